This design comes from an exercise in tuning for small area on the open sky130 flow, not from production work. In this exercise RTL edits were held to simulation tests only and were not proved equivalent to the original. Order is by start time. A run may have started before the one above it ended, and the first run may already hold edits. Not every run is shown, and edits may drop behaviour that the tests do not exercise.

File: design/flow/config.mk
export PLATFORM = sky130hd
export DESIGN_NAME = core
export DESIGN_NICKNAME = core
export VERILOG_FILES = /design/flow/design.v
export SDC_FILE = /design/flow/constraint.sdc
export NUM_CORES = 8
export LEC_CHECK = 0
export CAP_MARGIN = 20
export CORE_MARGIN = 2
export CORE_UTILIZATION = 40
export SLEW_MARGIN = 20
File: design/flow/constraint.sdc
create_clock -name core_clock -period 60.0 [get_ports {clk}]
set_input_delay 12.0000 -clock core_clock [delete_from_list [all_inputs] [get_ports {clk}]]
set_output_delay 12.0000 -clock core_clock [all_outputs]
set_load 0.01 [all_outputs]
File: design/flow/design.v
module core (clk, sum_out, mem_in, inst, reset, req_in, sum_in, ack_in, req_out, ack_out, out);
parameter col = 8;
parameter bw = 8;
parameter bw_psum = 2*bw+4;
parameter pr = 16;
output [bw_psum+3:0] sum_out;
output [bw_psum*col-1:0] out;
input  [bw_psum+3:0] sum_in;
input ack_in;
input req_in;
output ack_out;
output req_out;
wire   [bw_psum*col-1:0] pmem_out;
input  [pr*bw-1:0] mem_in;
input  clk;
input  [18:0] inst; 
input  reset;
wire  div;
wire  acc;
wire  fifo_valid;
wire  [pr*bw-1:0] mac_in;
wire  [pr*bw-1:0] kmem_out;     
wire  [pr*bw-1:0] qmem_out;
wire  [bw_psum*col-1:0] pmem_in;
wire  [bw_psum*col-1:0] fifo_out;
wire  [bw_psum*col-1:0] sfp_out;
wire  [bw_psum*col-1:0] array_out;
wire  [col-1:0] fifo_wr;
wire  ofifo_rd;
wire [3:0] qkmem_add;
wire [3:0] pmem_add;
wire  qmem_rd;
wire  qmem_wr; 
wire  kmem_rd;
wire  kmem_wr; 
wire  pmem_rd;
wire  pmem_wr; 
assign div = inst[18];
assign acc = inst[17];
assign ofifo_rd = inst[16];
assign qkmem_add = inst[15:12];
assign pmem_add = inst[11:8];
assign qmem_rd = inst[5];
assign qmem_wr = inst[4];
assign kmem_rd = inst[3];
assign kmem_wr = inst[2];
assign pmem_rd = inst[1];
assign pmem_wr = inst[0];
assign mac_in  = inst[6] ? kmem_out : qmem_out;
assign pmem_in = (div) ? sfp_out :fifo_out;
assign out = pmem_in;
mac_array #(.bw(bw), .bw_psum(bw_psum), .col(col), .pr(pr)) mac_array_instance (
        .in(mac_in), 
        .clk(clk), 
        .reset(reset), 
        .inst(inst[7:6]),     
        .fifo_wr(fifo_wr),     
 .out(array_out)
);
wire o_empty;
wire req_in_q_q;
wire ack_in_q_q;
wire sfp_valid;
sfp_row #(.bw(bw), .bw_psum(bw_psum), .col(col)) sfp_row_instance (
        .clk(clk),
        .reset(reset),
        .acc(acc),
        .div(div),
        .fifo_ext_rd(ack_in_q_q),
        .sum_in(sum_in),
        .sum_out(sum_out),
        .sfp_in(pmem_out),
        .sfp_out(sfp_out),
        .o_empty(o_empty),
        .ack_out(ack_out),
        .req_in(req_in_q_q),
        .valid_out(sfp_valid)
);
ofifo #(.bw(bw_psum), .col(col))  ofifo_inst (
        .reset(reset),
        .clk(clk),
        .in(array_out),
        .wr(fifo_wr),
        .rd(ofifo_rd),
        .o_valid(fifo_valid),
        .out(fifo_out)
);
handshake handshake_init (
    .reset(reset), 
    .clk(clk), 
    .ready(!o_empty), 
    .ack(ack_in_q_q), 
    .req(req_out)
);
sync sync_ack_in (
        .clk(clk), 
        .in(ack_in), 
        .out(ack_in_q_q)
);
sync sync_req_in (
        .clk(clk), 
        .in(req_in), 
        .out(req_in_q_q)
);
sram_w16 #(.sram_bit(pr*bw)) qmem_instance (
        .CLK(clk),
        .D(mem_in),
        .Q(qmem_out),
        .CEN(!(qmem_rd||qmem_wr)),
        .WEN(!qmem_wr), 
        .A(qkmem_add)
);
sram_w16 #(.sram_bit(pr*bw)) kmem_instance (
        .CLK(clk),
        .D(mem_in),
        .Q(kmem_out),
        .CEN(!(kmem_rd||kmem_wr)),
        .WEN(!kmem_wr), 
        .A(qkmem_add)
);
wire pmem_sfp_wr = (sfp_valid) ? 1 : 0;
wire pmem_wr_disable = (div) ? 0 : pmem_wr;
sram_w16 #(.sram_bit(col*bw_psum)) psum_mem_instance (
        .CLK(clk),
        .D(pmem_in),
        .Q(pmem_out),
        .CEN(!(pmem_rd||pmem_wr)),
        .WEN(!(pmem_wr_disable || pmem_sfp_wr)), 
        .A(pmem_add)
);
endmodule
module sfp_row (clk, reset, acc, div, fifo_ext_rd, sum_in, sum_out, sfp_in, sfp_out, o_empty, ack_out, req_in, valid_out);
  parameter col = 8;
  parameter bw = 8;
  parameter bw_psum = 2*bw+4;
  input  clk, reset, div, acc, fifo_ext_rd, req_in;
  input  [bw_psum+3:0] sum_in;
  input  [col*bw_psum-1:0] sfp_in;
  wire  [col*bw_psum-1:0] abs;
  reg    div_q;
  output [col*bw_psum-1:0] sfp_out;
  output [bw_psum+3:0] sum_out;
  output valid_out;
  output ack_out;
  output o_empty;
  assign ack_out = div_q;
  wire update_rd_ptr;
  wire update_ext_rd_ptr;
  reg valid;
  reg valid_q;
  reg valid_q_q;
  reg fifo_ext_rd_q;
  reg acc_q;
  wire [bw_psum+3:0] sum_this_core;
  wire signed [bw_psum-1:0] sum_2core;
  wire signed [bw_psum-1:0] sfp_in_sign0;
  wire signed [bw_psum-1:0] sfp_in_sign1;
  wire signed [bw_psum-1:0] sfp_in_sign2;
  wire signed [bw_psum-1:0] sfp_in_sign3;
  wire signed [bw_psum-1:0] sfp_in_sign4;
  wire signed [bw_psum-1:0] sfp_in_sign5;
  wire signed [bw_psum-1:0] sfp_in_sign6;
  wire signed [bw_psum-1:0] sfp_in_sign7;
  reg signed [bw_psum-1:0] sfp_out_sign0;
  reg signed [bw_psum-1:0] sfp_out_sign1;
  reg signed [bw_psum-1:0] sfp_out_sign2;
  reg signed [bw_psum-1:0] sfp_out_sign3;
  reg signed [bw_psum-1:0] sfp_out_sign4;
  reg signed [bw_psum-1:0] sfp_out_sign5;
  reg signed [bw_psum-1:0] sfp_out_sign6;
  reg signed [bw_psum-1:0] sfp_out_sign7;
  reg [bw_psum+3:0] sum_q;
  reg fifo_wr;
  assign sfp_in_sign0 =  sfp_in[bw_psum*1-1 : bw_psum*0];
  assign sfp_in_sign1 =  sfp_in[bw_psum*2-1 : bw_psum*1];
  assign sfp_in_sign2 =  sfp_in[bw_psum*3-1 : bw_psum*2];
  assign sfp_in_sign3 =  sfp_in[bw_psum*4-1 : bw_psum*3];
  assign sfp_in_sign4 =  sfp_in[bw_psum*5-1 : bw_psum*4];
  assign sfp_in_sign5 =  sfp_in[bw_psum*6-1 : bw_psum*5];
  assign sfp_in_sign6 =  sfp_in[bw_psum*7-1 : bw_psum*6];
  assign sfp_in_sign7 =  sfp_in[bw_psum*8-1 : bw_psum*7];
  assign sfp_out[bw_psum*1-1 : bw_psum*0] = sfp_out_sign0;
  assign sfp_out[bw_psum*2-1 : bw_psum*1] = sfp_out_sign1;
  assign sfp_out[bw_psum*3-1 : bw_psum*2] = sfp_out_sign2;
  assign sfp_out[bw_psum*4-1 : bw_psum*3] = sfp_out_sign3;
  assign sfp_out[bw_psum*5-1 : bw_psum*4] = sfp_out_sign4;
  assign sfp_out[bw_psum*6-1 : bw_psum*5] = sfp_out_sign5;
  assign sfp_out[bw_psum*7-1 : bw_psum*6] = sfp_out_sign6;
  assign sfp_out[bw_psum*8-1 : bw_psum*7] = sfp_out_sign7;
  assign sum_2core = sum_this_core[bw_psum+3:7] + sum_in[bw_psum+3:7];
  wire signed [bw_psum-1:0] quot0 = sfp_in_sign0 / sum_2core;
  wire signed [bw_psum-1:0] quot1 = sfp_in_sign1 / sum_2core;
  wire signed [bw_psum-1:0] quot2 = sfp_in_sign2 / sum_2core;
  wire signed [bw_psum-1:0] quot3 = sfp_in_sign3 / sum_2core;
  wire signed [bw_psum-1:0] quot4 = sfp_in_sign4 / sum_2core;
  wire signed [bw_psum-1:0] quot5 = sfp_in_sign5 / sum_2core;
  wire signed [bw_psum-1:0] quot6 = sfp_in_sign6 / sum_2core;
  wire signed [bw_psum-1:0] quot7 = sfp_in_sign7 / sum_2core;
  assign abs[bw_psum*1-1 : bw_psum*0] = (sfp_in[bw_psum*1-1]) ?  (~sfp_in[bw_psum*1-1 : bw_psum*0] + 1)  :  sfp_in[bw_psum*1-1 : bw_psum*0];
  assign abs[bw_psum*2-1 : bw_psum*1] = (sfp_in[bw_psum*2-1]) ?  (~sfp_in[bw_psum*2-1 : bw_psum*1] + 1)  :  sfp_in[bw_psum*2-1 : bw_psum*1];
  assign abs[bw_psum*3-1 : bw_psum*2] = (sfp_in[bw_psum*3-1]) ?  (~sfp_in[bw_psum*3-1 : bw_psum*2] + 1)  :  sfp_in[bw_psum*3-1 : bw_psum*2];
  assign abs[bw_psum*4-1 : bw_psum*3] = (sfp_in[bw_psum*4-1]) ?  (~sfp_in[bw_psum*4-1 : bw_psum*3] + 1)  :  sfp_in[bw_psum*4-1 : bw_psum*3];
  assign abs[bw_psum*5-1 : bw_psum*4] = (sfp_in[bw_psum*5-1]) ?  (~sfp_in[bw_psum*5-1 : bw_psum*4] + 1)  :  sfp_in[bw_psum*5-1 : bw_psum*4];
  assign abs[bw_psum*6-1 : bw_psum*5] = (sfp_in[bw_psum*6-1]) ?  (~sfp_in[bw_psum*6-1 : bw_psum*5] + 1)  :  sfp_in[bw_psum*6-1 : bw_psum*5];
  assign abs[bw_psum*7-1 : bw_psum*6] = (sfp_in[bw_psum*7-1]) ?  (~sfp_in[bw_psum*7-1 : bw_psum*6] + 1)  :  sfp_in[bw_psum*7-1 : bw_psum*6];
  assign abs[bw_psum*8-1 : bw_psum*7] = (sfp_in[bw_psum*8-1]) ?  (~sfp_in[bw_psum*8-1 : bw_psum*7] + 1)  :  sfp_in[bw_psum*8-1 : bw_psum*7];
  fifo_depth16 #(.bw(bw_psum+4)) fifo_inst_int (
     .rd_clk(clk), 
     .wr_clk(clk), 
     .in(sum_q),
     .out(sum_this_core), 
     .rd(update_rd_ptr), 
     .wr(fifo_wr), 
     .reset(reset)
  );
  fifo_depth16 #(.bw(bw_psum+4)) fifo_inst_ext (
     .rd_clk(clk), 
     .wr_clk(clk), 
     .in(sum_q),
     .out(sum_out), 
     .rd(update_ext_rd_ptr), 
     .wr(fifo_wr), 
     .reset(reset),
     .o_empty(o_empty)
  );
  assign update_rd_ptr = (valid_q == 0 && valid == 1) ? 1 : 0;
  assign update_ext_rd_ptr = (fifo_ext_rd_q == 0 && fifo_ext_rd == 1) ? 1 : 0;
  assign valid_out = (valid_q_q == 0 && valid_q == 1 && valid == 1) ? 1 : 0;
  always @ (posedge clk) begin
    if (reset) begin
      fifo_wr <= 0;
      valid <= 0;
    end
    else begin
       fifo_ext_rd_q <= fifo_ext_rd;
       valid_q_q <= valid_q;
       valid_q <= valid;
       div_q <= div && req_in;
       acc_q <= acc;
       if (acc_q) begin
         sum_q <= 
           {4'b0, abs[bw_psum*1-1 : bw_psum*0]} +
           {4'b0, abs[bw_psum*2-1 : bw_psum*1]} +
           {4'b0, abs[bw_psum*3-1 : bw_psum*2]} +
           {4'b0, abs[bw_psum*4-1 : bw_psum*3]} +
           {4'b0, abs[bw_psum*5-1 : bw_psum*4]} +
           {4'b0, abs[bw_psum*6-1 : bw_psum*5]} +
           {4'b0, abs[bw_psum*7-1 : bw_psum*6]} +
           {4'b0, abs[bw_psum*8-1 : bw_psum*7]} ;
         fifo_wr <= 1;
       end
       else begin
         fifo_wr <= 0;
         valid <= 0;
         if (div && req_in) begin
           valid <= 1;
           sfp_out_sign0 <= (sum_2core == 0) ? {bw_psum{1'b0}} : quot0;
           sfp_out_sign1 <= (sum_2core == 0) ? {bw_psum{1'b0}} : quot1;
           sfp_out_sign2 <= (sum_2core == 0) ? {bw_psum{1'b0}} : quot2;
           sfp_out_sign3 <= (sum_2core == 0) ? {bw_psum{1'b0}} : quot3;
           sfp_out_sign4 <= (sum_2core == 0) ? {bw_psum{1'b0}} : quot4;
           sfp_out_sign5 <= (sum_2core == 0) ? {bw_psum{1'b0}} : quot5;
           sfp_out_sign6 <= (sum_2core == 0) ? {bw_psum{1'b0}} : quot6;
           sfp_out_sign7 <= (sum_2core == 0) ? {bw_psum{1'b0}} : quot7;
         end
       end
   end
 end
endmodule
module handshake(reset, clk, ready, ack, req);
input reset;
input clk;
input ready;
input ack;
output req;
parameter SIZE = 2;
parameter IDLE = 2'b00; 
parameter READY = 2'b01;  
parameter SENT_WAIT = 2'b10;
reg [1:0] counter;
reg   [SIZE-1:0]    state;   
wire  [SIZE-1:0]    next_state   ;
assign next_state = fsm_function(state, ready, ack, counter);
assign req = (state == SENT_WAIT);
function [SIZE-1:0] fsm_function;
    input [SIZE-1:0] state;
    input ready;
    input ack;
    input [1:0] counter;
    case (state)
     IDLE: if (ready) begin
                fsm_function = READY;
            end else 
                fsm_function = IDLE;
     READY: if (counter == 2'b11) begin  
                fsm_function = SENT_WAIT;
            end else
                fsm_function = READY;
     SENT_WAIT: if (ack) begin
                fsm_function = IDLE;
            end else 
                fsm_function = SENT_WAIT;
     default : fsm_function = IDLE;
    endcase
endfunction
always @ (posedge clk)
    begin
    if (reset) begin
        state <=  IDLE;
        counter <= 0;
    end else begin
        state <=  next_state;
        if (state == READY) begin
            counter <= counter + 1;
        end else begin
            counter <= 0;
        end
    end
end
endmodule
module sync(clk, in, out);
input  in; 
input  clk;
output out;
reg    int1; 
reg    int2; 
assign out = int2;
always @ (posedge clk) begin
   int1 <= in;
   int2 <= int1;
end
endmodule
module mac_array (clk, reset, in, out, fifo_wr, inst);
parameter col = 8;
parameter bw = 8;
parameter bw_psum = 2*bw+6;
parameter pr = 8;
output [bw_psum*col-1:0] out;
input  [pr*bw-1:0] in;
input  clk, reset;
input  [1:0] inst;  
output [col-1:0] fifo_wr;
wire   [col*bw_psum-1:0] psum;
wire   [2*(col+1)-1:0] inst_temp;
wire   [2*(col+1)*bw*pr-1:0] q_temp;
genvar i;
assign inst_temp[1:0]    = inst;
assign q_temp[bw*pr-1:0] = in;
for (i=1; i < col+1 ; i=i+1) begin : col_idx
   mac_col #(.bw(bw), .bw_psum(bw_psum), .pr(pr), .col_id(i)) mac_col_inst (
        .q_in( q_temp[pr*bw*i-1    :pr*bw*(i-1)]), 
        .q_out(q_temp[pr*bw*(i+1)-1:pr*bw*i]), 
        .clk(clk), 
        .reset(reset), 
        .fifo_wr(fifo_wr[i-1]),
        .i_inst(inst_temp[2*i-1:2*(i-1)]),     
        .o_inst(inst_temp[2*(i+1)-1:2*(i)]),     
	.out(out[bw_psum*i-1 : bw_psum*(i-1)])
   );
end 
endmodule
module mac_col (clk, reset, out, q_in, q_out, i_inst, fifo_wr, o_inst);
parameter bw = 8;
parameter bw_psum = 2*bw+6;
parameter pr = 8;
parameter col_id = 0;
output signed [bw_psum-1:0] out;
input  signed [pr*bw-1:0] q_in;
output signed [pr*bw-1:0] q_out;
input  clk, reset;
input  [1:0] i_inst;  
output [1:0] o_inst;  
output fifo_wr;
reg    load_ready_q;
reg    [3:0] cnt_q;
reg    [1:0] inst_q;
reg    [1:0] inst_2q;
reg   signed [pr*bw-1:0] query_q;
reg   signed [pr*bw-1:0] key_q;
wire  signed [bw_psum-1:0] psum;
assign o_inst = inst_q;
assign fifo_wr = inst_2q[1];
assign q_out  = query_q;
assign out = psum;
mac_16in #(.bw(bw), .bw_psum(bw_psum), .pr(pr)) mac_16in_instance (
        .a(query_q), 
        .b(key_q),
	.out(psum)
); 
always @ (posedge clk) begin
  if (reset) begin
    cnt_q <= 0;
    load_ready_q <= 1;
    inst_q <= 0;
    inst_2q <= 0;
  end
  else begin
    inst_q <= i_inst;
    inst_2q <= inst_q;
    if (inst_q[0]) begin
       query_q <= q_in;
       if (cnt_q == 9-col_id)begin
         cnt_q <= 0;
         key_q <= q_in;
         load_ready_q <= 0;
       end
       else if (load_ready_q)
         cnt_q <= cnt_q + 1;
    end
    else if(inst_q[1]) begin
      query_q <= q_in;
    end
  end
end
endmodule
module mac_16in (out, a, b);
parameter bw = 8;
parameter bw_psum = 2*bw+6;
parameter pr = 64;  
output [bw_psum-1:0] out;
input  [pr*bw-1:0] a;
input  [pr*bw-1:0] b;
wire		[2*bw-1:0]	product0	;
wire		[2*bw-1:0]	product1	;
wire		[2*bw-1:0]	product2	;
wire		[2*bw-1:0]	product3	;
wire		[2*bw-1:0]	product4	;
wire		[2*bw-1:0]	product5	;
wire		[2*bw-1:0]	product6	;
wire		[2*bw-1:0]	product7	;
wire		[2*bw-1:0]	product8	;
wire	[2*bw-1:0]	product9	;
wire		[2*bw-1:0]	product10	;
wire		[2*bw-1:0]	product11	;
wire		[2*bw-1:0]	product12	;
wire		[2*bw-1:0]	product13	;
wire		[2*bw-1:0]	product14	;
wire		[2*bw-1:0]	product15	;
genvar i;
assign	product0	=	{{(bw){a[bw*	1	-1]}},	a[bw*	1	-1:bw*	0	]}	*	{{(bw){b[bw*	1	-1]}},	b[bw*	1	-1:	bw*	0	]};
assign	product1	=	{{(bw){a[bw*	2	-1]}},	a[bw*	2	-1:bw*	1	]}	*	{{(bw){b[bw*	2	-1]}},	b[bw*	2	-1:	bw*	1	]};
assign	product2	=	{{(bw){a[bw*	3	-1]}},	a[bw*	3	-1:bw*	2	]}	*	{{(bw){b[bw*	3	-1]}},	b[bw*	3	-1:	bw*	2	]};
assign	product3	=	{{(bw){a[bw*	4	-1]}},	a[bw*	4	-1:bw*	3	]}	*	{{(bw){b[bw*	4	-1]}},	b[bw*	4	-1:	bw*	3	]};
assign	product4	=	{{(bw){a[bw*	5	-1]}},	a[bw*	5	-1:bw*	4	]}	*	{{(bw){b[bw*	5	-1]}},	b[bw*	5	-1:	bw*	4	]};
assign	product5	=	{{(bw){a[bw*	6	-1]}},	a[bw*	6	-1:bw*	5	]}	*	{{(bw){b[bw*	6	-1]}},	b[bw*	6	-1:	bw*	5	]};
assign	product6	=	{{(bw){a[bw*	7	-1]}},	a[bw*	7	-1:bw*	6	]}	*	{{(bw){b[bw*	7	-1]}},	b[bw*	7	-1:	bw*	6	]};
assign	product7	=	{{(bw){a[bw*	8	-1]}},	a[bw*	8	-1:bw*	7	]}	*	{{(bw){b[bw*	8	-1]}},	b[bw*	8	-1:	bw*	7	]};
assign	product8	=	{{(bw){a[bw*	9	-1]}},	a[bw*	9	-1:bw*	8	]}	*	{{(bw){b[bw*	9	-1]}},	b[bw*	9	-1:	bw*	8	]};
assign	product9	=	{{(bw){a[bw*	10	-1]}},	a[bw*	10	-1:bw*	9	]}	*	{{(bw){b[bw*	10	-1]}},	b[bw*	10	-1:	bw*	9	]};
assign	product10	=	{{(bw){a[bw*	11	-1]}},	a[bw*	11	-1:bw*	10	]}	*	{{(bw){b[bw*	11	-1]}},	b[bw*	11	-1:	bw*	10	]};
assign	product11	=	{{(bw){a[bw*	12	-1]}},	a[bw*	12	-1:bw*	11	]}	*	{{(bw){b[bw*	12	-1]}},	b[bw*	12	-1:	bw*	11	]};
assign	product12	=	{{(bw){a[bw*	13	-1]}},	a[bw*	13	-1:bw*	12	]}	*	{{(bw){b[bw*	13	-1]}},	b[bw*	13	-1:	bw*	12	]};
assign	product13	=	{{(bw){a[bw*	14	-1]}},	a[bw*	14	-1:bw*	13	]}	*	{{(bw){b[bw*	14	-1]}},	b[bw*	14	-1:	bw*	13	]};
assign	product14	=	{{(bw){a[bw*	15	-1]}},	a[bw*	15	-1:bw*	14	]}	*	{{(bw){b[bw*	15	-1]}},	b[bw*	15	-1:	bw*	14	]};
assign	product15	=	{{(bw){a[bw*	16	-1]}},	a[bw*	16	-1:bw*	15	]}	*	{{(bw){b[bw*	16	-1]}},	b[bw*	16	-1:	bw*	15	]};
assign out = 
                {{(4){product0[2*bw-1]}},product0	}
	+	{{(4){product1[2*bw-1]}},product1	}
	+	{{(4){product2[2*bw-1]}},product2	}
	+	{{(4){product3[2*bw-1]}},product3	}
	+	{{(4){product4[2*bw-1]}},product4	}
	+	{{(4){product5[2*bw-1]}},product5	}
	+	{{(4){product6[2*bw-1]}},product6	}
	+	{{(4){product7[2*bw-1]}},product7	}
	+	{{(4){product8[2*bw-1]}},product8	}
	+	{{(4){product9[2*bw-1]}},product9	}
	+	{{(4){product10[2*bw-1]}},product10	}
	+	{{(4){product11[2*bw-1]}},product11	}
	+	{{(4){product12[2*bw-1]}},product12	}
	+	{{(4){product13[2*bw-1]}},product13	}
	+	{{(4){product14[2*bw-1]}},product14	}
	+	{{(4){product15[2*bw-1]}},product15	};
endmodule
module ofifo (clk, in, out, rd, wr, o_valid, reset, o_full);
  parameter col  = 16;
  parameter simd = 1;
  parameter bw = 24;
  input  clk;
  input  [col-1:0] wr;
  input  rd;
  input  reset;
  input  [simd*col*bw-1:0] in;
  output [simd*col*bw-1:0] out;
  output o_full;
  output o_valid;
  wire  [col-1:0] full;
  wire  [col-1:0] empty; 
  assign o_full = full[7];
  assign o_valid = !empty[0] && !empty[1] && !empty[2] && !empty[3] && !empty[4] && !empty[5] && !empty[6] && !empty[7];
  genvar i;
  for (i=0; i < col ; i=i+1) begin : col_idx
      fifo_depth16 #(.bw(bw), .simd(simd)) fifo_instance (
	 .rd_clk(clk),
	 .wr_clk(clk),
	 .rd(rd),
	 .wr(wr[i]),
	 .in(in[bw*simd*(i+1)-1:bw*simd*i]),
	 .out(out[bw*simd*(i+1)-1:bw*simd*i]),
	 .o_full(full[i]),
	 .o_empty(empty[i]),
         .reset(reset));
  end
endmodule
module fifo_depth16 (rd_clk, wr_clk, in, out, rd, wr, o_full, o_empty, reset);
  parameter bw = 4;
  parameter simd = 1;
  input  rd_clk;
  input  wr_clk;
  input  rd;
  input  wr;
  input  reset;
  output o_full;
  output o_empty;
  input  [simd*bw-1:0] in;
  output [simd*bw-1:0] out;
  wire full, empty;
  reg [4:0] rd_ptr;
  reg [4:0] wr_ptr;
  reg [simd*bw-1:0] q0;
  reg [simd*bw-1:0] q1;
  reg [simd*bw-1:0] q2;
  reg [simd*bw-1:0] q3;
  reg [simd*bw-1:0] q4;
  reg [simd*bw-1:0] q5;
  reg [simd*bw-1:0] q6;
  reg [simd*bw-1:0] q7;
  reg [simd*bw-1:0] q8;
  reg [simd*bw-1:0] q9;
  reg [simd*bw-1:0] q10;
  reg [simd*bw-1:0] q11;
  reg [simd*bw-1:0] q12;
  reg [simd*bw-1:0] q13;
  reg [simd*bw-1:0] q14;
  reg [simd*bw-1:0] q15;
 assign empty = (wr_ptr == rd_ptr) ? 1'b1 : 1'b0 ;
 assign full  = ((wr_ptr[3:0] == rd_ptr[3:0]) && (wr_ptr[4] != rd_ptr[4])) ? 1'b1 : 1'b0;
 assign o_full  = full;
 assign o_empty = empty;
  fifo_mux_16_1 #(.bw(bw), .simd(simd)) fifo_mux_16_1a (.in0(q0), .in1(q1), .in2(q2), .in3(q3), .in4(q4), .in5(q5), .in6(q6), .in7(q7),
                                 .in8(q8), .in9(q9), .in10(q10), .in11(q11), .in12(q12), .in13(q13), .in14(q14), .in15(q15),
	                         .sel(rd_ptr[3:0]), .out(out));
 always @ (posedge rd_clk) begin
   if (reset) begin
      rd_ptr <= 5'b00000;
   end
   else if ((rd == 1) && (empty == 0)) begin
      rd_ptr <= rd_ptr + 1;
   end
 end
 always @ (posedge wr_clk) begin
   if (reset) begin
      wr_ptr <= 5'b00000;
   end
   else begin 
      if ((wr == 1) && (full == 0)) begin
        wr_ptr <= wr_ptr + 1;
      end
      if (wr == 1) begin
        case (wr_ptr[3:0])
         4'b0000   :    q0  <= in ;
         4'b0001   :    q1  <= in ;
         4'b0010   :    q2  <= in ;
         4'b0011   :    q3  <= in ;
         4'b0100   :    q4  <= in ;
         4'b0101   :    q5  <= in ;
         4'b0110   :    q6  <= in ;
         4'b0111   :    q7  <= in ;
         4'b1000   :    q8  <= in ;
         4'b1001   :    q9  <= in ;
         4'b1010   :    q10 <= in ;
         4'b1011   :    q11 <= in ;
         4'b1100   :    q12 <= in ;
         4'b1101   :    q13 <= in ;
         4'b1110   :    q14 <= in ;
         4'b1111   :    q15 <= in ;
        endcase
      end
   end
 end
endmodule
module fifo_mux_16_1 (out, sel, in0, in1, in2, in3, in4, in5, in6, in7, in8, in9, in10, in11, in12, in13, in14, in15 );
  parameter bw = 4;
  parameter simd = 8;
  input  [3:0 ] sel ;
  input  [simd*bw-1:0] in0;
  input  [simd*bw-1:0] in1;
  input  [simd*bw-1:0] in2;
  input  [simd*bw-1:0] in3;
  input  [simd*bw-1:0] in4;
  input  [simd*bw-1:0] in5;
  input  [simd*bw-1:0] in6;
  input  [simd*bw-1:0] in7;
  input  [simd*bw-1:0] in8;
  input  [simd*bw-1:0] in9;
  input  [simd*bw-1:0] in10;
  input  [simd*bw-1:0] in11;
  input  [simd*bw-1:0] in12;
  input  [simd*bw-1:0] in13;
  input  [simd*bw-1:0] in14;
  input  [simd*bw-1:0] in15;
  output [simd*bw-1:0] out;
  wire   [simd*bw-1:0] out_sub0, out_sub1 ;
 fifo_mux_8_1  #(.bw(bw), .simd(simd)) mux_8_1a (.in0(in0), .in1(in1), .in2(in2), .in3(in3), .in4(in4), .in5(in5), .in6(in6), .in7(in7),       .sel(sel[2:0]), .out(out_sub0));
 fifo_mux_8_1  #(.bw(bw), .simd(simd)) mux_8_1b (.in0(in8), .in1(in9), .in2(in10), .in3(in11), .in4(in12), .in5(in13), .in6(in14), .in7(in15), .sel(sel[2:0]), .out(out_sub1));
 fifo_mux_2_1  #(.bw(bw), .simd(simd)) mux_2_1a (.in0(out_sub0), .in1(out_sub1), .sel(sel[3]), .out(out));
endmodule
module fifo_mux_8_1 (out, sel, in0, in1, in2, in3, in4, in5, in6, in7 );
  parameter bw = 4;
  parameter simd = 8;
  input  [2:0 ] sel ;
  input  [simd*bw-1:0] in0;
  input  [simd*bw-1:0] in1;
  input  [simd*bw-1:0] in2;
  input  [simd*bw-1:0] in3;
  input  [simd*bw-1:0] in4;
  input  [simd*bw-1:0] in5;
  input  [simd*bw-1:0] in6;
  input  [simd*bw-1:0] in7;
  output [simd*bw-1:0] out;
  wire   [simd*bw-1:0] out_sub0_0, out_sub0_1, out_sub0_2, out_sub0_3 ;
  wire   [simd*bw-1:0] out_sub1_0, out_sub1_1 ;
 fifo_mux_2_1 #(.bw(bw), .simd(simd)) fifo_mux_2_1a (.in0(in0), .in1(in1), .sel(sel[0]), .out(out_sub0_0));
 fifo_mux_2_1 #(.bw(bw), .simd(simd)) fifo_mux_2_1b (.in0(in2), .in1(in3), .sel(sel[0]), .out(out_sub0_1));
 fifo_mux_2_1 #(.bw(bw), .simd(simd)) fifo_mux_2_1c (.in0(in4), .in1(in5), .sel(sel[0]), .out(out_sub0_2));
 fifo_mux_2_1 #(.bw(bw), .simd(simd)) fifo_mux_2_1d (.in0(in6), .in1(in7), .sel(sel[0]), .out(out_sub0_3));
 fifo_mux_2_1 #(.bw(bw), .simd(simd)) fifo_mux_2_1e (.in0(out_sub0_0), .in1(out_sub0_1), .sel(sel[1]), .out(out_sub1_0));
 fifo_mux_2_1 #(.bw(bw), .simd(simd)) fifo_mux_2_1f (.in0(out_sub0_2), .in1(out_sub0_3), .sel(sel[1]), .out(out_sub1_1));
 fifo_mux_2_1 #(.bw(bw), .simd(simd)) fifo_mux_2_1g (.in0(out_sub1_0), .in1(out_sub1_1), .sel(sel[2]), .out(out));
endmodule
module fifo_mux_2_1(in0, in1, sel, out);
  parameter bw = 8;
  parameter simd = 4;
  input [simd*bw-1:0] in0;
  input [simd*bw-1:0] in1; 
  input sel;
  output [simd*bw-1:0] out;
  wire sbar; 
  wire [simd*bw-1:0] w1, w2, out;
  genvar i;
  not G01 (sbar, sel);
  for (i=0; i < simd*bw ; i=i+1) begin : gen
     and G0  (w1[i], in0[i], sbar);
     and G1  (w2[i], in1[i], sel);
     or  G2  (out[i], w1[i], w2[i]);
  end
 endmodule
module sram_w16 (CLK, D, Q, CEN, WEN, A);
  parameter sram_bit = 128;
  input  CLK;
  input  WEN;
  input  CEN;
  input  [sram_bit-1:0] D;
  input  [3:0] A;
  output reg [sram_bit-1:0] Q;
  reg [sram_bit-1:0] memory0;
  reg [sram_bit-1:0] memory1;
  reg [sram_bit-1:0] memory2;
  reg [sram_bit-1:0] memory3;
  reg [sram_bit-1:0] memory4;
  reg [sram_bit-1:0] memory5;
  reg [sram_bit-1:0] memory6;
  reg [sram_bit-1:0] memory7;
  reg [sram_bit-1:0] memory8;
  reg [sram_bit-1:0] memory9;
  reg [sram_bit-1:0] memory10;
  reg [sram_bit-1:0] memory11;
  reg [sram_bit-1:0] memory12;
  reg [sram_bit-1:0] memory13;
  reg [sram_bit-1:0] memory14;
  reg [sram_bit-1:0] memory15;
  always @ (posedge CLK) begin
   if (!CEN && WEN) begin  
     case (A)
      4'b0000: Q <= memory0; 
      4'b0001: Q <= memory1; 
      4'b0010: Q <= memory2; 
      4'b0011: Q <= memory3; 
      4'b0100: Q <= memory4; 
      4'b0101: Q <= memory5; 
      4'b0110: Q <= memory6; 
      4'b0111: Q <= memory7; 
      4'b1000: Q <= memory8; 
      4'b1001: Q <= memory9; 
      4'b1010: Q <= memory10; 
      4'b1011: Q <= memory11; 
      4'b1100: Q <= memory12; 
      4'b1101: Q <= memory13; 
      4'b1110: Q <= memory14; 
      4'b1111: Q <= memory15; 
    endcase
   end
   else if (!CEN && !WEN) begin  
     case (A)
      4'b0000: memory0  <= D; 
      4'b0001: memory1  <= D; 
      4'b0010: memory2  <= D; 
      4'b0011: memory3  <= D; 
      4'b0100: memory4  <= D; 
      4'b0101: memory5  <= D; 
      4'b0110: memory6  <= D; 
      4'b0111: memory7  <= D; 
      4'b1000: memory8  <= D; 
      4'b1001: memory9  <= D; 
      4'b1010: memory10 <= D; 
      4'b1011: memory11 <= D; 
      4'b1100: memory12 <= D; 
      4'b1101: memory13 <= D; 
      4'b1110: memory14 <= D; 
      4'b1111: memory15 <= D; 
    endcase
  end
end
endmodule
File: design/flow/run.sh
#!/bin/bash
# synth_recipe.tcl (not shown) runs the flow's synth.tcl, then flattens the netlist and writes it again
# the make line also repeats each setting of config.mk as NAME=value (left out here)
make -C /OpenROAD-flow-scripts/flow DESIGN_CONFIG=/design/flow/config.mk WORK_HOME=/design/flow/orfs CLKGATE_MAP_FILE= SYNTH_SCRIPT=/design/flow/synth_recipe.tcl finish
==> results of run 1 <==
layer usage:
| metal | vias to the layer above | track usage, % | routed length [um] |
|---|---|---|---|
| li1 | 246226 | - | - |
| met1 | 292274 | 31.5 | 1080000 |
| met2 | 20521 | 38.8 | 1250000 |
| met3 | 4344 | 3.81 | 206000 |
| met4 | 82 | 10.1 | 139000 |
| met5 | - | 0 | 575 |
cells by family (layout without fill, tap and decap cells):
kind of cell,after synthesis,count (layout)
simple gates,15337,15337
fa+ha+maj,14811,14811
flops,12692,12692
buf+inv,11972,14399
compound gates,10383,10383
xor+xnor,3531,3531
mux,1632,1632
other cells,0,175
synthesized netlist by cell type (668+ instances only):
cell / instances / area [um2]
nand2_1: 4277 / 16100
inv_1: 10361 / 38900
edfxtp_1: 12525 / 376000
o21bai_1: 855 / 6420
o21ai_0: 1058 / 5300
a22oi_1: 2273 / 17100
a21oi_1: 2527 / 12600
ha_1: 5671 / 71000
and2_1: 4824 / 30200
nor3_1: 758 / 3790
xnor2_1: 2893 / 25300
nor2_1: 2017 / 7570
clkbuf_1: 1270 / 4770
nand2b_1: 1052 / 6580
nand3_1: 668 / 3340
mux4_2: 1005 / 22600
fa_1: 9140 / 183000
nand4_1: 680 / 4250
per-stage QoR:
stage / instance area, um2 / setup slack, ps / setup TNS (ps)
after floorplan: 889000 / 375 / 0
after global placement: 936000 / -1430 / -31280
after detailed placement: 936000 / -1800 / -47910
after CTS: 978000 / 142 / 0
after global routing: 980000 / -128 / -863
final: 980000 / 2370 / 0
repair_timing:
item,in CTS,in global routing
cloned,0,0
setup endpoints to repair,16,160
setup buffers,0,44
pin swaps,0,26
resized for setup,4,264
layout by cell type (no fill, tap or decap), types with 213 or more instances in the layout:
cell	synthesis	final
inv_1	10361	10351
nand3_1	668	662
and2_1	4824	4790
fa_1	9140	9139
o21bai_1	855	854
clkbuf_1	1270	301
nand2b_1	1052	1051
nor2_1	2017	1834
xor2_1	638	631
clkinv_1	12	260
buf_4	19	1179
clkdlybuf4s50_1	0	322
or3_1	281	279
nand2_1	4277	4268
xnor2_1	2893	2847
clkbuf_16	0	1363
a21o_1	631	630
ha_1	5671	5670
mux2_2	493	493
nor2b_1	221	213
edfxtp_1	12525	12525
a22o_1	351	350
a21oi_1	2527	2507
o21ai_0	1058	1016
o22a_1	414	414
a221oi_1	352	348
a22oi_1	2273	2271
mux4_2	1005	1005
o21a_1	550	548
nor3_1	758	685
nand4_1	680	680
path summary, 6_finish.rpt:
path / startpoint / to / slack (ps) / cells after the start
max: sum_in[9] / sfp_row_instance.sfp_out_sign1[19] / 2370 / 204
min: sync_req_in.int1 / sync_req_in.int2 / 330 / 0
max reg2reg: sfp_row_instance.fifo_inst_int.rd_ptr[0] / sfp_row_instance.sfp_out_sign1[19] / 10620 / 206
min reg2reg: sync_req_in.int1 / sync_req_in.int2 / 330 / 0
cell type report:
cell class,instances,area share (%)
clock buffer,1697,3.64
timing repair buffer,1617,1.41
multi-input combinational,45694,47.7
tap,29371,3.75
sequential,12692,38.7
clock inverter,707,0.719
inverter,10378,3.98
antenna,175,0.0447
==> flow_summary.json, run 1 <==
{
  "fin_util_pct": 44.2,
  "htree_levels": 7,
  "routedWlPerCell_um": 26.2,
  "slowest_delay_ps": 590,
  "grt_antenna_before_repair": 246,
  "rows": 547,
  "clkLatencyLatePin_ps": 1440,
  "worstPathMaxFanout": 24,
  "initial_core_util_pct": 40.1,
  "drc": 0,
  "io_pins": 361,
  "dp_hpwl_um": 1900000,
  "die_area_mm2": 2.23,
  "die-height_um": 1490,
  "grt_util_all_layers_pct": 23.8,
  "synth_top_family_by_area": "adder cells",
  "clk_pin_slew_worst_paths_ps": 60,
  "multiInputGateArea_mm2": 0.468,
  "yosys.area_share.simple_pct": 8.89,
  "regArea_mm2": 0.380,
  "worst_hold_slack_ps": 329,
  "area_growth_pct": 10.3,
  "synthCells": 70358,
  "avgViaCountPerCell": 5.51,
  "cts_tree": "yes",
  "grt_start_max_net_pins": 113,
  "cts_buffers": 1352,
  "wl_um": 2680000,
  "die_w_um": 1490,
  "grt_pass1_vias": 573947,
  "final-setup-viol-count": 0,
  "seq_area_frac_synth_pct": 42.7,
  "routabilityCongestion": 0.954,
  "synth-warning-count": 15,
  "critical_path_class": "input port to flop",
  "synth_mux_area_share_pct": 3.32,
  "cp.required_ps": 61060,
  "critPathTopFamily": "compound AO/OA/AOI/OAI gates",
  "cts-root-buf": "clkbuf_16",
  "path_buf_inv": 14,
  "crit_slowest_cell": "clkdlybuf4s50_1",
  "syn_avg_cell_area_um2": 12.6,
  "slew_headroom_pct": 15.0,
  "ant_nets": 0,
  "port_buffers": 353,
  "endpoint_kind": "flop",
  "ys_seq_elements": 12692,
  "synth-main-ff-cell": "edfxtp_1",
  "reg.largest.list": "mac_array_instance.col_idx.mac_col_inst.key_q (1024), mac_array_instance.col_idx.mac_col_inst.query_q (1024)",
  "max_slew.worst_pin.slew_ps": 1280,
  "grt.overflow.total": 0,
  "initialDrtViolationCount": 53275,
  "fillers": 201755,
  "min_path_type": "flop to flop",
  "synth_area_mm2": 0.889,
  "fmax_ghz": 0.0174,
  "async_flop_share_pct": 0,
  "cts.sinks": 12692,
  "status": "finished clean",
  "synth_edf_count": 12525,
  "dp_cells": 99693,
  "synth_fa_ha_area_share_pct": 28.6,
  "finClkSkew_ps": 137,
  "fin_crit_sh_pct": 96.1,
  "layout.nets": 86721,
  "coreArea_mm2": 2.22,
  "cts_hold_buf": 0,
  "grt_pass1_wl_um": 3920000,
  "cp-start-kind": "input port",
  "drt_pass1_iterations": 8,
  "drive_gt1_share_pct": 7.58,
  "ys_types": 114,
  "hold_violations": 0,
  "synth_xor_area_share_pct": 3.48,
  "cts_buffer_depth": 6,
  "fin_crit_ps": 57630,
  "cap_violations": 0,
  "report.final.slew_viol_count": 0,
  "cpMostUsedCell": "ha_1",
  "worstPathArrival_ps": 58690,
  "vias": 563447,
  "instances_no_fill": 102331,
  "synth_compound_area_share_pct": 8.00
}
Power of run 1 is not shown: default switching activity piles up to over one toggle a cycle in this logic, so the estimate is an artifact.
## Run 2: large edit since run 1, in outline
design/flow/design.v: 713 -> 6832 lines; modules unchanged: 0
  core: edited, 131 -> 233 lines
  dotp: new, 5309 lines, shown in part
  absum8: new, 1279 lines, not shown
  divrow: new, 11 lines
  removed: sfp_row, handshake, sync, mac_array, mac_col, mac_16in, ofifo, fifo_depth16, fifo_mux_16_1, fifo_mux_8_1, fifo_mux_2_1, sram_w16
==> module core as of run 2 <==
module core (clk, sum_out, mem_in, inst, reset, req_in, sum_in, ack_in, req_out, ack_out, out);
  input          clk;
  input          reset;
  input  [18:0]  inst;
  input  [127:0] mem_in;
  input  [23:0]  sum_in;
  input          req_in;
  input          ack_in;
  output [23:0]  sum_out;
  output [159:0] out;
  output         req_out;
  output         ack_out;
  integer i;
  wire       div      = inst[18];
  wire       acc      = inst[17];
  wire       ofifo_rd = inst[16];
  wire [3:0] qk_add   = inst[15:12];
  wire [3:0] p_add    = inst[11:8];
  wire       ex       = inst[7];
  wire       ld       = inst[6];
  wire       q_rd     = inst[5];
  wire       q_wr     = inst[4];
  wire       k_rd     = inst[3];
  wire       k_wr     = inst[2];
  wire       p_rd     = inst[1];
  wire       p_wr     = inst[0];
  reg [2047:0] qm;
  reg [2047:0] km;
  reg [127:0]  qmem_out;
  reg [127:0]  kmem_out;
  reg [127:0]  q_rdata;
  reg [127:0]  k_rdata;
  always @(posedge clk) begin
    for (i = 0; i < 16; i = i + 1) begin
      if (q_wr && qk_add == i) qm[128*i +: 128] <= mem_in;
      if (k_wr && qk_add == i) km[128*i +: 128] <= mem_in;
    end
  end
  always @* begin
    q_rdata = 128'd0;
    k_rdata = 128'd0;
    for (i = 0; i < 16; i = i + 1) begin
      q_rdata = q_rdata | (qm[128*i +: 128] & {128{qk_add == i}});
      k_rdata = k_rdata | (km[128*i +: 128] & {128{qk_add == i}});
    end
  end
  always @(posedge clk) begin
    if (q_rd && !q_wr) qmem_out <= q_rdata;
    if (k_rd && !k_wr) kmem_out <= k_rdata;
  end
  wire [127:0] mac_in = ld ? kmem_out : qmem_out;
  reg [1023:0] qpipe;
  always @(posedge clk) qpipe <= {qpipe[895:0], mac_in};
  reg [15:0] instq;
  reg        inst2q_last;
  always @(posedge clk) begin
    if (reset) begin
      instq <= 16'd0;
      inst2q_last <= 1'b0;
    end else begin
      instq <= {instq[13:0], ex, ld};
      inst2q_last <= instq[15];
    end
  end
  wire [7:0] fifo_wr = {inst2q_last, instq[15], instq[13], instq[11], instq[9], instq[7], instq[5], instq[3]};
  reg [1023:0] keys;
  reg [31:0]   cnt;
  reg [7:0]    load_ready;
  wire [1023:0] q_in = {qpipe[895:0], mac_in};
  always @(posedge clk) begin
    for (i = 0; i < 8; i = i + 1) begin
      if (reset) begin
        cnt[4*i +: 4] <= 4'd0;
        load_ready[i] <= 1'b1;
      end else if (instq[2*i]) begin
        if (cnt[4*i +: 4] == 8 - i) begin
          cnt[4*i +: 4] <= 4'd0;
          keys[128*i +: 128] <= q_in[128*i +: 128];
          load_ready[i] <= 1'b0;
        end else if (load_ready[i]) begin
          cnt[4*i +: 4] <= cnt[4*i +: 4] + 4'd1;
        end
      end
    end
  end
  wire [159:0] psum;
  genvar g;
  generate
    for (g = 0; g < 8; g = g + 1) begin : col
      dotp u_dot (.a(qpipe[128*g +: 128]), .b(keys[128*g +: 128]), .y(psum[20*g +: 20]));
    end
  endgenerate
  reg [5119:0] ofq;       
  reg [39:0]   of_rp;
  reg [39:0]   of_wp;
  reg [159:0]  fifo_out;
  always @(posedge clk) begin
    for (i = 0; i < 8; i = i + 1) begin
      if (reset) begin
        of_rp[5*i +: 5] <= 5'd0;
        of_wp[5*i +: 5] <= 5'd0;
      end else begin
        if (ofifo_rd && of_rp[5*i +: 5] != of_wp[5*i +: 5])
          of_rp[5*i +: 5] <= of_rp[5*i +: 5] + 5'd1;
        if (fifo_wr[i] && !(of_wp[5*i +: 4] == of_rp[5*i +: 4] && of_wp[5*i+4] != of_rp[5*i+4]))
          of_wp[5*i +: 5] <= of_wp[5*i +: 5] + 5'd1;
      end
    end
  end
  always @(posedge clk) begin
    for (i = 0; i < 128; i = i + 1)
      if (!reset && fifo_wr[i/16] && of_wp[5*(i/16) +: 4] == (i%16))
        ofq[20*i +: 20] <= psum[20*(i/16) +: 20];
  end
  always @* begin
    fifo_out = 160'd0;
    for (i = 0; i < 128; i = i + 1)
      fifo_out[20*(i/16) +: 20] = fifo_out[20*(i/16) +: 20] |
        (ofq[320*(i/16) + 20*(i%16) +: 20] & {20{of_rp[5*(i/16) +: 4] == (i%16)}});
  end
  reg  [159:0] sfp_out;
  wire [159:0] pmem_in = div ? sfp_out : fifo_out;
  assign out = pmem_in;
  reg        fifo_wr_s;
  reg        valid;
  reg        valid_q;
  reg        valid_q_q;
  reg        fifo_ext_rd_q;
  reg        div_q;
  reg        acc_q;
  reg [23:0] sum_q;
  reg ack_s1, ack_s2, req_s1, req_s2;
  always @(posedge clk) begin
    ack_s1 <= ack_in; ack_s2 <= ack_s1;
    req_s1 <= req_in; req_s2 <= req_s1;
  end
  assign ack_out = div_q;
  reg [159:0] pmem_out;
  wire [23:0] abs_sum;
  absum8 u_abs (.x(pmem_out), .y(abs_sum));
  reg [271:0] sfi;        
  reg [383:0] sfe;        
  reg [4:0]   si_rp, si_wp, se_rp, se_wp;
  wire si_empty = si_rp == si_wp;
  wire si_full  = si_rp[3:0] == si_wp[3:0] && si_rp[4] != si_wp[4];
  wire se_empty = se_rp == se_wp;
  wire se_full  = se_rp[3:0] == se_wp[3:0] && se_rp[4] != se_wp[4];
  wire si_rd = valid && !valid_q;
  wire se_rd = ack_s2 && !fifo_ext_rd_q;
  wire sfp_valid = valid && valid_q && !valid_q_q;
  always @(posedge clk) begin
    if (reset) begin
      si_rp <= 5'd0; si_wp <= 5'd0; se_rp <= 5'd0; se_wp <= 5'd0;
    end else begin
      if (si_rd && !si_empty) si_rp <= si_rp + 5'd1;
      if (se_rd && !se_empty) se_rp <= se_rp + 5'd1;
      if (fifo_wr_s && !si_full) si_wp <= si_wp + 5'd1;
      if (fifo_wr_s && !se_full) se_wp <= se_wp + 5'd1;
      for (i = 0; i < 16; i = i + 1) begin
        if (fifo_wr_s && si_wp[3:0] == i) sfi[17*i +: 17] <= sum_q[23:7];
        if (fifo_wr_s && se_wp[3:0] == i) sfe[24*i +: 24] <= sum_q;
      end
    end
  end
  reg [16:0] sum_this;
  reg [23:0] sum_ext;
  always @* begin
    sum_this = 17'd0;
    sum_ext  = 24'd0;
    for (i = 0; i < 16; i = i + 1) begin
      sum_this = sum_this | (sfi[17*i +: 17] & {17{si_rp[3:0] == i}});
      sum_ext  = sum_ext  | (sfe[24*i +: 24] & {24{se_rp[3:0] == i}});
    end
  end
  assign sum_out = sum_ext;
  wire [17:0]  dsum = sum_this + sum_in[23:7];
  wire [159:0] quot;
  divrow u_div (.x(pmem_out), .d(dsum), .q(quot));
  always @(posedge clk) begin
    if (reset) begin
      fifo_wr_s <= 1'b0;
      valid <= 1'b0;
    end else begin
      fifo_ext_rd_q <= ack_s2;
      valid_q_q <= valid_q;
      valid_q <= valid;
      div_q <= div && req_s2;
      acc_q <= acc;
      if (acc_q) begin
        sum_q <= abs_sum;
        fifo_wr_s <= 1'b1;
      end else begin
        fifo_wr_s <= 1'b0;
        valid <= 1'b0;
        if (div && req_s2) begin
          valid <= 1'b1;
          sfp_out <= quot;
        end
      end
    end
  end
  reg [1:0] hs_state;
  reg [1:0] hs_cnt;
  assign req_out = hs_state == 2'b10;
  always @(posedge clk) begin
    if (reset) begin
      hs_state <= 2'b00;
      hs_cnt <= 2'b00;
    end else begin
      case (hs_state)
        2'b00: hs_state <= se_empty ? 2'b00 : 2'b01;
        2'b01: hs_state <= (hs_cnt == 2'b11) ? 2'b10 : 2'b01;
        2'b10: hs_state <= ack_s2 ? 2'b00 : 2'b10;
        default: hs_state <= 2'b00;
      endcase
      hs_cnt <= (hs_state == 2'b01) ? hs_cnt + 2'b01 : 2'b00;
    end
  end
  reg [2559:0] pm;
  reg [159:0]  p_rdata;
  wire p_en = p_rd || p_wr;
  wire p_we = (p_wr && !div) || sfp_valid;
  always @(posedge clk) begin
    for (i = 0; i < 16; i = i + 1)
      if (p_en && p_we && p_add == i) pm[160*i +: 160] <= pmem_in;
    if (p_en && !p_we) pmem_out <= p_rdata;
  end
  always @* begin
    p_rdata = 160'd0;
    for (i = 0; i < 16; i = i + 1)
      p_rdata = p_rdata | (pm[160*i +: 160] & {160{p_add == i}});
  end
endmodule
==> module dotp as of run 2, first 123 of 5309 lines <==
module dotp (input [127:0] a, input [127:0] b, output [19:0] y);
  wire n_s0;
  wire n_c1;
  wire n_s2;
  wire n_c3;
  wire n_p4;
  wire n_s5;
  wire n_c6;
  wire n_p7;
  wire n_s8;
  wire n_c9;
  wire n_p10;
  wire n_s11;
  wire n_c12;
  wire n_p13;
  wire n_s14;
  wire n_c15;
  wire n_p16;
  wire n_s17;
  wire n_c18;
  wire n_p19;
  wire n_s20;
  wire n_c21;
  wire n_p22;
  wire n_s23;
  wire n_d24;
  wire n_d25;
  wire n_d26;
  wire n_v27;
  wire n_v28;
  wire n_v29;
  wire n_v30;
  wire n_v31;
  wire n_v32;
  wire n_v33;
  wire n_v34;
  wire n_v35;
  wire n_d36;
  wire n_d37;
  wire n_d38;
  wire n_v39;
  wire n_v40;
  wire n_v41;
  wire n_v42;
  wire n_v43;
  wire n_v44;
  wire n_v45;
  wire n_v46;
  wire n_v47;
  wire n_d48;
  wire n_d49;
  wire n_d50;
  wire n_v51;
  wire n_v52;
  wire n_v53;
  wire n_v54;
  wire n_v55;
  wire n_v56;
  wire n_v57;
  wire n_v58;
  wire n_v59;
  wire n_d60;
  wire n_d61;
  wire n_d62;
  wire n_v63;
  wire n_v64;
  wire n_v65;
  wire n_v66;
  wire n_v67;
  wire n_v68;
  wire n_v69;
  wire n_v70;
  wire n_v71;
  wire n_d72;
  wire n_d73;
  wire n_d74;
  wire n_v75;
  wire n_v76;
  wire n_v77;
  wire n_v78;
  wire n_v79;
  wire n_v80;
  wire n_v81;
  wire n_v82;
  wire n_v83;
  wire n_d84;
  wire n_d85;
  wire n_d86;
  wire n_v87;
  wire n_v88;
  wire n_v89;
  wire n_v90;
  wire n_v91;
  wire n_v92;
  wire n_v93;
  wire n_v94;
  wire n_v95;
  wire n_d96;
  wire n_d97;
  wire n_d98;
  wire n_v99;
  wire n_v100;
  wire n_v101;
  wire n_v102;
  wire n_v103;
  wire n_v104;
  wire n_v105;
  wire n_v106;
  wire n_v107;
  wire n_d108;
  wire n_d109;
  wire n_d110;
  wire n_v111;
  wire n_v112;
  wire n_v113;
  wire n_v114;
  wire n_v115;
  wire n_v116;
  wire n_v117;
  wire n_v118;
  wire n_v119;
  wire n_s120;
  wire n_c121;
==> module divrow as of run 2 <==
module divrow (input [159:0] x, input [17:0] d, output [159:0] q);
  genvar g;
  wire signed [19:0] dd = {2'b0, d};
  generate
    for (g = 0; g < 8; g = g + 1) begin : l
      wire signed [19:0] xs = x[20*g +: 20];
      wire signed [19:0] qq = xs / dd;
      assign q[20*g +: 20] = (d == 18'd0) ? 20'd0 : qq;
    end
  endgenerate
endmodule
==> flow_summary.json, run 2 <==
{
  "status": "failed layout checks",
  "so.violations": "antenna rules",
  "cts_buffer_depth": 6,
  "initial_core_util_pct": 40.0,
  "initialDrtViolationCount": 70993,
  "syn_avg_cell_area_um2": 12.6,
  "wl_um": 2830000,
  "synth-warning-count": 1,
  "fin_crit_sh_pct": 95.7,
  "clkLatencyLatePin_ps": 1400,
  "synth_area_mm2": 0.724,
  "cap_violations": 0,
  "synth_top_area_share_pct": 47.6,
  "layout_commonest_cell": "edfxtp_1",
  "avgViaCountPerCell": 6.31,
  "grt_start_max_net_pins": 128,
  "hold_violations": 0,
  "coreArea_mm2": 1.81,
  "final_cell_mix": "edfxtp_1, fa_1, nor2_1, a22oi_1, a21oi_1",
  "use_met2_pct": 47.8,
  "worstPathArrival_ps": 58600,
  "synth_top_cells_by_count": "edfxtp_1, fa_1, nor2_1, clkbuf_1, a22oi_1",
  "cts_hold_buf": 0,
  "yosys-top-cells-area": "edfxtp_1, fa_1, a22oi_1",
  "slowest_delay_ps": 660,
  "synth-main-ff-cell": "edfxtp_1",
  "final-setup-viol-count": 0,
  "dp_hpwl_um": 1950000,
  "min_path_type": "flop to flop",
  "die-height_um": 1350,
  "cpMostUsedCell": "o21a_1",
  "grt_pass1_vias": 490631,
  "endpoint_kind": "flop",
  "path_buf_inv": 17,
  "max_slew.worst_pin.slew_ps": 1260,
  "grt_antenna_before_repair": 241,
  "reg.largest.list": "ofq (2560), pm (2560)",
  "synth_edf_count": 11468,
  "cts-root-buf": "clkbuf_16",
  "fin_crit_ps": 57420,
  "layout.nets": 63290,
  "cts_tree": "yes",
  "cp-start-kind": "input port",
  "port_buffers": 352,
  "io_pins": 361,
  "cts.sinks": 12659,
  "grt-busiest-layer": "met2",
  "slew_headroom_pct": 16.2,
  "clk_pin_slew_worst_paths_ps": 60,
  "seq_area_frac_synth_pct": 50.9,
  "report.final.slew_viol_count": 0,
  "grt_pass1_wl_um": 3910000,
  "die_w_um": 1350,
  "fin_ws_ps": 2580,
  "vias": 513827,
  "finClkSkew_ps": 126,
  "drc": 0,
  "yosys.area.top_type": "edfxtp_1",
  "rows": 494,
  "ant_nets": 1,
  "area_growth_pct": 10.6,
  "grt_util_all_layers_pct": 30.1,
  "ys_types": 111,
  "crit_slowest_cell": "or4b_2",
  "htree_levels": 7,
  "routedWlPerCell_um": 34.8,
  "critical_path_class": "input port to flop",
  "met3_usage_pct": 4.85,
  "fmax_ghz": 0.0174,
  "drt_pass1_iterations": 10,
  "async_flop_share_pct": 0,
  "critPathTopFamily": "compound AO/OA/AOI/OAI gates",
  "synth_most_common_cell": "edfxtp_1",
  "die_area_mm2": 1.82,
  "place_worst_setup_slack_ps": -665,
  "worstPathMaxFanout": 13,
  "cts_buffers": 1364,
  "grt.overflow.total": 0,
  "drive_gt1_share_pct": 10.9,
  "ys_seq_elements": 12659,
  "synthCells": 57257,
  "gr-usage-met1_pct": 38.6,
  "fin_util_pct": 44.3,
  "routabilityCongestion": 1.02,
  "cp.required_ps": 61180
}
-- run 2: metrics by stage --
step                      instance area [um2]  TNS (ps)  cells  hold WS, ps
after floorplan                        724000         0  57257          310
after global placement                 756000     -9660  78759          319
after detailed placement               756000     -7260  78761          324
after CTS                              798000         0  81140          334
after global routing                   800000      -279  81291          345
final                                  800000         0  81403          330
-- run 2: cell type report --
class | count | area (um2)
Antenna cell | 213 | 533
Clock buffer | 1709 | 36500
Clock inverter | 670 | 5860
Fill cell | 163309 | 1010000
Inverter | 2397 | 9050
Timing Repair Buffer | 2260 | 18800
Tap cell | 24056 | 30100
Multi-Input combinational cell | 37439 | 331000
Sequential cell | 12659 | 368000
-- run 2: logic make-up (layout without fill, tap and decap cells) --
logic type	after synthesis	in the layout	share of synthesized area (%)
buf+inv	7159	7036	3.74
simple gates	10362	10362	6.60
compound gates	16651	16651	16.7
mux	2103	2103	3.18
other cells	1	214	0.000518
xor+xnor	1328	1328	1.61
flops	12659	12659	50.9
fa+ha+maj	6994	6994	17.3
-- run 2: what timing repair did --
item / in CTS / in global routing
gates resized for setup: 0 / 273
buffers inserted: 0 / 41
setup endpoints to repair: 0 / 160
-- run 2: worst paths after layout --
check	depth (start not counted)	slack, ps	endpoint	start
worst max-delay path	209	2580	sfp_out[118]	sum_in[8]
worst min register to register	0	330	req_s2	req_s1
worst min-delay path	0	330	req_s2	req_s1
worst max register to register	213	11450	sfp_out[118]	si_rp[0]
-- run 2: per-layer routing --
metal	routed length [um]	vias to the layer above
met5	806	-
met4	219000	90
met3	250000	6014
met2	1290000	29489
met1	1070000	263325
li1	-	214909
Power of run 2 is left out for the same reason.
--- run 3: outline of the changes from run 2 ---
design/flow/design.v: 6832 -> 8049 lines; modules unchanged: 0
  core: edited, 233 -> 277 lines
  dotp: edited, 5309 -> 4919 lines, shown in part
  absum8: edited, 1279 -> 1215 lines, not shown
  div_sa: new, 870 lines, not shown
  div_sb: new, 768 lines, not shown
  removed: divrow
==> module core, changes in run 3 <==
@@ -51,4 +51,20 @@
   wire [127:0] mac_in = ld ? kmem_out : qmem_out;
-  reg [1023:0] qpipe;
-  always @(posedge clk) qpipe <= {qpipe[895:0], mac_in};
+  reg  [191:0]  mac_dec;
+  always @* begin
+    for (i = 0; i < 64; i = i + 1) begin
+      mac_dec[3*i]   =  mac_in[16*(i/8) + (i%8)] & ~mac_in[16*(i/8) + 8 + (i%8)];
+      mac_dec[3*i+1] = ~mac_in[16*(i/8) + (i%8)] &  mac_in[16*(i/8) + 8 + (i%8)];
+      mac_dec[3*i+2] =  mac_in[16*(i/8) + (i%8)] &  mac_in[16*(i/8) + 8 + (i%8)];
+    end
+  end
+  reg [1535:0] qpipe;
+  always @(posedge clk) qpipe <= {qpipe[1343:0], mac_dec};
+  reg [1023:0] q_in;
+  always @* begin
+    q_in[127:0] = mac_in;
+    for (i = 0; i < 448; i = i + 1) begin
+      q_in[128 + 128*(i/64) + 16*((i%64)/8) + (i%8)]     = qpipe[192*(i/64) + 3*(i%64)] | qpipe[192*(i/64) + 3*(i%64) + 2];
+      q_in[128 + 128*(i/64) + 16*((i%64)/8) + 8 + (i%8)] = qpipe[192*(i/64) + 3*(i%64) + 1] | qpipe[192*(i/64) + 3*(i%64) + 2];
+    end
+  end
   reg [15:0] instq;
@@ -68,3 +84,2 @@
   reg [7:0]    load_ready;
-  wire [1023:0] q_in = {qpipe[895:0], mac_in};
   always @(posedge clk) begin
@@ -85,3 +100,3 @@
   end
-  wire [159:0] psum;
+  wire [151:0] psum;
   genvar g;
@@ -89,9 +104,10 @@
     for (g = 0; g < 8; g = g + 1) begin : col
-      dotp u_dot (.a(qpipe[128*g +: 128]), .b(keys[128*g +: 128]), .y(psum[20*g +: 20]));
-    end
-  endgenerate
-  reg [5119:0] ofq;       
+      dotp u_dot (.dd(qpipe[192*g +: 192]), .b(keys[128*g +: 128]), .y(psum[19*g +: 19]));
+    end
+  endgenerate
+  reg [2431:0] ofq;       
   reg [39:0]   of_rp;
   reg [39:0]   of_wp;
-  reg [159:0]  fifo_out;
+  reg [151:0]  fifo_q;
+  wire [159:0] fifo_out;
   always @(posedge clk) begin
@@ -112,12 +128,22 @@
       if (!reset && fifo_wr[i/16] && of_wp[5*(i/16) +: 4] == (i%16))
-        ofq[20*i +: 20] <= psum[20*(i/16) +: 20];
-  end
-  always @* begin
-    fifo_out = 160'd0;
+        ofq[19*i +: 19] <= psum[19*(i/16) +: 19];
+  end
+  always @* begin
+    fifo_q = 152'd0;
     for (i = 0; i < 128; i = i + 1)
-      fifo_out[20*(i/16) +: 20] = fifo_out[20*(i/16) +: 20] |
-        (ofq[320*(i/16) + 20*(i%16) +: 20] & {20{of_rp[5*(i/16) +: 4] == (i%16)}});
-  end
-  reg  [159:0] sfp_out;
+      fifo_q[19*(i/16) +: 19] = fifo_q[19*(i/16) +: 19] |
+        (ofq[304*(i/16) + 19*(i%16) +: 19] & {19{of_rp[5*(i/16) +: 4] == (i%16)}});
+  end
+  generate
+    for (g = 0; g < 8; g = g + 1) begin : ofd
+      assign fifo_out[20*g +: 20] = {fifo_q[19*g+18] & (fifo_q[19*g +: 19] != 19'h40000), fifo_q[19*g +: 19]};
+    end
+  endgenerate
+  wire [159:0] sfp_out;
   wire [159:0] pmem_in = div ? sfp_out : fifo_out;
+  generate
+    for (g = 0; g < 8; g = g + 1) begin : pcode
+      assign pmem_code[19*g +: 19] = pmem_in[20*g +: 19];
+    end
+  endgenerate
   assign out = pmem_in;
@@ -130,3 +156,3 @@
   reg        acc_q;
-  reg [23:0] sum_q;
+  reg [21:0] sum_q;      
   reg ack_s1, ack_s2, req_s1, req_s2;
@@ -137,7 +163,7 @@
   assign ack_out = div_q;
-  reg [159:0] pmem_out;
-  wire [23:0] abs_sum;
+  reg [151:0] pmem_out;   
+  wire [21:0] abs_sum;
   absum8 u_abs (.x(pmem_out), .y(abs_sum));
-  reg [271:0] sfi;        
-  reg [383:0] sfe;        
+  reg [239:0] sfi;        
+  reg [351:0] sfe;        
   reg [4:0]   si_rp, si_wp, se_rp, se_wp;
@@ -159,21 +185,34 @@
       for (i = 0; i < 16; i = i + 1) begin
-        if (fifo_wr_s && si_wp[3:0] == i) sfi[17*i +: 17] <= sum_q[23:7];
-        if (fifo_wr_s && se_wp[3:0] == i) sfe[24*i +: 24] <= sum_q;
-      end
-    end
-  end
-  reg [16:0] sum_this;
-  reg [23:0] sum_ext;
-  always @* begin
-    sum_this = 17'd0;
-    sum_ext  = 24'd0;
+        if (fifo_wr_s && si_wp[3:0] == i) sfi[15*i +: 15] <= sum_q[21:7];
+        if (fifo_wr_s && se_wp[3:0] == i) sfe[22*i +: 22] <= sum_q;
+      end
+    end
+  end
+  reg [14:0] sum_this;
+  reg [21:0] sum_ext;
+  always @* begin
+    sum_this = 15'd0;
+    sum_ext  = 22'd0;
     for (i = 0; i < 16; i = i + 1) begin
-      sum_this = sum_this | (sfi[17*i +: 17] & {17{si_rp[3:0] == i}});
-      sum_ext  = sum_ext  | (sfe[24*i +: 24] & {24{se_rp[3:0] == i}});
-    end
-  end
-  assign sum_out = sum_ext;
+      sum_this = sum_this | (sfi[15*i +: 15] & {15{si_rp[3:0] == i}});
+      sum_ext  = sum_ext  | (sfe[22*i +: 22] & {22{se_rp[3:0] == i}});
+    end
+  end
+  assign sum_out = {2'b00, sum_ext};
   wire [17:0]  dsum = sum_this + sum_in[23:7];
-  wire [159:0] quot;
-  divrow u_div (.x(pmem_out), .d(dsum), .q(quot));
+  wire [151:0] dva_r;
+  wire [103:0] dva_qh;
+  reg  [151:0] dv_r;
+  reg  [103:0] dv_qh;
+  wire [7:0]   x_neg;
+  reg  [7:0]   dv_s;
+  reg  [17:0]  dv_d;
+  reg          dv_dz;
+  generate
+    for (g = 0; g < 8; g = g + 1) begin : dv
+      assign x_neg[g] = pmem_out[19*g+18] & (pmem_out[19*g +: 19] != 19'h40000);
+      div_sa u_sa (.x({pmem_out[19*g+18], pmem_out[19*g +: 19]}), .d(dsum), .r(dva_r[19*g +: 19]), .qh(dva_qh[13*g +: 13]));
+      div_sb u_sb (.r(dv_r[19*g +: 19]), .qh(dv_qh[13*g +: 13]), .s(dv_s[g]), .d(dv_d), .dz(dv_dz), .q(sfp_out[20*g +: 20]));
+    end
+  endgenerate
   always @(posedge clk) begin
@@ -196,3 +235,7 @@
           valid <= 1'b1;
-          sfp_out <= quot;
+          dv_r  <= dva_r;
+          dv_qh <= dva_qh;
+          dv_s  <= x_neg;
+          dv_d  <= dsum;
+          dv_dz <= dsum == 18'd0;
         end
@@ -218,4 +261,5 @@
   end
-  reg [2559:0] pm;
-  reg [159:0]  p_rdata;
+  reg [2431:0] pm;        
+  reg [151:0]  p_rdata;
+  wire [151:0] pmem_code;
   wire p_en = p_rd || p_wr;
@@ -224,3 +268,3 @@
     for (i = 0; i < 16; i = i + 1)
-      if (p_en && p_we && p_add == i) pm[160*i +: 160] <= pmem_in;
+      if (p_en && p_we && p_add == i) pm[152*i +: 152] <= pmem_code;
     if (p_en && !p_we) pmem_out <= p_rdata;
@@ -228,5 +272,5 @@
   always @* begin
-    p_rdata = 160'd0;
+    p_rdata = 152'd0;
     for (i = 0; i < 16; i = i + 1)
-      p_rdata = p_rdata | (pm[160*i +: 160] & {160{p_add == i}});
+      p_rdata = p_rdata | (pm[152*i +: 152] & {152{p_add == i}});
   end
==> module dotp, changes in run 3, first 108 of 9078 lines <==
@@ -1,2 +1,2 @@
-module dotp (input [127:0] a, input [127:0] b, output [19:0] y);
+module dotp (input [191:0] dd, input [127:0] b, output [18:0] y);
   wire n_s0;
@@ -25,5 +25,5 @@
   wire n_s23;
-  wire n_d24;
-  wire n_d25;
-  wire n_d26;
+  wire n_v24;
+  wire n_v25;
+  wire n_v26;
   wire n_v27;
@@ -37,5 +37,5 @@
   wire n_v35;
-  wire n_d36;
-  wire n_d37;
-  wire n_d38;
+  wire n_v36;
+  wire n_v37;
+  wire n_v38;
   wire n_v39;
@@ -49,5 +49,5 @@
   wire n_v47;
-  wire n_d48;
-  wire n_d49;
-  wire n_d50;
+  wire n_v48;
+  wire n_v49;
+  wire n_v50;
   wire n_v51;
@@ -61,5 +61,5 @@
   wire n_v59;
-  wire n_d60;
-  wire n_d61;
-  wire n_d62;
+  wire n_v60;
+  wire n_v61;
+  wire n_v62;
   wire n_v63;
@@ -73,5 +73,5 @@
   wire n_v71;
-  wire n_d72;
-  wire n_d73;
-  wire n_d74;
+  wire n_v72;
+  wire n_v73;
+  wire n_v74;
   wire n_v75;
@@ -85,5 +85,5 @@
   wire n_v83;
-  wire n_d84;
-  wire n_d85;
-  wire n_d86;
+  wire n_v84;
+  wire n_v85;
+  wire n_v86;
   wire n_v87;
@@ -97,53 +97,53 @@
   wire n_v95;
-  wire n_d96;
-  wire n_d97;
-  wire n_d98;
-  wire n_v99;
-  wire n_v100;
-  wire n_v101;
-  wire n_v102;
-  wire n_v103;
-  wire n_v104;
-  wire n_v105;
-  wire n_v106;
-  wire n_v107;
-  wire n_d108;
-  wire n_d109;
-  wire n_d110;
-  wire n_v111;
-  wire n_v112;
-  wire n_v113;
-  wire n_v114;
-  wire n_v115;
-  wire n_v116;
-  wire n_v117;
-  wire n_v118;
-  wire n_v119;
-  wire n_s120;
-  wire n_c121;
-  wire n_s122;
-  wire n_c123;
-  wire n_p124;
-  wire n_s125;
-  wire n_c126;
-  wire n_p127;
-  wire n_s128;
-  wire n_c129;
-  wire n_p130;
-  wire n_s131;
-  wire n_c132;
-  wire n_p133;
-  wire n_s134;
-  wire n_c135;
-  wire n_p136;
-  wire n_s137;
-  wire n_c138;
-  wire n_p139;
-  wire n_s140;
-  wire n_c141;
-  wire n_p142;
-  wire n_s143;
==> flow_summary.json, run 3 <==
{
  "status": "finished clean",
  "rsz0062_at_grt": "no",
  "critical_path_class": "input port to flop",
  "report.final.slew_viol_count": 0,
  "yosys.area.top_type": "edfxtp_1",
  "routabilityCongestion": 1.01,
  "grt_pass1_wl_um": 3740000,
  "grt_antenna_before_repair": 269,
  "drt_pass1_iterations": 22,
  "dp_hpwl_um": 1950000,
  "slew_headroom_pct": 14.1,
  "fin_crit_ps": 57140,
  "fin_setup_tns_ps": 0,
  "layout.nets": 51056,
  "io_pins": 361,
  "synth_top_area_share_pct": 50.6,
  "synth-main-ff-cell": "edfxtp_1",
  "ys_seq_elements": 12997,
  "grt.overflow.total": 0,
  "async_flop_share_pct": 0,
  "synth_most_common_cell": "edfxtp_1",
  "fillers": 146158,
  "max_slew.worst_pin.slew_ps": 1290,
  "cts_tree": "yes",
  "ys_types": 114,
  "reg2reg_depth": 136,
  "drc": 0,
  "cp.required_ps": 61060,
  "area_growth_pct": 10.9,
  "vias": 446961,
  "synth_top_cells_by_count": "edfxtp_1, fa_1, clkbuf_1, a222oi_1, inv_1",
  "syn_avg_cell_area_um2": 14.8,
  "cts_hold_buf": 0,
  "rr_startpoint": "si_rp[0]",
  "rows": 475,
  "seq_area_frac_synth_pct": 55.7,
  "min_from": "hs_state[1]",
  "grt_start_max_net_pins": 125,
  "die_w_um": 1300,
  "cts.repair.resized": 0,
  "die-height_um": 1300,
  "crit_slowest_cell": "fa_1",
  "cts-root-buf": "clkbuf_16",
  "synthCells": 45139,
  "fin_crit_sh_pct": 95.2,
  "wl_um": 2760000,
  "cpMostUsedCell": "fa_1",
  "final_cell_mix": "edfxtp_1, fa_1, a222oi_1, inv_1, a22o_1",
  "grt_pass1_vias": 438852,
  "fmax_ghz": 0.0175,
  "avgViaCountPerCell": 6.63,
  "hold_violations": 0,
  "layout_commonest_cell": "edfxtp_1",
  "slowest_delay_ps": 600,
  "synth-warning-count": 1,
  "htree_levels": 7,
  "worstPathArrival_ps": 58200,
  "ff2ff_setup_slack_ps": 11510,
  "finClkSkew_ps": 175,
  "endpoint_kind": "flop",
  "worstHoldPathCells": 1,
  "yosys-top-cells-area": "edfxtp_1, fa_1, a222oi_1",
  "postCtsSetupRepairBufs": 0,
  "port_buffers": 351,
  "cap_violations": 0,
  "clk_pin_slew_worst_paths_ps": 60,
  "initialDrtViolationCount": 90674,
  "reg.largest.list": "ofq (2432), pm (2432)",
  "final-setup-viol-count": 0,
  "synth_area_mm2": 0.670,
  "hold_end": "hs_cnt[0]",
  "cp-start-kind": "input port",
  "cts_buffers": 1420,
  "reg2reg_to": "dv_r[75]",
  "cts_buffer_depth": 6,
  "coreArea_mm2": 1.67,
  "die_area_mm2": 1.69,
  "drive_gt1_share_pct": 11.4,
  "initial_core_util_pct": 40.1,
  "worstPathMaxFanout": 21,
  "cts.sinks": 12997,
  "synth_edf_count": 11294,
  "routedWlPerCell_um": 40.9,
  "clkLatencyLatePin_ps": 1410,
  "grt_util_all_layers_pct": 31.7,
  "ant_nets": 0,
  "min_path_type": "flop to flop"
}
## run 3: cell types whose count changed in the layout (fill, tap and decap cells not counted), sizes merged, moves of 821 or more
cell / before / now
a222oi: 7 / 3408
a22o: 3260 / 2048
a22oi: 4039 / 1514
mux2: 1582 / 450
fa: 5029 / 6238
or2: 146 / 967
ha: 1965 / 707
nor2: 4401 / 1119
nand2: 2076 / 1045
a21oi: 3585 / 354
inv: 2460 / 3471
## run 3: area by class of cell
type                    instances  area (um2)  share of cell area (%)
repair buffers               1486       12700                    1.71
well taps                   22180       27800                    3.74
clock buffers                1767       38000                    5.11
flip-flops and latches      12997      373000                    50.2
multi-input cells           24620      271000                    36.5
diodes                        200         500                  0.0674
inverters                    3411       12800                    1.73
clock inverters               728        6730                   0.905
## run 3: worst max-delay path by stage
| stage | startpoint | endpoint | slack (ps) |
|---|---|---|---|
| detailed placement | sum_in[7] | dv_r[75] | 1800 |
| global placement | sum_in[7] | dv_r[75] | 1390 |
| finish | sum_in[7] | dv_r[75] | 2860 |
| floorplan | sum_in[7] | dv_r[46] | 520 |
| CTS | sum_in[7] | dv_r[75] | 3030 |
| global route | sum_in[7] | dv_r[105] | 1090 |
## run 3: per-layer routing
metal  wire, um  part of all wire, %  GRT usage, %
met5       1320                0.048         0.129
met4     162000                  5.9          15.0
met3     344000                   12          9.47
met2    1210000                   44          47.7
met1    1040000                   38          42.1
## run 3: kinds of logic (layout without fill, tap and decap cells)
family	Yosys count	after routing	synth area share [%]
flip-flops	12997	12997	55.7
AO/OA/AOI/OAI	11332	11332	14.3
buffers and inverters	7523	7392	4.24
adder cells (fa/ha/maj)	6945	6945	20.0
AND/OR/NAND/NOR	5019	5019	3.84
multiplexers	901	901	1.44
XOR/XNOR	421	421	0.550
other	1	202	0.000560
## run 3: through the flow
step / utilization [%] / cells / area [um2] / hold slack (ps) / setup slack, ps
3_5_place_dp: 41.7 / 64687 / 698000 / 321 / 1800
5_1_grt: 44.4 / 67281 / 743000 / 360 / 1090
6_report: 44.4 / 67389 / 743000 / 350 / 2860
4_1_cts: 44.4 / 67182 / 742000 / 352 / 3030
3_3_place_gp: 41.7 / 64675 / 697000 / 322 / 1390
2_1_floorplan: - / 45140 / 670000 / 310 / 520
## run 3: critical path: cells and delay by family
| family | cells | cell delay [ps] |
|---|---|---|
| adder cells (fa/ha/maj) | 80 | 34270 |
| AND/OR/NAND/NOR | 26 | 6120 |
| AO/OA/AOI/OAI | 16 | 3020 |
| buffers and inverters | 9 | 2050 |
| multiplexers | 1 | 350 |
| XOR/XNOR | 1 | 330 |
Power of run 3 is left out for the same reason.
--- run 4: outline of the changes from run 3 ---
design/flow/design.v: 8049 -> 8065 lines; modules unchanged: 4
  dotp: edited, 4919 -> 4935 lines, shown in part
==> module dotp, changes in run 4, first 116 of 8572 lines <==
@@ -3,25 +3,25 @@
   wire n_c1;
-  wire n_s2;
-  wire n_c3;
-  wire n_p4;
-  wire n_s5;
-  wire n_c6;
-  wire n_p7;
-  wire n_s8;
-  wire n_c9;
-  wire n_p10;
-  wire n_s11;
-  wire n_c12;
-  wire n_p13;
-  wire n_s14;
-  wire n_c15;
-  wire n_p16;
-  wire n_s17;
-  wire n_c18;
-  wire n_p19;
-  wire n_s20;
-  wire n_c21;
-  wire n_p22;
-  wire n_s23;
-  wire n_v24;
+  wire n_p2;
+  wire n_s3;
+  wire n_c4;
+  wire n_p5;
+  wire n_s6;
+  wire n_c7;
+  wire n_p8;
+  wire n_s9;
+  wire n_c10;
+  wire n_p11;
+  wire n_s12;
+  wire n_c13;
+  wire n_p14;
+  wire n_s15;
+  wire n_c16;
+  wire n_p17;
+  wire n_s18;
+  wire n_c19;
+  wire n_p20;
+  wire n_s21;
+  wire n_c22;
+  wire n_p23;
+  wire n_s24;
   wire n_v25;
@@ -97,28 +97,28 @@
   wire n_v95;
-  wire n_s96;
-  wire n_c97;
-  wire n_s98;
-  wire n_c99;
-  wire n_p100;
-  wire n_s101;
-  wire n_c102;
-  wire n_p103;
-  wire n_s104;
-  wire n_c105;
-  wire n_p106;
-  wire n_s107;
-  wire n_c108;
-  wire n_p109;
-  wire n_s110;
-  wire n_c111;
-  wire n_p112;
-  wire n_s113;
-  wire n_c114;
-  wire n_p115;
-  wire n_s116;
-  wire n_c117;
-  wire n_p118;
-  wire n_s119;
-  wire n_v120;
-  wire n_v121;
+  wire n_v96;
+  wire n_s97;
+  wire n_c98;
+  wire n_p99;
+  wire n_s100;
+  wire n_c101;
+  wire n_p102;
+  wire n_s103;
+  wire n_c104;
+  wire n_p105;
+  wire n_s106;
+  wire n_c107;
+  wire n_p108;
+  wire n_s109;
+  wire n_c110;
+  wire n_p111;
+  wire n_s112;
+  wire n_c113;
+  wire n_p114;
+  wire n_s115;
+  wire n_c116;
+  wire n_p117;
+  wire n_s118;
+  wire n_c119;
+  wire n_p120;
+  wire n_s121;
   wire n_v122;
@@ -193,4 +193,4 @@
   wire n_v191;
-  wire n_s192;
-  wire n_c193;
+  wire n_v192;
+  wire n_v193;
   wire n_s194;
@@ -217,5 +217,5 @@
   wire n_s215;
-  wire n_v216;
-  wire n_v217;
-  wire n_v218;
--- a/design/flow/config.mk
+++ b/design/flow/config.mk
@@ -10,2 +10,5 @@
 export CORE_UTILIZATION = 40
+export CTS_BUF_LIST = sky130_fd_sc_hd__clkbuf_4
+export CTS_CLUSTER_DIAMETER = 50
+export CTS_CLUSTER_SIZE = 8
 export SLEW_MARGIN = 20
==> flow_summary.json, run 4 <==
{
  "die-height_um": 1300,
  "cp.required_ps": 48000,
  "area_growth_pct": 7.53,
  "cp-startpoint": "dv_d[1]",
  "status": "finished clean",
  "synth-main-ff-cell": "edfxtp_1",
  "cpMostUsedCell": "fa_1",
  "setup.worst_path.end": "out[118]",
  "final-setup-viol-count": 0,
  "cts_tree": "yes",
  "rows": 474,
  "finClkSkew_ps": 293,
  "fin_setup_tns_ps": 0,
  "ant_nets": 0,
  "path_depth": 107,
  "cts.repair.resized": 0,
  "drt_pass1_iterations": 23,
  "clkLatencyLatePin_ps": 2260,
  "syn_avg_cell_area_um2": 15.0,
  "synth_compound_area_share_pct": 14.2,
  "ys_seq_elements": 12997,
  "seq_area_frac_synth_pct": 56.0,
  "ys_types": 105,
  "cts_hold_buf": 0,
  "rr_startpoint": "si_rp[0]",
  "crit_slowest_cell": "clkdlybuf4s50_1",
  "synth_top_area_share_pct": 50.9,
  "layout_commonest_cell": "edfxtp_1",
  "initialDrtViolationCount": 95453,
  "cts_buffers": 1948,
  "ff2ff_setup_slack_ps": 12000,
  "max_slew.worst_pin.slew_ps": 1370,
  "synth_xor_area_share_pct": 0.600,
  "fin_crit_sh_pct": 95.8,
  "grt_start_max_net_pins": 129,
  "min_from": "pm[911]",
  "cap_violations": 0,
  "regArea_mm2": 0.373,
  "fmax_ghz": 0.0174,
  "synth_top_family_by_area": "adder cells",
  "htree_levels": 7,
  "cts.sinks": 12997,
  "dp_hpwl_um": 1970000,
  "cts_buffer_depth": 6,
  "wl_um": 2800000,
  "yosys.area_share.simple_pct": 3.61,
  "die_w_um": 1300,
  "multiInputGateArea_mm2": 0.269,
  "routedWlPerCell_um": 41.8,
  "synth_edf_count": 11294,
  "critPathTopFamily": "adder cells",
  "synth_fa_ha_area_share_pct": 20.1,
  "synth-warning-count": 1,
  "io_pins": 361,
  "critical_path_class": "flop to primary output",
  "rsz0062_at_grt": "no",
  "port_buffers": 351,
  "synth_top_cells_by_count": "edfxtp_1, fa_1, a222oi_1, clkbuf_1, inv_1",
  "synth_most_common_cell": "edfxtp_1",
  "synth_mux_area_share_pct": 1.44,
  "drive_gt1_share_pct": 13.0,
  "synth_area_mm2": 0.667,
  "worst_hold_slack_ps": 314,
  "yosys.area.top_type": "edfxtp_1",
  "reg.largest.list": "ofq (2432), pm (2432)",
  "yosys-top-cells-area": "edfxtp_1, fa_1, a222oi_1",
  "final_cell_mix": "edfxtp_1, fa_1, a222oi_1, inv_1, clkbuf_4",
  "postCtsSetupRepairBufs": 0,
  "path_buf_inv": 6,
  "cp-start-kind": "flop",
  "reg2reg_to": "dv_r[121]",
  "routabilityCongestion": 1.06,
  "report.final.slew_viol_count": 0,
  "die_area_mm2": 1.68,
  "grt_util_all_layers_pct": 32.4,
  "reg2reg_depth": 134,
  "drc": 0,
  "initial_core_util_pct": 40.1,
  "grt_antenna_before_repair": 369,
  "grt_pass1_wl_um": 3770000,
  "synthCells": 44356,
  "clk_pin_slew_worst_paths_ps": 100,
  "async_flop_share_pct": 0,
  "endpoint_kind": "primary output",
  "hold_violations": 0,
  "grt.overflow.total": 0,
  "fin_crit_ps": 57480,
  "min_path_type": "flop to flop",
  "vias": 448612,
  "fillers": 148359,
  "coreArea_mm2": 1.66,
  "worstPathArrival_ps": 45480,
  "slowest_delay_ps": 880,
  "layout.nets": 50889,
  "slew_headroom_pct": 8.77,
  "avgViaCountPerCell": 6.70,
  "worstPathMaxFanout": 21,
  "grt_pass1_vias": 441637,
  "cts-root-buf": "clkbuf_4"
}
-- run 4: how the worst min path moves through the flow --
stage                    end  slack, ps  cells after the start
2_1_floorplan         ack_s2        310                      0
4_1_cts        pmem_out[151]        310                      2
5_1_grt               ack_s2        340                      0
3_5_place_dp          ack_s2        320                      0
3_3_place_gp          req_s2        320                      0
6_report       pmem_out[151]        310                      2
-- run 4: metrics by stage --
step	setup WS, ps	cell area [um2]	cells	util, %
global placement	2370	695000	63932	41.7
floorplan	1670	667000	44357	-
global route	854	716000	66728	43.1
finish	2520	717000	66937	43.1
CTS	2230	716000	66622	43.0
detailed placement	2740	695000	63942	41.7
-- run 4: routing by layer --
| metal | global-route usage, % | vias up | routed length [um] |
|---|---|---|---|
| li1 | - | 172544 | - |
| met1 | 40.7 | 233277 | 995000 |
| met2 | 50.2 | 35076 | 1260000 |
| met3 | 8.37 | 7581 | 322000 |
| met4 | 20.3 | 134 | 222000 |
| met5 | 0.154 | - | 1630 |
-- run 4: layout make-up --
class / count / area share, %
clock buffers: 2415 / 2.53
flip-flops and latches: 12997 / 52.1
inverters: 3211 / 1.68
diodes: 304 / 0.106
repair buffers: 1460 / 1.76
multi-input cells: 24151 / 37.6
clock inverters: 265 / 0.438
well taps: 22134 / 3.86
-- run 4: logic make-up (layout without fill, tap and decap cells) --
family,after synthesis,after routing
AOI/OAI and AO/OA,11115,11115
xor gates and xnor gates,456,456
adders and majority gates,6945,6945
buffers and inverters,7209,7351
DFF,12997,12997
muxes,900,900
other,1,306
and+or+nand+nor,4733,4733
-- run 4: worst reg2reg max path, delay by kind of cell (launching register included) --
| kind | cells | cell delay, ps |
|---|---|---|
| flip-flops | 1 | 480 |
| buffers and inverters | 8 | 1680 |
| XOR/XNOR | 1 | 170 |
| multiplexers | 2 | 690 |
| AND/OR/NAND/NOR | 26 | 7920 |
| AO/OA/AOI/OAI | 17 | 4040 |
| adder cells (fa/ha/maj) | 80 | 32530 |
Power of run 4 is left out for the same reason.
==> run 5: changes to the inputs <==
==> design/flow/flow/run.sh (new file) <==
#!/bin/bash
# Layout flow: the standard synthesis and layout (standard.sh) with three
# changes:
#  - the clock tree is built from clkbuf_4 cells driving clusters of at most 8
#    flip-flops, without dummy loads;
#  - the port buffers are buf_1 cells;
#  - after global routing, antennas are repaired once more with a ratio margin.
set -euo pipefail
here=$(pwd)
bash standard.sh synth > synth.log 2>&1
CTS="-sink_clustering_enable -repair_clock_nets -dont_use_dummy_load"
CTS="$CTS -buf_list sky130_fd_sc_hd__clkbuf_4"
CTS="$CTS -sink_clustering_size 8 -sink_clustering_max_diameter 50"
bash standard.sh "CTS_ARGS=$CTS" \
  "BUFFER_PORTS_ARGS=-buffer_cell sky130_fd_sc_hd__buf_1" \
  "POST_GLOBAL_ROUTE_TCL=$here/flow/grt_antenna.tcl" \
  finish > layout.log 2>&1
==> design/flow/flow/grt_antenna.tcl (new file) <==
# Run after global routing (POST_GLOBAL_ROUTE_TCL): repair antennas again with a
# ratio margin, so that nets close to the limit get a diode before detailed
# routing, then rewrite the route guides for the detailed router.
repair_antennas -ratio_margin 20 -iterations 3 -allow_congestion
check_placement -verbose
write_guides $::env(RESULTS_DIR)/route.guide
==> design/flow/standard.sh (new file) <==
#!/bin/bash
# synth_recipe.tcl (not shown) runs the flow's synth.tcl, then flattens the netlist and writes it again
# the make line also repeats each setting of config.mk as NAME=value (left out here)
make -C /OpenROAD-flow-scripts/flow DESIGN_CONFIG=/design/flow/config.mk WORK_HOME=/design/flow/orfs CLKGATE_MAP_FILE= SYNTH_SCRIPT=/design/flow/synth_recipe.tcl "${@:-finish}"
--- a/design/flow/config.mk
+++ b/design/flow/config.mk
@@ -10,5 +10,2 @@
 export CORE_UTILIZATION = 40
-export CTS_BUF_LIST = sky130_fd_sc_hd__clkbuf_4
-export CTS_CLUSTER_DIAMETER = 50
-export CTS_CLUSTER_SIZE = 8
 export SLEW_MARGIN = 20
removed: design/flow/run.sh
==> flow_summary.json, run 5 <==
{
  "hold_end": "ack_s2",
  "cp-start-kind": "flop",
  "grt_start_max_net_pins": 111,
  "drc": 0,
  "drive_gt1_share_pct": 11.5,
  "report.final.slew_viol_count": 0,
  "clkLatencyLatePin_ps": 2260,
  "final_cell_mix": "edfxtp_1, fa_1, a222oi_1, inv_1, a22o_1",
  "cts_tree": "yes",
  "routedWlPerCell_um": 40.4,
  "die_area_mm2": 1.68,
  "slew_headroom_pct": 9.85,
  "reg.largest.list": "ofq (2432), pm (2432)",
  "grt_pass1_vias": 440689,
  "fin_crit_sh_pct": 93.9,
  "fin_crit_ps": 56360,
  "die-height_um": 1300,
  "synth_mux_area_share_pct": 1.44,
  "finClkSkew_ps": 322,
  "critPathTopFamily": "adder cells",
  "hold_violations": 0,
  "instances_no_fill": 66118,
  "ant_nets": 0,
  "synth-main-ff-cell": "edfxtp_1",
  "cpMostUsedCell": "fa_1",
  "cts_hold_buf": 0,
  "rows": 474,
  "cts.repair.resized": 0,
  "worstPathArrival_ps": 44360,
  "synth_top_area_share_pct": 50.9,
  "min_path_type": "flop to flop",
  "ys_seq_elements": 12997,
  "vias": 441711,
  "die_w_um": 1300,
  "layout.nets": 50880,
  "max_slew.worst_pin.slew_ps": 1350,
  "status": "finished clean",
  "synth_fa_ha_area_share_pct": 20.1,
  "ys_types": 105,
  "grt_antenna_before_repair": 210,
  "path_buf_inv": 4,
  "fin_ws_ps": 3640,
  "coreArea_mm2": 1.66,
  "synth_most_common_cell": "edfxtp_1",
  "grt.overflow.total": 0,
  "drt_pass1_iterations": 28,
  "worstHoldPathCells": 0,
  "synth_xor_area_share_pct": 0.600,
  "layout_commonest_cell": "edfxtp_1",
  "clk_pin_slew_worst_paths_ps": 50,
  "min_from": "ack_s1",
  "yosys.area.top_type": "edfxtp_1",
  "synth_top_cells_by_count": "edfxtp_1, fa_1, a222oi_1, clkbuf_1, inv_1",
  "synth_edf_count": 11294,
  "synth-warning-count": 1,
  "synth_compound_area_share_pct": 14.2,
  "place_worst_setup_slack_ps": 3030,
  "ff2ff_setup_slack_ps": 12450,
  "dp_hpwl_um": 1870000,
  "grt_util_all_layers_pct": 31.0,
  "cap_violations": 0,
  "critical_path_class": "flop to primary output",
  "htree_levels": 7,
  "cts.sinks": 12997,
  "crit_slowest_cell": "a2111oi_0",
  "synthCells": 44356,
  "fin_setup_tns_ps": 0,
  "slowest_delay_ps": 860,
  "yosys-top-cells-area": "edfxtp_1, fa_1, a222oi_1",
  "cp.required_ps": 48000,
  "io_pins": 361,
  "area_growth_pct": 6.11,
  "worstPathMaxFanout": 25,
  "reg2reg_to": "dv_r[122]",
  "avgViaCountPerCell": 6.68,
  "dp_cells": 63928,
  "wl_um": 2670000,
  "seq_area_frac_synth_pct": 56.0,
  "port_buffers": 351,
  "routabilityCongestion": 1.02,
  "initialDrtViolationCount": 88523,
  "grt_pass1_wl_um": 3640000,
  "initial_core_util_pct": 40.1,
  "yosys.area_share.simple_pct": 3.61,
  "rr_startpoint": "si_rp[0]",
  "cts-root-buf": "clkbuf_4",
  "endpoint_kind": "primary output",
  "fmax_ghz": 0.0177,
  "synth_top_family_by_area": "adder cells",
  "async_flop_share_pct": 0,
  "cts_buffer_depth": 6,
  "fin_util_pct": 42.5,
  "cts_buffers": 1944,
  "final-setup-viol-count": 0,
  "synth_area_mm2": 0.667,
  "syn_avg_cell_area_um2": 15.0,
  "reg2reg_depth": 135,
  "postCtsSetupRepairBufs": 0
}
-- run 5: cell counts after synthesis --
Identical to the previous run, type by type.
-- run 5: final cells by class --
cell class,instances,area [um2]
clock buffer,1944,14600
fill,149137,957000
tap,22134,27700
inverter,3211,12100
antenna,226,566
multi-input combinational,24151,269000
timing repair buffer,1455,10400
sequential,12997,373000
-- run 5: worst max path at each step --
stage | from | slack (ps) | cells past startpoint | endpoint
after floorplan | sum_in[7] | 1670 | 133 | dv_r[102]
after global placement | sum_in[7] | 2960 | 127 | dv_r[53]
after detailed placement | sum_in[7] | 3030 | 130 | dv_r[121]
after CTS | dv_d[1] | 3270 | 105 | out[118]
final | dv_d[1] | 3640 | 105 | out[118]
-- run 5: routing by layer --
| layer | wire length (um) | GRT usage (%) | vias to the layer above |
|---|---|---|---|
| li1 | - | - | 171710 |
| met2 | 1230000 | 48.9 | 33143 |
| met1 | 943000 | 38.6 | 229682 |
| met4 | 215000 | 19.9 | 108 |
| met3 | 286000 | 6.92 | 7068 |
| met5 | 941 | 0.106 | - |
-- run 5: per-stage QoR --
step | cell area [um2] | hold WS [ps]
after floorplan | 667000 | 310
after global placement | 692000 | 325
after detailed placement | 692000 | 323
after CTS | 707000 | 347
final | 707000 | 336
-- run 5: logic make-up (layout without fill, tap and decap cells) --
logic type      after synthesis  after routing
buf+inv                    7209           6610
simple gates               4733           4733
flops                     12997          12997
compound gates            11115          11115
xor+xnor                    456            456
mux                         900            900
fa+ha+maj                  6945           6945
other cells                   1            228
Power of run 5 is left out for the same reason.
## Run 6: large edit since run 5, in outline
design/flow/design.v: 8065 -> 8129 lines; modules unchanged: 0
  core: edited, 277 -> 266 lines
  dotp: edited, 4935 -> 4941 lines
  absum8: edited, 1215 -> 1279 lines, shown in part
  div_sa: edited, 870 -> 875 lines, not shown
  div_sb: edited, 768 -> 768 lines
==> module core, changes in run 6 <==
@@ -100,3 +100,3 @@
   end
-  wire [151:0] psum;
+  wire [159:0] psum;
   genvar g;
@@ -104,10 +104,9 @@
     for (g = 0; g < 8; g = g + 1) begin : col
-      dotp u_dot (.dd(qpipe[192*g +: 192]), .b(keys[128*g +: 128]), .y(psum[19*g +: 19]));
+      dotp u_dot (.dd(qpipe[192*g +: 192]), .b(keys[128*g +: 128]), .y(psum[20*g +: 20]));
     end
   endgenerate
-  reg [2431:0] ofq;       
+  reg [5119:0] ofq;       
   reg [39:0]   of_rp;
   reg [39:0]   of_wp;
-  reg [151:0]  fifo_q;
-  wire [159:0] fifo_out;
+  reg [159:0]  fifo_out;
   always @(posedge clk) begin
@@ -128,22 +127,12 @@
       if (!reset && fifo_wr[i/16] && of_wp[5*(i/16) +: 4] == (i%16))
-        ofq[19*i +: 19] <= psum[19*(i/16) +: 19];
-  end
-  always @* begin
-    fifo_q = 152'd0;
+        ofq[20*i +: 20] <= psum[20*(i/16) +: 20];
+  end
+  always @* begin
+    fifo_out = 160'd0;
     for (i = 0; i < 128; i = i + 1)
-      fifo_q[19*(i/16) +: 19] = fifo_q[19*(i/16) +: 19] |
-        (ofq[304*(i/16) + 19*(i%16) +: 19] & {19{of_rp[5*(i/16) +: 4] == (i%16)}});
-  end
-  generate
-    for (g = 0; g < 8; g = g + 1) begin : ofd
-      assign fifo_out[20*g +: 20] = {fifo_q[19*g+18] & (fifo_q[19*g +: 19] != 19'h40000), fifo_q[19*g +: 19]};
-    end
-  endgenerate
+      fifo_out[20*(i/16) +: 20] = fifo_out[20*(i/16) +: 20] |
+        (ofq[320*(i/16) + 20*(i%16) +: 20] & {20{of_rp[5*(i/16) +: 4] == (i%16)}});
+  end
   wire [159:0] sfp_out;
   wire [159:0] pmem_in = div ? sfp_out : fifo_out;
-  generate
-    for (g = 0; g < 8; g = g + 1) begin : pcode
-      assign pmem_code[19*g +: 19] = pmem_in[20*g +: 19];
-    end
-  endgenerate
   assign out = pmem_in;
@@ -156,3 +145,3 @@
   reg        acc_q;
-  reg [21:0] sum_q;      
+  reg [23:0] sum_q;
   reg ack_s1, ack_s2, req_s1, req_s2;
@@ -163,7 +152,7 @@
   assign ack_out = div_q;
-  reg [151:0] pmem_out;   
-  wire [21:0] abs_sum;
+  reg [159:0] pmem_out;
+  wire [23:0] abs_sum;
   absum8 u_abs (.x(pmem_out), .y(abs_sum));
-  reg [239:0] sfi;        
-  reg [351:0] sfe;        
+  reg [271:0] sfi;        
+  reg [383:0] sfe;        
   reg [4:0]   si_rp, si_wp, se_rp, se_wp;
@@ -185,18 +174,18 @@
       for (i = 0; i < 16; i = i + 1) begin
-        if (fifo_wr_s && si_wp[3:0] == i) sfi[15*i +: 15] <= sum_q[21:7];
-        if (fifo_wr_s && se_wp[3:0] == i) sfe[22*i +: 22] <= sum_q;
-      end
-    end
-  end
-  reg [14:0] sum_this;
-  reg [21:0] sum_ext;
-  always @* begin
-    sum_this = 15'd0;
-    sum_ext  = 22'd0;
+        if (fifo_wr_s && si_wp[3:0] == i) sfi[17*i +: 17] <= sum_q[23:7];
+        if (fifo_wr_s && se_wp[3:0] == i) sfe[24*i +: 24] <= sum_q;
+      end
+    end
+  end
+  reg [16:0] sum_this;
+  reg [23:0] sum_ext;
+  always @* begin
+    sum_this = 17'd0;
+    sum_ext  = 24'd0;
     for (i = 0; i < 16; i = i + 1) begin
-      sum_this = sum_this | (sfi[15*i +: 15] & {15{si_rp[3:0] == i}});
-      sum_ext  = sum_ext  | (sfe[22*i +: 22] & {22{se_rp[3:0] == i}});
-    end
-  end
-  assign sum_out = {2'b00, sum_ext};
+      sum_this = sum_this | (sfi[17*i +: 17] & {17{si_rp[3:0] == i}});
+      sum_ext  = sum_ext  | (sfe[24*i +: 24] & {24{se_rp[3:0] == i}});
+    end
+  end
+  assign sum_out = sum_ext;
   wire [17:0]  dsum = sum_this + sum_in[23:7];
@@ -204,5 +193,6 @@
   wire [103:0] dva_qh;
+  wire [7:0]   dva_corr;
   reg  [151:0] dv_r;
   reg  [103:0] dv_qh;
-  wire [7:0]   x_neg;
+  reg  [7:0]   dv_corr;
   reg  [7:0]   dv_s;
@@ -212,5 +202,4 @@
     for (g = 0; g < 8; g = g + 1) begin : dv
-      assign x_neg[g] = pmem_out[19*g+18] & (pmem_out[19*g +: 19] != 19'h40000);
-      div_sa u_sa (.x({pmem_out[19*g+18], pmem_out[19*g +: 19]}), .d(dsum), .r(dva_r[19*g +: 19]), .qh(dva_qh[13*g +: 13]));
-      div_sb u_sb (.r(dv_r[19*g +: 19]), .qh(dv_qh[13*g +: 13]), .s(dv_s[g]), .d(dv_d), .dz(dv_dz), .q(sfp_out[20*g +: 20]));
+      div_sa u_sa (.x(pmem_out[20*g +: 20]), .d(dsum), .r(dva_r[19*g +: 19]), .qh(dva_qh[13*g +: 13]), .corr(dva_corr[g]));
+      div_sb u_sb (.r(dv_r[19*g +: 19]), .qh(dv_qh[13*g +: 13]), .s(dv_s[g]), .d(dv_d), .dz(dv_dz), .corr(dv_corr[g]), .q(sfp_out[20*g +: 20]));
     end
@@ -237,3 +226,4 @@
           dv_qh <= dva_qh;
-          dv_s  <= x_neg;
+          dv_corr <= dva_corr;
+          for (i = 0; i < 8; i = i + 1) dv_s[i] <= pmem_out[20*i+19];
           dv_d  <= dsum;
@@ -261,5 +251,4 @@
   end
-  reg [2431:0] pm;        
-  reg [151:0]  p_rdata;
-  wire [151:0] pmem_code;
+  reg [2559:0] pm;
+  reg [159:0]  p_rdata;
   wire p_en = p_rd || p_wr;
@@ -268,3 +257,3 @@
     for (i = 0; i < 16; i = i + 1)
-      if (p_en && p_we && p_add == i) pm[152*i +: 152] <= pmem_code;
+      if (p_en && p_we && p_add == i) pm[160*i +: 160] <= pmem_in;
     if (p_en && !p_we) pmem_out <= p_rdata;
@@ -272,5 +261,5 @@
   always @* begin
-    p_rdata = 152'd0;
+    p_rdata = 160'd0;
     for (i = 0; i < 16; i = i + 1)
-      p_rdata = p_rdata | (pm[152*i +: 152] & {152{p_add == i}});
+      p_rdata = p_rdata | (pm[160*i +: 160] & {160{p_add == i}});
   end
==> module dotp, changes in run 6 <==
@@ -1,2 +1,2 @@
-module dotp (input [191:0] dd, input [127:0] b, output [18:0] y);
+module dotp (input [191:0] dd, input [127:0] b, output [19:0] y);
   wire n_s0;
@@ -2467,2 +2467,5 @@
   wire n_s2465;
+  wire n_c2466;
+  wire n_p2467;
+  wire n_s2468;
   assign n_p2 = ~b[0] ^ ~b[8];
@@ -4932,4 +4935,7 @@
   assign n_c2463 = (n_s2459 & n_c2451) | (n_p2464 & n_c2454);
-  assign n_s2465 = n_c2457 ^ n_c2460 ^ n_c2463;
-  assign y = {n_s2465, n_s2462, n_s2453, n_s2432, n_s2387, n_s2318, n_s2225, n_s2109, n_s1969, n_s1812, n_s1639, n_s1460, n_s1293, n_s1150, n_s1031, n_s935, n_s864, n_s814, n_s785};
+  assign n_p2467 = n_c2457 ^ n_c2460;
+  assign n_s2465 = n_p2467 ^ n_c2463;
+  assign n_c2466 = (n_c2457 & n_c2460) | (n_p2467 & n_c2463);
+  assign n_s2468 = ~n_c2466;
+  assign y = {n_s2468, n_s2465, n_s2462, n_s2453, n_s2432, n_s2387, n_s2318, n_s2225, n_s2109, n_s1969, n_s1812, n_s1639, n_s1460, n_s1293, n_s1150, n_s1031, n_s935, n_s864, n_s814, n_s785};
 endmodule
==> module absum8, changes in run 6, first 107 of 1939 lines <==
@@ -1,2 +1,2 @@
-module absum8 (input [151:0] x, output [21:0] y);
+module absum8 (input [159:0] x, output [23:0] y);
   wire a_v0;
@@ -153,25 +153,25 @@
   wire a_v151;
-  wire a_s152;
-  wire a_c153;
-  wire a_p154;
-  wire a_s155;
-  wire a_c156;
-  wire a_p157;
-  wire a_s158;
-  wire a_c159;
-  wire a_p160;
-  wire a_s161;
-  wire a_c162;
-  wire a_p163;
-  wire a_s164;
-  wire a_c165;
-  wire a_p166;
-  wire a_s167;
-  wire a_c168;
-  wire a_p169;
-  wire a_s170;
-  wire a_c171;
-  wire a_p172;
-  wire a_s173;
-  wire a_c174;
+  wire a_v152;
+  wire a_v153;
+  wire a_v154;
+  wire a_v155;
+  wire a_v156;
+  wire a_v157;
+  wire a_v158;
+  wire a_v159;
+  wire a_s160;
+  wire a_c161;
+  wire a_p162;
+  wire a_s163;
+  wire a_c164;
+  wire a_p165;
+  wire a_s166;
+  wire a_c167;
+  wire a_p168;
+  wire a_s169;
+  wire a_c170;
+  wire a_p171;
+  wire a_s172;
+  wire a_c173;
+  wire a_p174;
   wire a_s175;
@@ -184,17 +184,17 @@
   wire a_c182;
-  wire a_p183;
-  wire a_s184;
-  wire a_c185;
-  wire a_p186;
-  wire a_s187;
-  wire a_c188;
-  wire a_p189;
-  wire a_s190;
-  wire a_c191;
-  wire a_p192;
-  wire a_s193;
-  wire a_c194;
-  wire a_p195;
-  wire a_s196;
-  wire a_c197;
+  wire a_s183;
+  wire a_c184;
+  wire a_p185;
+  wire a_s186;
+  wire a_c187;
+  wire a_p188;
+  wire a_s189;
+  wire a_c190;
+  wire a_p191;
+  wire a_s192;
+  wire a_c193;
+  wire a_p194;
+  wire a_s195;
+  wire a_c196;
+  wire a_p197;
   wire a_s198;
@@ -207,17 +207,17 @@
   wire a_c205;
-  wire a_p206;
-  wire a_s207;
-  wire a_c208;
-  wire a_p209;
-  wire a_s210;
-  wire a_c211;
-  wire a_p212;
-  wire a_s213;
-  wire a_c214;
-  wire a_p215;
-  wire a_s216;
-  wire a_c217;
-  wire a_p218;
-  wire a_s219;
-  wire a_c220;
+  wire a_s206;
+  wire a_c207;
+  wire a_p208;
+  wire a_s209;
==> module div_sb, changes in run 6 <==
@@ -1,2 +1,2 @@
-module div_sb (input [18:0] r, input [12:0] qh, input s, input [17:0] d, input dz, output [19:0] q);
+module div_sb (input [18:0] r, input [12:0] qh, input s, input [17:0] d, input dz, input corr, output [19:0] q);
   wire b_s0;
@@ -766,3 +766,3 @@
   end
-  assign q = {((qq[19] ^ (s & por[19])) & ~dz), ((qq[18] ^ (s & por[18])) & ~dz), ((qq[17] ^ (s & por[17])) & ~dz), ((qq[16] ^ (s & por[16])) & ~dz), ((qq[15] ^ (s & por[15])) & ~dz), ((qq[14] ^ (s & por[14])) & ~dz), ((qq[13] ^ (s & por[13])) & ~dz), ((qq[12] ^ (s & por[12])) & ~dz), ((qq[11] ^ (s & por[11])) & ~dz), ((qq[10] ^ (s & por[10])) & ~dz), ((qq[9] ^ (s & por[9])) & ~dz), ((qq[8] ^ (s & por[8])) & ~dz), ((qq[7] ^ (s & por[7])) & ~dz), ((qq[6] ^ (s & por[6])) & ~dz), ((qq[5] ^ (s & por[5])) & ~dz), ((qq[4] ^ (s & por[4])) & ~dz), ((qq[3] ^ (s & por[3])) & ~dz), ((qq[2] ^ (s & por[2])) & ~dz), ((qq[1] ^ (s & por[1])) & ~dz), ((qq[0] ^ (s & por[0])) & ~dz)};
+  assign q = {((qq[19] ^ (s & (corr | por[19]))) & ~dz), ((qq[18] ^ (s & (corr | por[18]))) & ~dz), ((qq[17] ^ (s & (corr | por[17]))) & ~dz), ((qq[16] ^ (s & (corr | por[16]))) & ~dz), ((qq[15] ^ (s & (corr | por[15]))) & ~dz), ((qq[14] ^ (s & (corr | por[14]))) & ~dz), ((qq[13] ^ (s & (corr | por[13]))) & ~dz), ((qq[12] ^ (s & (corr | por[12]))) & ~dz), ((qq[11] ^ (s & (corr | por[11]))) & ~dz), ((qq[10] ^ (s & (corr | por[10]))) & ~dz), ((qq[9] ^ (s & (corr | por[9]))) & ~dz), ((qq[8] ^ (s & (corr | por[8]))) & ~dz), ((qq[7] ^ (s & (corr | por[7]))) & ~dz), ((qq[6] ^ (s & (corr | por[6]))) & ~dz), ((qq[5] ^ (s & (corr | por[5]))) & ~dz), ((qq[4] ^ (s & (corr | por[4]))) & ~dz), ((qq[3] ^ (s & (corr | por[3]))) & ~dz), ((qq[2] ^ (s & (corr | por[2]))) & ~dz), ((qq[1] ^ (s & (corr | por[1]))) & ~dz), ((qq[0] ^ (s & (corr | por[0]))) & ~dz)};
 endmodule
==> flow_summary.json, run 6 <==
{
  "status": "finished clean",
  "port_buffers": 352,
  "io_pins": 361,
  "endpoint_kind": "flop",
  "clk_pin_slew_worst_paths_ps": 90,
  "grt_pass1_vias": 450726,
  "worstPathMaxFanout": 15,
  "vias": 454904,
  "crit_slowest_cell": "nand4b_1",
  "grt.overflow.total": 0,
  "dp_hpwl_um": 1980000,
  "die_w_um": 1310,
  "fmax_ghz": 0.0178,
  "grt_antenna_before_repair": 244,
  "routedWlPerCell_um": 41.9,
  "reg.largest.list": "ofq (2560), pm (2560)",
  "finClkSkew_ps": 371,
  "slew_headroom_pct": 4.25,
  "cts-root-buf": "clkbuf_4",
  "fillers": 151782,
  "cts.repair.resized": 0,
  "grt-busiest-layer": "met2",
  "yosys-top-cells-area": "edfxtp_1, fa_1, a222oi_1",
  "grt_util_all_layers_pct": 32.3,
  "final-setup-viol-count": 0,
  "critical_path_class": "input port to flop",
  "routabilityCongestion": 1.02,
  "min_path_type": "flop to flop",
  "die-height_um": 1310,
  "report.final.slew_viol_count": 0,
  "ys_seq_elements": 13302,
  "htree_levels": 7,
  "grt_pass1_wl_um": 3840000,
  "layout.nets": 52014,
  "wl_um": 2840000,
  "fin_crit_ps": 56240,
  "rows": 479,
  "grt_start_max_net_pins": 130,
  "slowest_delay_ps": 720,
  "cap_violations": 0,
  "yosys.area.top_type": "edfxtp_1",
  "cts_hold_buf": 0,
  "cp-start-kind": "input port",
  "synth-warning-count": 1,
  "fin_setup_tns_ps": 0,
  "ant_nets": 0,
  "initialDrtViolationCount": 94260,
  "fin_crit_sh_pct": 93.7,
  "synth-main-ff-cell": "edfxtp_1",
  "initial_core_util_pct": 40.1,
  "synth_edf_count": 11599,
  "synth_top_cells_by_count": "edfxtp_1, fa_1, a222oi_1, clkbuf_1, inv_1",
  "drc": 0,
  "cp.required_ps": 61860,
  "postCtsSetupRepairBufs": 0,
  "layout_commonest_cell": "edfxtp_1",
  "max_slew.worst_pin.slew_ps": 1440,
  "worstPathArrival_ps": 58100,
  "area_growth_pct": 6.26,
  "seq_area_frac_synth_pct": 56.2,
  "use_met2_pct": 50.1,
  "die_area_mm2": 1.71,
  "coreArea_mm2": 1.70,
  "syn_avg_cell_area_um2": 15.0,
  "cpMostUsedCell": "fa_1",
  "synth_top_area_share_pct": 51.2,
  "met3_usage_pct": 6.48,
  "drive_gt1_share_pct": 11.5,
  "avgViaCountPerCell": 6.72,
  "async_flop_share_pct": 0,
  "cts_buffers": 1980,
  "drt_pass1_iterations": 22,
  "synth_area_mm2": 0.680,
  "synth_most_common_cell": "edfxtp_1",
  "synthCells": 45412,
  "final_cell_mix": "edfxtp_1, fa_1, a222oi_1, inv_1, a22o_1",
  "gr-usage-met1_pct": 40.6,
  "cts_buffer_depth": 6,
  "regArea_mm2": 0.382,
  "hold_violations": 0,
  "cts_tree": "yes",
  "multiInputGateArea_mm2": 0.273,
  "clkLatencyLatePin_ps": 2370,
  "ys_types": 106,
  "cts.sinks": 13302
}
-- run 6: layer usage --
layer  wire length [um]  vias to the layer above  share of wire [%]
met5                594                        -              0.021
met4             249000                       86                8.8
met2            1290000                    34518                 45
met3             299000                     6906                 11
li1                   -                   175996                  -
met1            1000000                   237398                 35
-- run 6: worst paths after layout --
| path | startpoint | to | slack [ps] | depth (start not counted) |
|---|---|---|---|---|
| max | sum_in[7] | dv_r[16] | 3760 | 132 |
| min | km[814] | kmem_out[46] | 330 | 2 |
| max reg2reg | pmem_out[19] | dv_r[16] | 11060 | 147 |
| min reg2reg | km[814] | kmem_out[46] | 330 | 2 |
-- run 6: final cells by class --
class	count	share of cell area, %
antenna	264	0.0914
timing repair buffer	1555	1.57
tap	22607	3.91
inverter	3223	1.68
multi-input combinational	24807	37.8
clock buffer	1980	2.06
sequential	13302	52.9
-- run 6: metrics by stage --
stage          area [um2]  instances  util, %  hold slack, ps  setup WS, ps
6_report           723000      67738     42.6             326          3760
3_5_place_dp       707000      65471     41.6             312          2230
4_1_cts            722000      67451     42.5             335          3830
2_1_floorplan      680000      45412        -             310          1310
3_3_place_gp       707000      65468     41.6             320          1700
-- run 6: cell families (layout without fill, tap and decap cells) --
family | count (synthesis) | in the layout | synth area share [%]
DFF | 13302 | 13302 | 56.2
AOI/OAI and AO/OA | 11434 | 11434 | 14.3
buffers and inverters | 7303 | 6758 | 4.04
adders and majority gates | 6974 | 6974 | 19.7
and+or+nand+nor | 5137 | 5137 | 3.84
muxes | 827 | 827 | 1.29
xor gates and xnor gates | 434 | 434 | 0.559
other | 1 | 265 | 0.000551
-- run 6: worst max-delay path: cells and delay by family --
family / cells / cell delay [ps]
adder cells (fa/ha/maj): 79 / 32100
AO/OA/AOI/OAI: 17 / 3670
buffers and inverters: 8 / 1680
AND/OR/NAND/NOR: 26 / 7800
multiplexers: 2 / 740
Power of run 6 is left out for the same reason.

## static timing again, ports no longer ideal
No port has a modelled driver above. Below, the same layouts with a new extraction and two added sets of constraints.
Step 1 (the two cells are an assumption about what drives the block):
set clk [get_ports {clk}]
set_driving_cell -lib_cell sky130_fd_sc_hd__clkbuf_16 $clk
set_driving_cell -lib_cell sky130_fd_sc_hd__buf_2 [delete_from_list [all_inputs] $clk]
Step 2 adds t to the input delays and takes it off the output delays; t is the mean of the earliest and latest rising clock arrival at the registers after step 1. Input paths then give back, and output paths get back, about the clock's delay inside the block.
Three values: ideal, step 1, step 2; two values: the first two.
run	shift t [ns]	setup WS [ns]	worst register clock-pin slew, ns
run 1	1.587	2.368 / 2.559 / 0.972	0.08 / 0.08
run 2	1.522	2.577 / 2.738 / 1.217	0.08 / 0.08
run 3	1.508	2.865 / 3.026 / 1.518	0.08 / 0.08
run 4	2.365	2.518 / 2.279 / 1.900	0.12 / 0.12
run 5	2.284	3.642 / 3.439 / 2.658	0.11 / 0.11
run 6	2.386	3.761 / 3.698 / 1.573	0.11 / 0.11
The setup slack of run 6, which loses most, moves by -0.063 ns with the drivers and by -2.188 ns with both steps.
